Context: an optimization exercise on an open-source flow, tuned for small area. The choices shown serve that exercise and are no tape-out recipe.
In this exercise RTL edits were held to simulation tests only and were not proved equivalent to the original.
The runs stand in the order in which they began. Some may have run side by side, so a run need not build on the results above it, and the first need not be the original design.
Some runs may be left out. An edit can pass the tests and still lose a function that they never use.

$ cat run.sh
#!/bin/bash
# synth_recipe.tcl (not shown) runs the flow's synth.tcl, then flattens the netlist and writes it again
# the make line also repeats each setting of config.mk as NAME=value (left out here)
make -C /OpenROAD-flow-scripts/flow DESIGN_CONFIG=/design/flow/config.mk WORK_HOME=/design/flow/orfs CLKGATE_MAP_FILE= SYNTH_SCRIPT=/design/flow/synth_recipe.tcl finish
$ cat config.mk
export PLATFORM = sky130hd
export DESIGN_NAME = simple_microprocessor
export DESIGN_NICKNAME = simple_microprocessor
export VERILOG_FILES = /design/flow/design.v
export SDC_FILE = /design/flow/constraint.sdc
export NUM_CORES = 4
export LEC_CHECK = 0
export CAP_MARGIN = 20
export CORE_MARGIN = 2
export CORE_UTILIZATION = 40
export SLEW_MARGIN = 20
$ cat constraint.sdc
create_clock -name core_clock -period 10.0 [get_ports {CLK100MHZ}]
set_input_delay 2.0000 -clock core_clock [delete_from_list [all_inputs] [get_ports {CLK100MHZ}]]
set_output_delay 2.0000 -clock core_clock [all_outputs]
set_load 0.01 [all_outputs]
$ cat design.v
`timescale 1ns / 1ps
module ALU(Y,A,B,F);
input logic [3:0] A,B;
input logic [2:0] F;
output logic [3:0] Y;
parameter OP_AND = 3'b000;
parameter OP_OR = 3'b001;
parameter OP_ADD = 3'b010;
parameter OP_ANDI = 3'b011;
parameter OP_MOV = 3'b100;
parameter OP_SUB = 3'b101;
parameter OP_LT = 3'b110;
parameter OP_GT = 3'b111;
always_comb
begin
    case(F)
        OP_AND : Y = A & B;
        OP_OR  : Y = A | B;
        OP_ADD : Y = A + B;
        OP_ANDI: Y = A & ~B;
        OP_MOV : Y = A;
        OP_SUB : Y = A - B;
        OP_LT : begin
            if(A < B)
                Y = A;
            else
                Y = B;
        end
        OP_GT : begin
            if(A >= B)
                Y = A;
            else
                Y = B;
        end
        default: Y = 0;
    endcase
end
endmodule
`timescale 1ns / 1ps
module mux_2_to_1(y,d0,d1,s);
input logic [3:0] d0,d1;
input logic s;
output logic [3:0] y;
assign y = s ? d1 : d0;
endmodule
`timescale 1ns / 1ps
module program_counter(address_out,clk,rst,enable);
input logic clk,rst,enable;
output logic [2:0] address_out;
always_ff@(posedge clk or posedge rst)
begin
    if(rst==1)
    begin
        address_out <= -1;
    end
    else begin
        if(enable==1)
            address_out <= address_out + 1;
    end
end
endmodule
`timescale 1ns / 1ps
module instruction_register(data_out,data_in,clk,rst);
input logic clk,rst;
input logic [11:0] data_in;
output logic [11:0] data_out;
always_ff@(posedge clk or posedge rst)
begin
    if(rst)
        data_out <= 0;
    else
        data_out <= data_in;
end
endmodule
`timescale 1ns / 1ps
module instruction_memory_v2(data_out,clk,rst,address,isexternal,switches,record);
input logic clk,rst,isexternal,record;
input logic [2:0] address;
input logic [11:0] switches;
output logic [11:0] data_out;
logic [11:0] memory [7:0];  
always_ff @(posedge clk or posedge rst)
begin
    if(rst==1) 
    begin  
        memory[0] <= 12'b010_010_000_001;  
        memory[1] <= 12'b011_011_000_001;  
        memory[2] <= 12'b110_000_000_111;  
        memory[3] <= 12'b100_100_000_100;  
        memory[4] <= 12'b110_000_000_111;  
        memory[5] <= 12'b101_100_000_100;  
        memory[6] <= 12'b110_000_000_111;  
        memory[7] <= 12'b111_111_111_111;  
        data_out <= 0;  
    end
    else
    begin
        if(record==0)
        begin
            if(isexternal==1)
                data_out <= switches;
            else
                data_out <= memory[address];
        end
        else
            memory[address] = switches;
    end
end
endmodule
`timescale 1ns / 1ps
module data_memory(M_rd,M_add,M_we,M_re,M_wd,clk,rst);
input logic M_we,M_re,clk,rst;
input logic [3:0] M_add;
input logic [3:0] M_wd;
output logic [3:0] M_rd;
logic [3:0] memory [15:0];
always_ff@(posedge clk or posedge rst)
begin
    if(rst)
    begin  
        memory[0] <= 0;
        memory[1] <= 1;
        memory[2] <= 5;
        memory[3] <= 0;
        memory[4] <= 0;
        memory[5] <= 0;
        memory[6] <= 0;
        memory[7] <= 0;
        memory[8] <= 0;
        memory[9] <= 0;
        memory[10] <= 0;
        memory[11] <= 0;
        memory[12] <= 0;
        memory[13] <= 0;
        memory[14] <= 0;
        memory[15] <= 0;
        M_rd <= 0;
    end
    else 
    begin
        if(M_we && M_re)  
        begin
            memory[M_add] <= M_wd;
            M_rd <= M_wd;
        end
        else if(M_we)
            memory[M_add] <= M_wd;
        else if(M_re)
            M_rd <= memory[M_add];
    end
end
endmodule
`timescale 1ns / 1ps
module register_file_v2(RF_d1,RF_d2,RF_ad1,RF_ad2,RF_wa,RF_we,RF_wd,clk,rst,sw,record);
input logic RF_we,clk,rst,record;
input logic [2:0] RF_ad1,RF_ad2,RF_wa;
input logic [3:0] RF_wd;
input logic [6:0] sw;
output logic [3:0] RF_d1,RF_d2;
logic [3:0] registers [7:0];
always_ff@(posedge clk or posedge rst)
begin
    if(rst==1)
    begin
        registers[0] <= 6;
        registers[1] <= 3;
        registers[2] <= 2;
        registers[3] <= 3;
        registers[4] <= 4;
        registers[5] <= 5;
        registers[6] <= 6;
        registers[7] <= 7;
        RF_d1 <= 0;
        RF_d2 <= 0;
    end
    else begin
        if(record==0)
        begin
            if(RF_we==1)  
            begin
                registers[RF_wa] <= RF_wd;
            end
            else  
            begin
                RF_d1 <= registers[RF_ad1];
                RF_d2 <= registers[RF_ad2];
            end
        end
        else
        begin
            registers[sw[2:0]] = sw[6:3];
        end
    end
end
endmodule
`timescale 1ns / 1ps
module control_block_v2(
btnC,btnU,btnL,btnR,
ALU_A,ALU_B,ALU_Y,
ALU_operation,M_re,
RF_ad1,RF_ad2,RF_wa,RF_we,
M_add,M_we,Mux_select,
PC_enable,IR,isexternal,
IM_record,RF_record,clk,rst,S4,S3,S2,S1);
input logic clk,rst;
input logic [11:0] IR;
input logic btnC,btnU,btnL,btnR;
input logic [3:0] ALU_A,ALU_B,ALU_Y;
output logic PC_enable,RF_we,M_we,M_re,Mux_select,IM_record,RF_record;
output logic [2:0] ALU_operation;
output logic [2:0] RF_ad1,RF_ad2,RF_wa;
output logic [3:0] M_add;
output logic [3:0] S4,S3,S2,S1;
output logic isexternal;
typedef enum {FETCH1,FETCH2,DECODE,
EX_LOAD,EX_STORE,EX_SUB1,EX_SUB2,EX_ADD1,EX_ADD2,
EX_ASC1,EX_ASC2,EX_ASC3,EX_ASC4,
EX_ASC5,EX_ASC6,EX_ASC7,EX_ASC8,EX_ASC9,
EX_DES1,EX_DES2,EX_DES3,EX_DES4,
EX_DES5,EX_DES6,EX_DES7,EX_DES8,EX_DES9,
EX_DISP1,EX_DISP2
} state_type;
state_type state;
localparam LOAD=3'b000;
localparam STORE=3'b001;
localparam SUB=3'b010;
localparam ADD=3'b011;
localparam ASC=3'b100;
localparam DES=3'b101;
localparam DISP=3'b110;
parameter OP_AND = 3'b000;
parameter OP_OR = 3'b001;
parameter OP_ADD = 3'b010;
parameter OP_ANDI = 3'b011;
parameter OP_MOV = 3'b100;
parameter OP_SUB = 3'b101;
parameter OP_LT = 3'b110;
parameter OP_GT = 3'b111;
logic [2:0] source_start_address;
logic [2:0] source_end_address;
logic [2:0] source_current_address;
logic [2:0] target_start_address;
logic [2:0] target_end_address;
logic [2:0] target_current_address;
logic ov;  
logic [2:0] count_limit;
localparam integer timer_limit = 20;  
integer counter;
state_type state_n;
integer counter_n;
logic PC_enable_n,RF_we_n,M_we_n,M_re_n,Mux_select_n,IM_record_n,RF_record_n,isexternal_n;
logic [2:0] ALU_operation_n,RF_ad1_n,RF_ad2_n,RF_wa_n;
logic [3:0] M_add_n,S1_n,S2_n,S3_n,S4_n;
logic [2:0] source_start_address_n,source_end_address_n,source_current_address_n;
logic [2:0] target_start_address_n,target_end_address_n,target_current_address_n,count_limit_n;
always_comb
begin
    ov = 0;
    state_n = state;
    counter_n = counter;
    PC_enable_n = PC_enable;
    RF_we_n = RF_we;
    M_we_n = M_we;
    M_re_n = M_re;
    Mux_select_n = Mux_select;
    ALU_operation_n = ALU_operation;
    RF_ad1_n = RF_ad1;
    RF_ad2_n = RF_ad2;
    RF_wa_n = RF_wa;
    M_add_n = M_add;
    source_start_address_n = source_start_address;
    source_end_address_n = source_end_address;
    source_current_address_n = source_current_address;
    target_start_address_n = target_start_address;
    target_end_address_n = target_end_address;
    target_current_address_n = target_current_address;
    count_limit_n = count_limit;
    isexternal_n = isexternal;
    IM_record_n = IM_record;
    RF_record_n = RF_record;
    S1_n = S1;
    S2_n = S2;
    S3_n = S3;
    S4_n = S4;
    begin
        case(state_n)
            FETCH1: begin  
                counter_n = 0;
                PC_enable_n = 0;
                RF_we_n = 0;
                M_we_n = 0;
                M_re_n = 0;
                Mux_select_n = 0;
                ALU_operation_n = 0;
                RF_ad1_n = 0;
                RF_ad2_n = 0;
                RF_wa_n = 0;
                M_add_n = 0;
                ov = 0;
                RF_record_n = 0;
                IM_record_n = 0;
                isexternal_n = 0;
                if(btnC)  
                    IM_record_n = 1;
                else if(btnU)  
                    RF_record_n = 1;
                else if(btnR)
                begin
                    isexternal_n = 1;
                    state_n = FETCH2;  
                end
                else if(btnL)
                    state_n = FETCH2;  
                else
                    state_n = FETCH1;  
            end
            FETCH2: begin  
                if(counter_n == 0)  
                begin
                    if(isexternal_n) 
                        PC_enable_n = 0; 
                    else
                        PC_enable_n = 1;  
                    counter_n = 1;
                end
                else if (counter_n < 2)
                begin
                    PC_enable_n = 0;
                    counter_n = counter_n + 1;
                end
                else
                begin
                    state_n = DECODE;
                    counter_n = 0;
                end
            end
            DECODE: begin
                case(IR[11:9])
                    LOAD: begin
                        Mux_select_n = 1;
                        M_re_n = 1;
                        M_we_n = 0;
                        M_add_n = IR[3:0];
                        state_n = EX_LOAD;
                    end
                    STORE: begin
                        RF_we_n = 0;
                        RF_ad1_n = IR[6:4];
                        state_n = EX_STORE;                    
                    end
                    SUB: begin
                        RF_we_n = 0;  
                        RF_ad1_n = IR[5:3];
                        RF_ad2_n = IR[2:0];
                        ALU_operation_n = OP_SUB;
                        Mux_select_n = 0;  
                        state_n = EX_SUB1;                    
                    end
                    ADD: begin
                        RF_we_n = 0;
                        RF_ad1_n = IR[5:3];
                        RF_ad2_n = IR[2:0];
                        ALU_operation_n = OP_ADD;
                        Mux_select_n = 0;
                        state_n = EX_ADD1;                    
                    end
                    ASC: begin
                        counter_n = 0;
                        count_limit_n = IR[2:0];
                        source_start_address_n = IR[5:3];
                        {ov,source_end_address_n} = IR[5:3] + IR[2:0] - 1;
                        if(ov == 1)
                            source_end_address_n = 3'b111;
                        source_current_address_n = IR[5:3];
                        target_start_address_n = IR[8:6];
                        target_current_address_n = IR[8:6];
                        {ov,target_end_address_n} = IR[8:6]+ IR[2:0] - 1;
                        if(ov == 1)
                            target_end_address_n = 3'b111;
                        Mux_select_n = 0;
                        state_n = EX_ASC1;
                    end
                    DES: begin
                        counter_n = 0;
                        count_limit_n = IR[2:0];
                        source_start_address_n = IR[5:3];
                        {ov,source_end_address_n} = IR[5:3] + IR[2:0] - 1;
                        if(ov == 1)
                            source_end_address_n = 3'b111;
                        source_current_address_n = IR[5:3];
                        target_start_address_n = IR[8:6];
                        target_current_address_n = IR[8:6];
                        if(ov == 1)
                            target_end_address_n = 3'b111;
                        Mux_select_n = 0;
                        state_n = EX_DES1;
                    end
                    DISP: begin
                        source_start_address_n = IR[5:3];
                        {ov,source_end_address_n} = IR[5:3] + IR[2:0] - 1;
                        if(ov == 1)
                            source_end_address_n = 3'b111;
                        source_current_address_n = IR[5:3];
                        Mux_select_n = 0;
                        RF_we_n = 0;
                        state_n = EX_DISP1;                    
                    end
                    default:  
                        state_n = FETCH1; 
                endcase
            end
            EX_LOAD: begin
                RF_we_n = 1;
                RF_wa_n = IR[6:4];
                state_n = FETCH1;
            end
            EX_STORE: begin
                M_we_n = 1;
                M_re_n = 0;
                M_add_n = IR[3:0];
                state_n = FETCH1;
            end
            EX_SUB1: begin
                state_n = EX_SUB2;
            end
            EX_SUB2: begin
                S4_n = ALU_A;
                S3_n = ALU_B;
                S2_n = 4'b1111;
                S1_n = ALU_Y;
                RF_we_n = 1;
                RF_wa_n = IR[8:6];
                state_n = FETCH1;
            end
            EX_ADD1: begin
                state_n = EX_ADD2;
            end
            EX_ADD2: begin
                S4_n = ALU_A;
                S3_n = ALU_B;
                S2_n = 4'b1111;
                S1_n = ALU_Y;
                RF_we_n = 1;
                RF_wa_n = IR[8:6];
                state_n = FETCH1;
            end
            EX_ASC1: begin
                RF_we_n = 0;
                ALU_operation_n = OP_LT;
                RF_ad1_n = source_current_address_n;
                RF_ad2_n = source_current_address_n+1;
                state_n = EX_ASC2;
            end
            EX_ASC2: begin
                RF_we_n = 1;
                RF_wa_n = target_current_address_n;
                state_n = EX_ASC3;
            end
            EX_ASC3: begin
                RF_we_n = 0;
                ALU_operation_n = OP_GT;
                RF_ad1_n = source_current_address_n;
                RF_ad2_n = source_current_address_n+1;
                state_n = EX_ASC4;
            end
            EX_ASC4: begin
                RF_we_n = 1;
                RF_wa_n = target_current_address_n+1;
                state_n = EX_ASC5;
            end 
            EX_ASC5: begin
                RF_we_n = 0;
                ALU_operation_n = OP_MOV;
                RF_ad1_n = target_current_address_n;
                RF_ad2_n = target_current_address_n+1;
                state_n = EX_ASC6;
            end
            EX_ASC6: begin
                RF_we_n = 1;
                RF_wa_n = source_current_address_n;
                state_n = EX_ASC7;
            end
            EX_ASC7: begin
                RF_we_n = 0;
                ALU_operation_n = OP_MOV;
                RF_ad1_n = target_current_address_n+1;
                RF_ad2_n = target_current_address_n;
                state_n = EX_ASC8;
            end
            EX_ASC8: begin
                RF_we_n = 1;
                RF_wa_n = source_current_address_n+1;
                state_n = EX_ASC9;
            end
            EX_ASC9: begin
                RF_we_n = 0;  
                if(source_current_address_n == source_end_address_n-1)
                begin
                    source_current_address_n = source_start_address_n;
                    target_current_address_n = target_start_address_n;
                    counter_n = counter_n + 1;
                end
                else begin
                    source_current_address_n = source_current_address_n + 1;
                    target_current_address_n = target_current_address_n + 1;   
                end
                if(count_limit_n == 0 || counter_n < count_limit_n-1)  
                    state_n = EX_ASC1;
                else  
                begin
                    source_current_address_n = source_start_address_n;
                    state_n = EX_DISP1;
                end
            end
            EX_DES1: begin
                RF_we_n = 0;
                ALU_operation_n = OP_GT;
                RF_ad1_n = source_current_address_n;
                RF_ad2_n = source_current_address_n+1;
                state_n = EX_DES2;
            end
            EX_DES2: begin
                RF_we_n = 1;
                RF_wa_n = target_current_address_n;
                state_n = EX_DES3;
            end
            EX_DES3: begin
                RF_we_n = 0;
                ALU_operation_n = OP_LT;
                RF_ad1_n = source_current_address_n;
                RF_ad2_n = source_current_address_n+1;
                state_n = EX_DES4;
            end
            EX_DES4: begin
                RF_we_n = 1;
                RF_wa_n = target_current_address_n+1;
                state_n = EX_DES5;
            end 
            EX_DES5: begin
                RF_we_n = 0;
                ALU_operation_n = OP_MOV;
                RF_ad1_n = target_current_address_n;
                RF_ad2_n = target_current_address_n+1;
                state_n = EX_DES6;
            end
            EX_DES6: begin
                RF_we_n = 1;
                RF_wa_n = source_current_address_n;
                state_n = EX_DES7;
            end
            EX_DES7: begin
                RF_we_n = 0;
                ALU_operation_n = OP_MOV;
                RF_ad1_n = target_current_address_n+1;
                RF_ad2_n = target_current_address_n;
                state_n = EX_DES8;
            end
            EX_DES8: begin
                RF_we_n = 1;
                RF_wa_n = source_current_address_n+1;
                state_n = EX_DES9;
            end
            EX_DES9: begin
                RF_we_n = 0;  
                if(source_current_address_n == source_end_address_n-1)
                begin
                    source_current_address_n = source_start_address_n;
                    target_current_address_n = target_start_address_n;
                    counter_n = counter_n + 1;
                end
                else begin
                    source_current_address_n = source_current_address_n + 1;
                    target_current_address_n = target_current_address_n + 1;   
                end
                if(count_limit_n == 0 || counter_n < count_limit_n-1)  
                    state_n = EX_DES1;
                else  
                begin
                    source_current_address_n = source_start_address_n;
                    state_n = EX_DISP1;
                end
            end
            EX_DISP1: begin
                counter_n = 0;
                ALU_operation_n = OP_MOV;
                RF_ad1_n = source_current_address_n;
                S4_n = RF_ad1_n;
                S3_n = 4'b1111;
                S2_n = 4'b1111;
                state_n = EX_DISP2;
            end           
            EX_DISP2: begin  
                S1_n = ALU_Y;
                if(counter_n < timer_limit)  
                begin
                    counter_n = counter_n + 1;
                end
                else 
                begin
                    if(source_current_address_n<source_end_address_n)
                    begin 
                        source_current_address_n = source_current_address_n + 1;
                        state_n = EX_DISP1;
                    end
                    else
                    begin
                        state_n = FETCH1;
                    end
                end
            end            
            default: state_n = FETCH1;
        endcase
    end
end
always_ff@(posedge clk or posedge rst)
begin
    if(rst)
    begin
        state <= FETCH1;
        counter <= 0;
        PC_enable <= 0;
        RF_we <= 0;
        M_we <= 0;
        M_re <= 0;
        Mux_select <= 0;
        ALU_operation <= 0;
        RF_ad1 <= 0;
        RF_ad2 <= 0;
        RF_wa <= 0;
        M_add <= 0;
        source_start_address <= 0;
        source_end_address <= 0;
        source_current_address <= 0;
        target_start_address <= 0;
        target_end_address <= 0;
        target_current_address <= 0;
        count_limit <= 0;
        isexternal <= 0;
        IM_record <= 0;
        RF_record <= 0;
        S1 <= 0;
        S2 <= 0;
        S3 <= 0;
        S4 <= 0;
    end
    else
    begin
        state <= state_n;
        counter <= counter_n;
        PC_enable <= PC_enable_n;
        RF_we <= RF_we_n;
        M_we <= M_we_n;
        M_re <= M_re_n;
        Mux_select <= Mux_select_n;
        ALU_operation <= ALU_operation_n;
        RF_ad1 <= RF_ad1_n;
        RF_ad2 <= RF_ad2_n;
        RF_wa <= RF_wa_n;
        M_add <= M_add_n;
        source_start_address <= source_start_address_n;
        source_end_address <= source_end_address_n;
        source_current_address <= source_current_address_n;
        target_start_address <= target_start_address_n;
        target_end_address <= target_end_address_n;
        target_current_address <= target_current_address_n;
        count_limit <= count_limit_n;
        isexternal <= isexternal_n;
        IM_record <= IM_record_n;
        RF_record <= RF_record_n;
        S1 <= S1_n;
        S2 <= S2_n;
        S3 <= S3_n;
        S4 <= S4_n;
    end
end
endmodule
`timescale 1ns / 1ps
module seven_segment(number,segment_out);
input logic [3:0] number;
output logic [6:0] segment_out;
reg[6:0] LED_out;
always_comb
begin
 case(number)
 4'b0000: segment_out = 7'b1000000;  
 4'b0001: segment_out = 7'b1111001;  
 4'b0010: segment_out = 7'b0100100;  
 4'b0011: segment_out = 7'b0110000;  
 4'b0100: segment_out = 7'b0011001;  
 4'b0101: segment_out = 7'b0010010;  
 4'b0110: segment_out = 7'b0000010;  
 4'b0111: segment_out = 7'b1111000;  
 4'b1000: segment_out = 7'b0000000;  
 4'b1001: segment_out = 7'b0010000;  
 4'b1010: segment_out = 7'b0001000;  
 4'b1011: segment_out = 7'b0000011;  
 4'b1100: segment_out = 7'b1000110;  
 4'b1101: segment_out = 7'b0100001;  
 4'b1110: segment_out = 7'b0000110;  
 4'b1111: segment_out = 7'b1111111;  
 default: segment_out = 7'b1000000;  
 endcase
end
endmodule
`timescale 1ns / 1ps
module seven_segment_four(segment_out,segment_enable,d4,d3,d2,d1,clk,rst);
input logic clk,rst;
input logic [3:0] d4,d3,d2,d1;
output logic [6:0] segment_out;
output logic [3:0] segment_enable;
logic [3:0] segment_number;
integer counter;
localparam counter_limit = 3;  
typedef enum {D1,D2,D3,D4} state_type;
state_type state;
seven_segment seven_segment_inst(segment_number,segment_out);
always_ff@(posedge clk or posedge rst)
begin
    if(rst)
    begin
        counter <= 0;
        state <= D1;
    end
    else begin
        if(counter<counter_limit)
        begin
            counter <= counter + 1;
        end
        else begin  
            counter <= 0;
            case(state)
            D1: begin
                state <= D2;
            end
            D2: begin
                state <= D3;
            end
            D3: begin
                state <= D4;
            end
            D4: begin
                state <= D1;
            end
            default: begin
                state <= D1;
            end                  
            endcase
        end
    end
end
always_comb
begin
    case(state)
        D1: begin
            segment_number = d1;
            segment_enable = 4'b1110;                    
        end
        D2: begin
            segment_number = d2;
            segment_enable = 4'b1101;                    
        end
        D3: begin
            segment_number = d3;
            segment_enable = 4'b1011;                    
        end
        D4: begin
            segment_number = d4;
            segment_enable = 4'b0111;                    
        end
        default: begin
            segment_number = 0;
            segment_enable = 0;         
        end
    endcase
end
endmodule
`timescale 1ns / 1ps
module debouncer(button,button_out,clk,rst);
input logic button,clk,rst;
output logic button_out;
typedef enum {FIRST,SECOND} state_type;
state_type state;
logic ff1_out, ff2_out, xor_out, counter_out,result;
integer counter;
localparam counter_limit = 20;  
assign xor_out = ff1_out^ff2_out;
always_ff@(posedge clk or posedge rst)  
begin
    if(rst)
    begin
        ff1_out <= 0;
        ff2_out <= 0;
        counter <= 0;
        counter_out <= 0;
        result <= 0;
    end
    else begin
        ff1_out <= button;
        ff2_out <= ff1_out;
        if(counter_out == 1)
            result <= ff2_out;
        if(xor_out)  
        begin
            counter <= 0;
            counter_out <= 0;
        end
        else
        begin
            if(counter_out==0)  
                if(counter < counter_limit)
                        counter <= counter + 1;
                else
                        counter_out <= 1;
        end
    end
end
always_ff@(posedge clk or posedge rst)  
begin
    if(rst)
    begin
        state <= FIRST;
        button_out <= 0;
    end
    else
    begin
        case(state)
        FIRST: begin
            if(result==1)
            begin
                state <= SECOND;
                button_out <= 1;
            end
            else
            begin
                state <= FIRST;
                button_out <= 0;
            end
        end
        SECOND: begin
            button_out <= 0;
            if(result==0)
                state <= FIRST;
            else
                state <= SECOND;
            end
        endcase
    end
end
endmodule
`timescale 1ns / 1ps
module simple_microprocessor(btnC,btnU,btnL,btnR,btnD,CLK100MHZ,rst_in,sw,seg,an);
input logic btnC,btnU,btnL,btnR,btnD;
input logic rst_in;  
input logic CLK100MHZ;
input logic [15:0] sw;
output logic [6:0] seg;
output logic [3:0] an;
logic btnC_dbd,btnL_dbd,btnR_dbd,btnU_dbd,btnD_dbd;
debouncer dbd1(btnC,btnC_dbd,CLK100MHZ,rst_in);
debouncer dbd2(btnR,btnR_dbd,CLK100MHZ,rst_in);
debouncer dbd3(btnL,btnL_dbd,CLK100MHZ,rst_in);
debouncer dbd4(btnU,btnU_dbd,CLK100MHZ,rst_in);
debouncer dbd5(btnD,btnD_dbd,CLK100MHZ,rst_in);
logic [2:0] ALU_operation;
logic PC_enable,RF_we,M_we,M_re,Mux_select,IM_record,RF_record;
logic [2:0] RF_ad1,RF_ad2,RF_wa;
logic [3:0] M_add;
logic isexternal;
logic rst;
assign rst = btnD_dbd | rst_in;
logic [3:0] S4,S3,S2,S1;
seven_segment_four seven_segment_four_inst(seg,an,S4,S3,S2,S1,CLK100MHZ,rst);
logic [2:0] PC_address_out;
logic [11:0] IM_data_out;
logic [11:0] IR_data_out;
logic [3:0] M_rd;
logic [3:0] Mux_out;
logic [3:0] ALU_out;
logic [3:0] RF_d1,RF_d2;
control_block_v2 control_block_inst(
.btnC(btnC_dbd),
.btnU(btnU_dbd),
.btnL(btnL_dbd),
.btnR(btnR_dbd),
.ALU_operation(ALU_operation),
.M_re(M_re),
.RF_ad1(RF_ad1),
.RF_ad2(RF_ad2),
.RF_wa(RF_wa),
.RF_we(RF_we),
.M_add(M_add),
.M_we(M_we),
.Mux_select(Mux_select),
.PC_enable(PC_enable),
.IR(IR_data_out),
.isexternal(isexternal),
.IM_record(IM_record),
.RF_record(RF_record),
.clk(CLK100MHZ),
.rst(rst),
.ALU_A(RF_d1),
.ALU_B(RF_d2),
.ALU_Y(ALU_out),
.S4(S4),
.S3(S3),
.S2(S2),
.S1(S1)
);
program_counter program_counter_inst(
.address_out(PC_address_out),
.clk(CLK100MHZ),
.rst(rst),
.enable(PC_enable));
instruction_memory_v2 instruction_memory_inst(
.data_out(IM_data_out),
.clk(CLK100MHZ),
.rst(rst),
.address(PC_address_out),
.isexternal(isexternal),
.switches(sw[11:0]),
.record(IM_record));
instruction_register instruction_register_inst(
.data_out(IR_data_out),
.data_in(IM_data_out),
.clk(CLK100MHZ),
.rst(rst));
data_memory data_memory_inst(
.M_rd(M_rd),
.M_add(M_add),
.M_we(M_we),
.M_re(M_re),
.M_wd(RF_d1),
.clk(CLK100MHZ),
.rst(rst));
mux_2_to_1 mux_2_to_1(
.y(Mux_out),
.d0(ALU_out),
.d1(M_rd),
.s(Mux_select));
ALU ALU_inst(
.Y(ALU_out),
.A(RF_d1),
.B(RF_d2),
.F(ALU_operation));
register_file_v2 register_file_inst(
.RF_d1(RF_d1),
.RF_d2(RF_d2),
.RF_ad1(RF_ad1),
.RF_ad2(RF_ad2),
.RF_wa(RF_wa),
.RF_we(RF_we),
.RF_wd(Mux_out),
.clk(CLK100MHZ),
.rst(rst),
.sw(sw[15:9]),
.record(RF_record));
endmodule
==> impl_metrics.toml, run 1 <==
[global_route]
grt_usage_pct = 18.95
grt_pass1_wl_mm = 120.4
grt_pass1_vias = 22450
antenna_found_initial = 0
grt_overflow_total = 0
grt_max_degree = 164

[synth]
ys_seq_elements = 547
synthArstFlopShare_pct = 100.0
syn_nets = 3193
synth_area_leader_cell = "dfrtp_1"
synthMuxAreaShare_pct = 8.577
synthSimpleGateAreaFrac_pct = 18.84
syn_area_um2 = 29660
synthMostInstantiatedCell = "dfrtp_1"
ys_seq_area_share_pct = 46.42
synth_fa_ha_area_share_pct = 3.662
synth_ff_type = "dfrtp_1"
ys.warnings.count = 13
synth_area_leaders = "dfrtp_1, mux2_2, dfstp_2, nor2_1, nand2_1"
synthCells = 3085
synth-compound-area-share_pct = 13.31
syn_avg_cell_area_um2 = 9.613
synth_top_family_by_area = "simple AND/OR/NAND/NOR gates"
synth_edf_count = 0
synth_cell_types = 80
synth-xor-area-share_pct = 5.928
synth_common_cells = "dfrtp_1, nor2_1, nand2_1"
yosysTopAreaCellShare_pct = 40.84

[clocking]
clock_latency_ps = 620
h-tree-depth = 3
cts.sinks = 547
cts_resized = 0
cts_root_buf = "clkbuf_16"
cts_buffer_depth = 3
cts_buffers = 66
cts_setup_buffers = 0
cts_hold_buf = 0
tritoncts = "done"
path_clk_slew_ps = 60

[worst_hold_path]
min_path_cells = 0
hold_end = "instruction_register_inst.data_out[4]"
hold_start = "instruction_memory_inst.data_out[4]"
hold_class = "reg2reg"

[setup_path]
end_kind = "primary output"
start_kind = "flip-flop"
critPathSlowestCell = "clkdlybuf4s50_1"
rrSetupSlack_ps = 5180
cp_max_fo = 7
max_stage_delay_ps = 470
rr_startpoint = "control_block_inst.counter[0]"
arrival_ps = 3310
critPathKind = "reg2out"
worstRegToRegCells = 16
regToRegEndpoint = "control_block_inst.source_current_address[0]"
cp.required_ps = 8000
critical_path.cell_chain = "inv_1 -> ha_1 -> a22oi_1 -> and3_1 -> inv_1 -> ha_1 -> or2_2 -> a31o_2 -> clkdlybuf4s50_1"
cp_top_family = "buffers and inverters"
crit_buf_inv = 3

[sta]
finClkSkew_ps = 31.69
timing.hold.ws_ps = 366.7
setup_viol = 0
grt_setup_unrepaired = "false"
finalSetupTns_ps = 0
post-route-period-util_pct = 53.13
max_freq_ghz = 0.1882
slew_headroom_pct = 30.52
min_period_ps = 5313
worst_pin_slew_ps = 1042
hold_viol = 0
drv_slew = 0

[die]
core.rowCount = 99
die_w_um = 276.3
dieArea_um2 = 76330
core_area_um2 = 73210
io_pins = 34
start_util_pct = 40.51
die_h_um = 276.3

[place]
gp_congestion = 0.9208
dp.final_hpwl_mm = 47.96
dp.cells = 3958
port_buffers = 33

[flow_run]
maxCapViolCount = 0

[cells_and_area]
layout.nets = 3175
drive_gt1_share_pct = 13.47
layoutNonFillerInstCount = 4076
fin_util_pct = 45.30
num_antenna_cells = 0
area_growth_syn_to_layout_pct = 11.82

[route]
wl_mm = 72.21
dr_total_vias = 22880
drc = 0
dr.pass1.iters = 5
detail_route.wl_per_cell_um = 17.72
ant_nets = 0
drtIter0Drc = 1862
avgViaCountPerCell = 5.613

[status]
outcome = "finished clean"
metal layers:
layer,GRT usage [%],share of wire (%)
met1,26.13,47
met2,30.74,47
met3,2.408,3.8
met4,6.641,2.9
met5,0,0
how the worst max path moves through the flow:
stage,start,end,slack [ps],cells after the start
global route,seven_segment_four_inst.state[0],seg[4],4490,9
global placement,control_block_inst.counter[0],control_block_inst.source_current_address[0],5340,16
finish,seven_segment_four_inst.state[0],seg[4],4690,9
detailed placement,control_block_inst.counter[0],control_block_inst.source_current_address[0],5270,16
CTS,seven_segment_four_inst.state[0],seg[4],4650,9
floorplan,rst_in,control_block_inst.ALU_operation[0],900,1
sequential cells by signal, summed over array words and instances (netlist names), 5 cells and up:
name	cells
dbd3.counter	32
control_block_inst.state	5
dbd4.counter	32
instruction_memory_inst.data_out	12
dbd5.counter	32
control_block_inst.counter	32
instruction_register_inst.data_out	12
dbd2.counter	32
data_memory_inst.memory	64
seven_segment_four_inst.counter	32
dbd1.counter	32
instruction_memory_inst.memory	96
register_file_inst.registers	32
cells by family after synthesis:
logic type      after synthesis
mux                         223
xor+xnor                    199
fa+ha+maj                    85
buf+inv                     256
flops                       547
simple gates               1147
compound gates              628
cell type report:
cell class                 instances  area [um^2]
fill                            6969        40050
sequential                       547        13770
tap                              959         1200
inverter                         104        397.9
timing repair buffer              66        590.6
clock buffer                     104         2006
clock inverter                    14        165.2
multi-input combinational       2282        15030
stage by stage:
stage,worst slack (ps),area (um^2)
after floorplan,899.2,29660
after global placement,5335,30970
after detailed placement,5275,30970
after CTS,4654,33140
after global routing,4491,33160
final,4687,33160
layout by cell type, fill, tap and decap left out, types with 20 or more instances in the layout:
cell / count
nand2b_1: 20
dfrtp_1: 484
buf_4: 32
nand3_1: 92
o22ai_1: 21
nand2_1: 286
and3_1: 46
nor4_1: 67
xor2_1: 82
a31oi_1: 21
a21oi_1: 175
dfstp_2: 63
nor2b_1: 29
a22oi_1: 23
a211oi_1: 21
xnor2_1: 111
nor2_1: 324
mux2i_1: 37
clkbuf_16: 67
nor3_1: 71
o21ai_0: 186
mux2_2: 178
clkdlybuf4s50_1: 33
ha_1: 82
or3_1: 53
inv_1: 97
a221o_1: 21
nand4_1: 70
Power of run 1 is not shown: the default activity estimate is doubtful for this run.
==> run 2: changes to the inputs <==
==> design.v (replaced) <==
`timescale 1ns / 1ps
module seven_segment(number,segment_out);
input logic [3:0] number;
output logic [6:0] segment_out;
always_comb
begin
 case(number)
 4'b0000: segment_out = 7'b1000000;
 4'b0001: segment_out = 7'b1111001;
 4'b0010: segment_out = 7'b0100100;
 4'b0011: segment_out = 7'b0110000;
 4'b0100: segment_out = 7'b0011001;
 4'b0101: segment_out = 7'b0010010;
 4'b0110: segment_out = 7'b0000010;
 4'b0111: segment_out = 7'b1111000;
 4'b1000: segment_out = 7'b0000000;
 4'b1001: segment_out = 7'b0010000;
 4'b1010: segment_out = 7'b0001000;
 4'b1011: segment_out = 7'b0000011;
 4'b1100: segment_out = 7'b1000110;
 4'b1101: segment_out = 7'b0100001;
 4'b1110: segment_out = 7'b0000110;
 default: segment_out = 7'b1111111;
 endcase
end
endmodule
`timescale 1ns / 1ps
module seven_segment_four(segment_out,segment_enable,d4,d3,d2,d1,clk,rst);
input logic clk,rst;
input logic [3:0] d4,d3,d2,d1;
output logic [6:0] segment_out;
output logic [3:0] segment_enable;
logic [3:0] cnt;  
logic [3:0] segment_number;
seven_segment seven_segment_inst(segment_number,segment_out);
always_ff @(posedge clk or posedge rst)
begin
    if (rst)
        cnt <= 0;
    else
        cnt <= cnt + 1;
end
always_comb
begin
    case (cnt[3:2])
        2'd0: begin segment_number = d1; segment_enable = 4'b1110; end
        2'd1: begin segment_number = d2; segment_enable = 4'b1101; end
        2'd2: begin segment_number = d3; segment_enable = 4'b1011; end
        default: begin segment_number = d4; segment_enable = 4'b0111; end
    endcase
end
endmodule
`timescale 1ns / 1ps
module debouncer(button,button_out,clk,rst);
input logic button,clk,rst;
output logic button_out;
logic ff1, ff2, result, state;
logic [4:0] cnt;
logic done;
assign done = cnt[4] & cnt[2] & cnt[0];  
always_ff @(posedge clk or posedge rst)
begin
    if (rst) begin
        ff1 <= 0;
        ff2 <= 0;
        cnt <= 0;
        result <= 0;
        state <= 0;
        button_out <= 0;
    end
    else begin
        ff1 <= button;
        ff2 <= ff1;
        if (done)
            result <= ff2;
        if (ff1 ^ ff2)
            cnt <= 0;
        else if (!done)
            cnt <= cnt + 1;
        state <= result;
        button_out <= result & ~state;
    end
end
endmodule
`timescale 1ns / 1ps
module simple_microprocessor(btnC,btnU,btnL,btnR,btnD,CLK100MHZ,rst_in,sw,seg,an);
input logic btnC,btnU,btnL,btnR,btnD;
input logic rst_in;
input logic CLK100MHZ;
input logic [15:0] sw;
output logic [6:0] seg;
output logic [3:0] an;
logic clk;
assign clk = CLK100MHZ;
logic bC,bL,bR,bU,bD;
debouncer dbd1(btnC,bC,clk,rst_in);
debouncer dbd2(btnR,bR,clk,rst_in);
debouncer dbd3(btnL,bL,clk,rst_in);
debouncer dbd4(btnU,bU,clk,rst_in);
debouncer dbd5(btnD,bD,clk,rst_in);
logic rst;
assign rst = bD | rst_in;
logic [3:0] S4,S3,S1;
logic S2;
seven_segment_four disp(seg,an,S4,S3,{4{S2}},S1,clk,rst);
localparam [4:0] FETCH1=5'd0, F2A=5'd1, F2B=5'd2, F2C=5'd3, DECODE=5'd4,
    EXLOAD=5'd5, EXSTORE=5'd6, AR1=5'd7, AR2=5'd8,
    SO1=5'd9, SO2=5'd10, SO3=5'd11, SO4=5'd12, SO5=5'd13, SO6=5'd14, SO7=5'd15, SO8=5'd16, SO9=5'd17,
    DISP1=5'd18, DISP2=5'd19;
logic [4:0] st;
logic [4:0] cnt;
logic isext, imrec, rfrec, rfwe, mwe, msel, opf;
logic [2:0] ad1, ad2, wa;
logic [3:0] madd;
logic [2:0] ss, cl, ts, sc, tc;
logic [11:0] im [0:7];
logic [11:0] sd1, sd2;
logic [11:0] I;
assign I = isext ? sd2 : im[0];
always_ff @(posedge clk)
begin
    sd1 <= sw[11:0];
    sd2 <= sd1;
end
logic rot;
assign rot = (st == DECODE) & ~isext;
always_ff @(posedge clk or posedge rst)
begin
    if (rst) begin
        im[0] <= 12'b111_111_111_111;
        im[1] <= 12'b010_010_000_001;
        im[2] <= 12'b011_011_000_001;
        im[3] <= 12'b110_000_000_111;
        im[4] <= 12'b100_100_000_100;
        im[5] <= 12'b110_000_000_111;
        im[6] <= 12'b101_100_000_100;
        im[7] <= 12'b110_000_000_111;
    end
    else if (rot) begin
        for (int k = 0; k < 7; k++) im[k] <= im[k+1];
        im[7] <= im[0];
    end
    else if (imrec)
        im[0] <= sw[11:0];
end
logic [3:0] rf [0:7];
logic [3:0] d1, d2;
logic [3:0] dm [0:15];
logic [3:0] Y;
logic [3:0] wd;
assign wd = msel ? dm[madd] : Y;
always_ff @(posedge clk or posedge rst)
begin
    if (rst) begin
        rf[0] <= 6; rf[1] <= 3; rf[2] <= 2; rf[3] <= 3;
        rf[4] <= 4; rf[5] <= 5; rf[6] <= 6; rf[7] <= 7;
        d1 <= 0;
        d2 <= 0;
    end
    else if (rfrec)
        rf[sw[11:9]] <= sw[15:12];
    else if (rfwe)
        rf[wa] <= wd;
    else begin
        d1 <= rf[ad1];
        d2 <= rf[ad2];
    end
end
always_ff @(posedge clk or posedge rst)
begin
    if (rst) begin
        for (int k = 0; k < 16; k++) dm[k] <= 0;
        dm[1] <= 1;
        dm[2] <= 5;
    end
    else if (mwe)
        dm[madd] <= d1;
end
logic [4:0] diff;
logic lt, wantmin, selA;
assign diff = {1'b0,d1} - {1'b0,d2};
assign lt = diff[4];
assign wantmin = (st == SO3) ^ opf;
assign selA = wantmin ? lt : ~lt;
always_comb
begin
    if (st == SO3 || st == SO5)
        Y = selA ? d1 : d2;
    else if (st == SO7 || st == SO9 || st == DISP2)
        Y = d1;
    else
        Y = opf ? d1 + d2 : diff[3:0];
end
logic [3:0] sum;
logic [2:0] se;
assign sum = ss + cl;
assign se = (sum == 4'd0 || sum[3]) ? 3'd7 : sum[2:0] - 3'd1;
logic pass_end, more;
logic [4:0] cnt_p;
assign pass_end = (se != 3'd0) && (sc == se - 3'd1);
assign cnt_p = pass_end ? cnt + 5'd1 : cnt;
assign more = (cl == 3'd0) || ({2'b00,cl} - 5'd1 > cnt_p);
always_ff @(posedge clk or posedge rst)
begin
    if (rst) begin
        st <= FETCH1;
        cnt <= 0;
        isext <= 0; imrec <= 0; rfrec <= 0; rfwe <= 0; mwe <= 0; msel <= 0; opf <= 0;
        ad1 <= 0; ad2 <= 0; wa <= 0; madd <= 0;
        ss <= 0; cl <= 0; ts <= 0; sc <= 0; tc <= 0;
        S1 <= 0; S2 <= 0; S3 <= 0; S4 <= 0;
    end
    else begin
        case (st)
        FETCH1: begin
            cnt <= 0;
            rfwe <= 0; mwe <= 0; msel <= 0;
            ad1 <= 0; ad2 <= 0; wa <= 0; madd <= 0;
            imrec <= bC;
            rfrec <= ~bC & bU;
            isext <= ~bC & ~bU & bR;
            if (~bC & ~bU & (bR | bL))
                st <= F2A;
        end
        F2A: st <= F2B;
        F2B: st <= F2C;
        F2C: st <= DECODE;
        DECODE: begin
            case (I[11:9])
            3'b000: begin msel <= 1; madd <= I[3:0]; st <= EXLOAD; end
            3'b001: begin ad1 <= I[6:4]; st <= EXSTORE; end
            3'b010, 3'b011: begin
                ad1 <= I[5:3]; ad2 <= I[2:0]; opf <= I[9]; msel <= 0; st <= AR1;
            end
            3'b100, 3'b101: begin
                cl <= I[2:0]; ss <= I[5:3]; sc <= I[5:3]; ts <= I[8:6]; tc <= I[8:6];
                opf <= I[9]; msel <= 0; st <= SO1;
            end
            3'b110: begin
                cl <= I[2:0]; ss <= I[5:3]; sc <= I[5:3]; msel <= 0; st <= DISP1;
            end
            default: st <= FETCH1;
            endcase
        end
        EXLOAD: begin rfwe <= 1; wa <= I[6:4]; st <= FETCH1; end
        EXSTORE: begin mwe <= 1; madd <= I[3:0]; st <= FETCH1; end
        AR1: st <= AR2;
        AR2: begin
            S4 <= d1; S3 <= d2; S2 <= 1; S1 <= Y;
            rfwe <= 1; wa <= I[8:6]; st <= FETCH1;
        end
        SO1: begin rfwe <= 0; ad1 <= sc; ad2 <= sc + 3'd1; st <= SO2; end
        SO2: begin rfwe <= 1; wa <= tc; st <= SO3; end
        SO3: begin rfwe <= 0; ad1 <= sc; ad2 <= sc + 3'd1; st <= SO4; end
        SO4: begin rfwe <= 1; wa <= tc + 3'd1; st <= SO5; end
        SO5: begin rfwe <= 0; ad1 <= tc; ad2 <= tc + 3'd1; st <= SO6; end
        SO6: begin rfwe <= 1; wa <= sc; st <= SO7; end
        SO7: begin rfwe <= 0; ad1 <= tc + 3'd1; ad2 <= tc; st <= SO8; end
        SO8: begin rfwe <= 1; wa <= sc + 3'd1; st <= SO9; end
        SO9: begin
            rfwe <= 0;
            cnt <= cnt_p;
            if (more) begin
                st <= SO1;
                if (pass_end) begin sc <= ss; tc <= ts; end
                else begin sc <= sc + 3'd1; tc <= tc + 3'd1; end
            end
            else begin
                st <= DISP1;
                sc <= ss;
                if (pass_end) tc <= ts; else tc <= tc + 3'd1;
            end
        end
        DISP1: begin
            cnt <= 0; ad1 <= sc;
            S4 <= {1'b0, sc}; S3 <= 4'b1111; S2 <= 1;
            st <= DISP2;
        end
        DISP2: begin
            S1 <= Y;
            if (cnt < 5'd20)
                cnt <= cnt + 5'd1;
            else if (sc < se) begin
                sc <= sc + 3'd1;
                st <= DISP1;
            end
            else
                st <= FETCH1;
        end
        default: st <= FETCH1;
        endcase
    end
end
endmodule
==> impl_metrics.toml, run 2 <==
[status]
outcome = "finished clean"

[synth]
synth_area_leader_cell = "dfrtp_1"
synthMostInstantiatedCell = "dfrtp_1"
synth_ff_type = "dfrtp_1"
ys.warnings.count = 7
syn_nets = 1593
synthArstFlopShare_pct = 92.86
synth_edf_count = 0
synth_cell_types = 71
ys_seq_elements = 336
syn_area_um2 = 16490
synth_area_leaders = "dfrtp_1, mux2_2, dfstp_2, mux2i_1, nand2_1"
synth_common_cells = "dfrtp_1, mux2_2, nand2_1"
syn_avg_cell_area_um2 = 10.79
synthCells = 1529
ys_seq_area_share_pct = 50.71
yosysTopAreaCellShare_pct = 38.23

[cells_and_area]
mostFrequentLayoutCells = "dfrtp_1, mux2_2, nand2_1"
drive_gt1_share_pct = 20.51
layout.nets = 1600
final_common_cell = "dfrtp_1"
area_growth_syn_to_layout_pct = 12.73
layoutNonFillerInstCount = 2098
largest_register = "im"
stdcell_area_um2 = 18590
largest_reg_flops = 96
reg.largest.list = "im (96), dm (64), rf (32)"
num-fill-cells = 3846

[place]
dp.cells = 2028
placed_area_um2 = 17290
dp.final_hpwl_mm = 25.59
port_buffers = 33
gp_congestion = 0.8932

[die]
die_w_um = 207.1
core_area_um2 = 40740
die_h_um = 207.1
dieArea_um2 = 42870
start_util_pct = 40.49
core.rowCount = 74
io_pins = 34

[sta]
drv_slew = 0
finalSetupTns_ps = 0
post-route-period-util_pct = 55.82
finClkSkew_ps = 14.44
setup_viol = 0
slew_headroom_pct = 35.11
grt_setup_unrepaired = "false"
min_period_ps = 5582
timing.hold.ws_ps = 319.2
max_freq_ghz = 0.1792
hold_viol = 0
worst_pin_slew_ps = 973.3

[setup_path]
arrival_ps = 6000
critPathKind = "reg2reg"
end_kind = "flip-flop"
cp_max_fo = 6
rrSetupSlack_ps = 4420
start_kind = "flip-flop"
cp.required_ps = 10420

[route]
drc = 0
ant_nets = 0
avgViaCountPerCell = 5.573
detail_route.wl_per_cell_um = 17.90
dr_total_vias = 11690
wl_mm = 37.55
dr.pass1.iters = 6
drtIter0Drc = 955

[global_route]
grt_max_degree = 141
grt_pass1_wl_mm = 62.28
grt_usage_pct = 17.55
antenna_found_initial = 0
grt_pass1_vias = 11790
grt_overflow_total = 0

[clocking]
cts_root_buf = "clkbuf_16"
path_clk_slew_ps = 60
cts_buffers = 38
cts_setup_buffers = 0
cts_hold_buf = 0
cts_buffer_depth = 3
clock_latency_ps = 530
tritoncts = "done"
cts.sinks = 336
h-tree-depth = 2
cts_resized = 0

[flow_run]
maxCapViolCount = 0

[worst_hold_path]
hold_class = "reg2reg"
[run 2: cell types whose count changed after synthesis, sizes merged, moves of 69 or more]
| cell | before | now |
|---|---|---|
| xor2 | 87 | 17 |
| clkbuf | 135 | 52 |
| xnor2 | 111 | 11 |
| dfrtp | 484 | 252 |
| nor4 | 72 | 3 |
| nand2 | 286 | 139 |
| o21ai | 194 | 102 |
| a21oi | 175 | 82 |
| nor2 | 326 | 99 |
[run 2: final cells by class]
type,instances,area (um^2),area share (%)
Antenna cell,1,2.502,0.01346
Clock buffer,57,1104,5.935
Clock inverter,12,191.4,1.030
Inverter,49,185.2,0.9960
Multi-Input combinational cell,1067,7656,41.18
Sequential cell,336,8363,44.98
Tap cell,532,665.6,3.580
Timing Repair Buffer,44,425.4,2.288
[run 2: cells by family after synthesis]
kind of cell	Yosys count	synth area share, %
xor+xnor	28	1.487
buf+inv	126	2.997
flops	336	50.71
mux	251	17.01
compound gates	338	12.68
simple gates	409	11.87
fa+ha+maj	41	3.247
[run 2: critical path: stages, from the launching register on]
cell,delay [ps]
dfrtp_1,420
ha_1,230
inv_1,70
fa_1,420
ha_1,220
a221oi_1,410
and2_1,210
ha_1,150
ha_1,230
xnor2_1,130
nor4_1,680
nand2_1,140
xor2_1,180
ha_1,300
and3_1,190
a31oi_1,90
or2_2,280
o21ai_0,430
mux2i_1,250
o221ai_1,130
mux2_2,300
[run 2: layer usage]
layer  routed length (um)  up-vias  GRT usage [%]
li1                     -     5537              -
met1                17900     5857          24.72
met2                17070      237          27.75
met3                 1705       62          2.911
met4                  879        0          5.443
met5                    0        -              0
[run 2: path summary, 6_finish.rpt]
check,startpoint,end,depth (start not counted)
min in group asynchronous,dbd5.button_out,im[4][5],2
worst max register to register,ss[0],sc[1],20
worst max-delay path,ss[0],sc[1],20
worst min register to register,sd1[1],sd2[1],0
max in group asynchronous,rst_in,tc[2],4
worst min-delay path,sd1[1],sd2[1],0
[run 2: stage by stage]
| stage | setup slack, ps | util [%] |
|---|---|---|
| 2_1_floorplan | 2848 | - |
| 3_3_place_gp | 4557 | 42.44 |
| 3_5_place_dp | 4371 | 42.45 |
| 4_1_cts | 4383 | 45.63 |
| 5_1_grt | 3871 | 45.63 |
| 6_report | 4418 | 45.64 |
Power of run 2 is not shown: the default activity estimate is doubtful for this run.
==> run 3: changes to the inputs <==
==> design.v (replaced) <==
`timescale 1ns / 1ps
module seven_segment(number,segment_out);
input logic [3:0] number;
output logic [6:0] segment_out;
always_comb
begin
 case(number)
 4'b0000: segment_out = 7'b1000000;
 4'b0001: segment_out = 7'b1111001;
 4'b0010: segment_out = 7'b0100100;
 4'b0011: segment_out = 7'b0110000;
 4'b0100: segment_out = 7'b0011001;
 4'b0101: segment_out = 7'b0010010;
 4'b0110: segment_out = 7'b0000010;
 4'b0111: segment_out = 7'b1111000;
 4'b1000: segment_out = 7'b0000000;
 4'b1001: segment_out = 7'b0010000;
 4'b1010: segment_out = 7'b0001000;
 4'b1011: segment_out = 7'b0000011;
 4'b1100: segment_out = 7'b1000110;
 4'b1101: segment_out = 7'b0100001;
 4'b1110: segment_out = 7'b0000110;
 default: segment_out = 7'b1111111;
 endcase
end
endmodule
`timescale 1ns / 1ps
module seven_segment_four(segment_out,segment_enable,d4,d3,d2,d1,clk,rst);
input logic clk,rst;
input logic [3:0] d4,d3,d2,d1;
output logic [6:0] segment_out;
output logic [3:0] segment_enable;
logic [3:0] cnt;  
logic [3:0] segment_number;
seven_segment seven_segment_inst(segment_number,segment_out);
always_ff @(posedge clk or posedge rst)
begin
    if (rst)
        cnt <= 0;
    else
        cnt <= cnt + 1;
end
always_comb
begin
    case (cnt[3:2])
        2'd0: begin segment_number = d1; segment_enable = 4'b1110; end
        2'd1: begin segment_number = d2; segment_enable = 4'b1101; end
        2'd2: begin segment_number = d3; segment_enable = 4'b1011; end
        default: begin segment_number = d4; segment_enable = 4'b0111; end
    endcase
end
endmodule
`timescale 1ns / 1ps
module debouncer(button,button_out,clk,rst);
input logic button,clk,rst;
output logic button_out;
logic ff1, ff2, result, state;
logic [4:0] cnt;
logic done;
assign done = cnt[4] & cnt[2] & cnt[0];  
always_ff @(posedge clk or posedge rst)
begin
    if (rst) begin
        ff1 <= 0;
        ff2 <= 0;
        cnt <= 0;
        result <= 0;
        state <= 0;
        button_out <= 0;
    end
    else begin
        ff1 <= button;
        ff2 <= ff1;
        if (done)
            result <= ff2;
        if (ff1 ^ ff2)
            cnt <= 0;
        else if (!done)
            cnt <= cnt + 1;
        state <= result;
        button_out <= result & ~state;
    end
end
endmodule
`timescale 1ns / 1ps
module simple_microprocessor(btnC,btnU,btnL,btnR,btnD,CLK100MHZ,rst_in,sw,seg,an);
input logic btnC,btnU,btnL,btnR,btnD;
input logic rst_in;
input logic CLK100MHZ;
input logic [15:0] sw;
output logic [6:0] seg;
output logic [3:0] an;
logic clk;
assign clk = CLK100MHZ;
logic bC,bL,bR,bU,bD;
debouncer dbd1(btnC,bC,clk,rst_in);
debouncer dbd2(btnR,bR,clk,rst_in);
debouncer dbd3(btnL,bL,clk,rst_in);
debouncer dbd4(btnU,bU,clk,rst_in);
debouncer dbd5(btnD,bD,clk,rst_in);
logic rst;
assign rst = bD | rst_in;
logic [3:0] S4,S3,S1;
logic S2;
seven_segment_four disp(seg,an,S4,S3,{4{S2}},S1,clk,rst);
localparam [5:0]
    F1=6'd0, F1L=6'd1, F1A=6'd2, F1S=6'd3, F1C=6'd4, F1U=6'd5,   
    F2=6'd8, DEC=6'd9,
    L1=6'd10, L2=6'd11, L3=6'd12,
    T1=6'd13, T2=6'd14, T3=6'd15,
    A1=6'd16, A2=6'd17, A3=6'd18, A4=6'd19,
    Q1=6'd20, Q2=6'd21, P1=6'd22, P2=6'd23, N1=6'd24, N2=6'd25,
    DISP1=6'd26, DISP2=6'd27,
    SO1=6'd32, SO2=6'd33, SO3=6'd34, SO4=6'd35, SO5=6'd36, SO6=6'd37, SO7=6'd38, SO8=6'd39, SO9=6'd40;
logic [5:0] st;
logic [4:0] cnt;
logic isext, opf;
logic [2:0] ss, cl, ts, sc, tc;
logic idle;
assign idle = (st[5:3] == 3'b000);
logic [11:0] im [0:7];
logic [11:0] I;
assign I = isext ? sw[11:0] : im[0];
logic rot;
assign rot = (st == DEC) & ~isext;
always_ff @(posedge clk or posedge rst)
begin
    if (rst) begin
        im[0] <= 12'b111_111_111_111;
        im[1] <= 12'b010_010_000_001;
        im[2] <= 12'b011_011_000_001;
        im[3] <= 12'b110_000_000_111;
        im[4] <= 12'b100_100_000_100;
        im[5] <= 12'b110_000_000_111;
        im[6] <= 12'b101_100_000_100;
        im[7] <= 12'b110_000_000_111;
    end
    else if (rot) begin
        for (int k = 0; k < 7; k++) im[k] <= im[k+1];
        im[7] <= im[0];
    end
    else if (st == F1C)
        im[0] <= sw[11:0];
end
logic [3:0] rf [0:7];
logic [3:0] dm [0:15];
logic [3:0] A, B, Y, wd;
logic [2:0] ra1, ra2, wa;
logic we;
always_comb
begin
    if (st == SO7 || (st == DISP2 && cnt == 5'd0))
        ra1 = tc;
    else if (st == SO9)
        ra1 = tc + 3'd1;
    else if (st == F1S)
        ra1 = {tc[0], sc[2:1]};
    else
        ra1 = sc;
    if (st[5])
        ra2 = sc + 3'd1;
    else
        ra2 = cl;
    if (st == F1U)
        wa = sw[11:9];
    else if (st == F1L || st == F1A || st == SO3)
        wa = tc;
    else if (st == SO5)
        wa = tc + 3'd1;
    else if (st == SO7)
        wa = sc;
    else
        wa = sc + 3'd1;
    we = (st == F1U) || (st == F1L) || (st == F1A) || (st == SO3) || (st == SO5) || (st == SO7) || (st == SO9);
    if (st == F1U)
        wd = sw[15:12];
    else if (st == F1L)
        wd = dm[{opf, cl}];
    else
        wd = Y;
end
assign A = rf[ra1];
assign B = rf[ra2];
always_ff @(posedge clk or posedge rst)
begin
    if (rst) begin
        rf[0] <= 6; rf[1] <= 3; rf[2] <= 2; rf[3] <= 3;
        rf[4] <= 4; rf[5] <= 5; rf[6] <= 6; rf[7] <= 7;
    end
    else if (we)
        rf[wa] <= wd;
end
always_ff @(posedge clk or posedge rst)
begin
    if (rst) begin
        for (int k = 0; k < 16; k++) dm[k] <= 0;
        dm[1] <= 1;
        dm[2] <= 5;
    end
    else if (st == F1S)
        dm[{opf, cl}] <= A;
end
logic [4:0] diff;
logic lt, wantmin, selA;
assign diff = {1'b0,A} - {1'b0,B};
assign lt = diff[4];
assign wantmin = (st == SO3) ^ opf;
assign selA = wantmin ? lt : ~lt;
always_comb
begin
    if (st == SO3 || st == SO5)
        Y = selA ? A : B;
    else if (st[5] || st == DISP2)
        Y = A;
    else
        Y = opf ? A + B : diff[3:0];
end
logic [3:0] sum;
logic [2:0] se;
assign sum = ss + cl;
assign se = (sum == 4'd0 || sum[3]) ? 3'd7 : sum[2:0] - 3'd1;
logic pass_end, more;
logic [4:0] cnt_p;
assign pass_end = (sc == se - 3'd1);
assign cnt_p = pass_end ? cnt + 5'd1 : cnt;
assign more = (cl == 3'd0) || ({2'b00,cl} - 5'd1 > cnt_p);
always_ff @(posedge clk or posedge rst)
begin
    if (rst) begin
        st <= F1;
        cnt <= 0;
        isext <= 0; opf <= 0;
        ss <= 0; cl <= 0; ts <= 0; sc <= 0; tc <= 0;
        S1 <= 0; S2 <= 0; S3 <= 0; S4 <= 0;
    end
    else begin
        if (idle) begin
            cnt <= 0;
            isext <= ~bC & ~bU & bR;
            if (bC) st <= F1C;
            else if (bU) st <= F1U;
            else if (bR | bL) st <= F2;
            else st <= F1;
        end
        else case (st)
        F2: st <= DEC;
        DEC: begin
            ss <= I[5:3]; sc <= I[5:3]; cl <= I[2:0]; ts <= I[8:6];
            opf <= (I[11:9] == 3'b000) ? I[3] : I[9];
            tc <= (I[11:9] == 3'b110) ? 3'd0 : I[8:6];
            case (I[11:9])
            3'b000: st <= L1;
            3'b001: st <= T1;
            3'b010, 3'b011: st <= A1;
            3'b100, 3'b101: st <= Q1;
            3'b110: st <= P1;
            default: st <= N1;
            endcase
        end
        L1: begin tc <= I[6:4]; st <= L2; end
        L2: st <= L3;
        L3: st <= F1L;
        T1: begin cl <= I[2:0]; opf <= I[3]; st <= T2; end
        T2: st <= T3;
        T3: st <= F1S;
        A1: st <= A2;
        A2: begin tc <= I[8:6]; st <= A3; end
        A3: st <= A4;
        A4: begin
            S4 <= A; S3 <= B; S2 <= 1; S1 <= Y;
            st <= F1A;
        end
        Q1: st <= Q2;
        Q2: st <= SO1;
        P1: st <= P2;
        P2: st <= DISP1;
        N1: st <= N2;
        N2: st <= F1;
        SO1: st <= SO2;
        SO2: st <= SO3;
        SO3: st <= SO4;
        SO4: st <= SO5;
        SO5: st <= SO6;
        SO6: st <= SO7;
        SO7: st <= SO8;
        SO8: st <= SO9;
        SO9: begin
            cnt <= cnt_p;
            if (more) begin
                st <= SO1;
                if (pass_end) begin sc <= ss; tc <= ts; end
                else begin sc <= sc + 3'd1; tc <= tc + 3'd1; end
            end
            else begin
                st <= DISP1;
                sc <= ss;
                tc <= tc + 3'd1;
            end
        end
        DISP1: begin
            cnt <= 0;
            S4 <= {1'b0, sc}; S3 <= 4'b1111; S2 <= 1;
            st <= DISP2;
        end
        DISP2: begin
            S1 <= Y;
            if (cnt < 5'd20)
                cnt <= cnt + 5'd1;
            else if (sc < se) begin
                tc <= sc;
                sc <= sc + 3'd1;
                st <= DISP1;
            end
            else
                st <= F1;
        end
        default: st <= F1;
        endcase
    end
end
endmodule
==> impl_metrics.toml, run 3 <==
[status]
outcome = "finished clean"

[clocking]
h-tree-depth = 1
cts_setup_buffers = 0
cts.sinks = 287
cts_buffers = 31
tritoncts = "done"
clock_latency_ps = 590
cts_hold_buf = 0
cts_root_buf = "clkbuf_16"
cts_buffer_depth = 3
path_clk_slew_ps = 60
cts_resized = 0

[synth]
synth_common_cells = "dfrtp_1, nand2_1, mux2_2"
ys_seq_elements = 287
synthMostInstantiatedCell = "dfrtp_1"
syn_avg_cell_area_um2 = 10.81
synthArstFlopShare_pct = 100.0
yosysTopAreaCellShare_pct = 36.95
synth_area_leader_cell = "dfrtp_1"
syn_nets = 1490
synth_area_leaders = "dfrtp_1, mux2_2, dfstp_2, nand2_1, ha_1"
synth-xor-area-share_pct = 1.815
synth-compound-area-share_pct = 15.29
syn_area_um2 = 15370
ys.warnings.count = 7
synth_edf_count = 0
synth_ff_type = "dfrtp_1"
ys_seq_area_share_pct = 47.20
synthCells = 1422
synth_top_family_by_area = "multiplexers"
synth_fa_ha_area_share_pct = 3.809
synthMuxAreaShare_pct = 15.61
synth_cell_types = 101
synthSimpleGateAreaFrac_pct = 12.83

[sta]
min_period_ps = 6566
post-route-period-util_pct = 65.66
drv_slew = 0
setup_viol = 0
slew_headroom_pct = 30.21
finClkSkew_ps = 11.83
hold_viol = 0
worst_pin_slew_ps = 1038
postLayoutSetupSlackWorst_ps = 3434
grt_setup_unrepaired = "false"
max_freq_ghz = 0.1523
finalSetupTns_ps = 0

[setup_path]
rrSetupSlack_ps = 3430
rr_startpoint = "st[3]"
regToRegEndpoint = "rf[2][0]"
cp.depth = 16
critPathKind = "reg2reg"
start_kind = "flip-flop"
cp_max_fo = 27
cp_common_cell = "nand2_1"
worstRegToRegCells = 16
cp_top_family = "simple AND/OR/NAND/NOR gates"
crit_buf_inv = 1
crit_end = "rf[2][0]"
critPathSlowestCell = "dfrtp_1"
cp.required_ps = 10460
critical_path.cell_chain = "nor2b_1 -> nand2_1 -> nor2_1 -> o31a_1 -> nand3_2 -> o32a_1 -> a32oi_2 -> inv_1 -> ha_1 -> a21oi_1 -> xnor2_1 -> mux2_2 -> or2_2 -> or3_1 -> nand2_1 -> o21ai_0"
arrival_ps = 7020
crit_start = "st[3]"
max_stage_delay_ps = 930
end_kind = "flip-flop"

[route]
detail_route.wl_per_cell_um = 18.10
ant_nets = 0
dr.pass1.iters = 8
dr_wl_met2_mm = 16.33
dr_total_vias = 10970
drc = 0
wl_mm = 35.48
highest_layer = "met4"
drtIter0Drc = 864
wl_met3_mm = 1.595
avgViaCountPerCell = 5.597
wl_met1_mm = 16.71

[worst_hold_path]
hold_start = "dbd2.state"
hold_class = "reg2reg"

[die]
dieArea_um2 = 40020
core_area_um2 = 37760
io_pins = 34
core.rowCount = 71
start_util_pct = 40.72
die_h_um = 200.0
die_w_um = 200.0

[cells_and_area]
largest_reg_flops = 96
mostFrequentLayoutCells = "dfrtp_1, nand2_1, mux2_2"
layout.nets = 1492
reg.largest.list = "im (96), dm (64), rf (32)"
drive_gt1_share_pct = 23.26
area_growth_syn_to_layout_pct = 11.69
largest_register = "im"
fin_util_pct = 45.48
final_common_cell = "dfrtp_1"
num_antenna_cells = 0

[global_route]
grt_pass1_vias = 10790
grt_pass1_wl_mm = 58.53
grt_overflow_total = 0
grt_usage_pct = 18.24
grt_max_degree = 156
antenna_found_initial = 0

[place]
pre_cts_ws_ps = 3615
dp.final_hpwl_mm = 24.50
gp_congestion = 0.8828
port_buffers = 33

[flow_run]
maxCapViolCount = 0
run 3: cell types whose count changed after synthesis, sizes merged, moves of 12 or more:
cell / delta
a21oi: -19
a22oi: +17
a31oi: -19
dfrtp: -25
dfxtp: -24
inv: -12
mux2i: -39
nand2: +36
nor2: -25
run 3: cells by family (layout without fill, tap and decap cells):
logic type,count (synthesis),in the layout
AOI/OAI and AO/OA,333,333
xor gates and xnor gates,31,31
adders and majority gates,45,45
buffers and inverters,115,142
DFF,287,287
muxes,206,206
and+or+nand+nor,405,405
run 3: metal layers:
metal,vias to the layer above,GRT usage [%]
met5,-,0
met3,57,2.688
met2,258,28.52
met1,5457,26.43
li1,5199,-
met4,0,5.075
run 3: how the worst min path moves through the flow:
stage | cells past startpoint | to
finish | 1 | dbd2.button_out
global route | 0 | dbd2.ff2
CTS | 1 | dbd2.button_out
detailed placement | 0 | dbd3.state
global placement | 0 | dbd3.state
floorplan | 0 | dbd1.state
run 3: stage by stage:
stage | hold WS [ps] | instance area, um^2 | cells
2_1_floorplan | 361.6 | 15380 | 1422
3_3_place_gp | 375.2 | 16080 | 1901
3_5_place_dp | 379.8 | 16080 | 1901
4_1_cts | 394.7 | 17150 | 1959
5_1_grt | 407.9 | 17170 | 1960
6_report | 387.4 | 17170 | 1960
run 3: area by class of cell:
| class | count | area (um^2) |
|---|---|---|
| clock inverter | 12 | 155.1 |
| timing repair buffer | 46 | 452.9 |
| clock buffer | 46 | 912.1 |
| fill | 3548 | 20580 |
| inverter | 38 | 143.9 |
| multi-input combinational | 1020 | 7610 |
| tap | 511 | 639.4 |
| sequential | 287 | 7257 |
Power of run 3 is not shown: the default activity estimate is doubtful for this run.
==> run 4: changes to the inputs <==
--- a/config.mk
+++ b/config.mk
@@ -5,7 +5,9 @@
 export SDC_FILE = /design/flow/constraint.sdc
 export NUM_CORES = 4
 export LEC_CHECK = 0
+export ABC_AREA = 1
 export CAP_MARGIN = 20
 export CORE_MARGIN = 2
-export CORE_UTILIZATION = 40
+export CORE_UTILIZATION = 60
+export CTS_BUF_LIST = sky130_fd_sc_hd__clkbuf_4 sky130_fd_sc_hd__clkbuf_8
 export SLEW_MARGIN = 20
==> impl_metrics.toml, run 4 <==
[synth]
ys_seq_elements = 287
synth_area_leader_cell = "dfrtp_1"
synthMostInstantiatedCell = "nand2_1"
ys.warnings.count = 7
synth_cell_types = 55
synth_ff_type = "dfrtp_1"
synthArstFlopShare_pct = 100.0
synth_common_cells = "nand2_1, dfrtp_1, inv_1"
syn_avg_cell_area_um2 = 8.081
syn_nets = 1918
synth_area_leaders = "dfrtp_1, nand2_1, dfstp_2, inv_1, o21ai_0"
synth_edf_count = 0
syn_area_um2 = 14950
synthCells = 1850
yosysTopAreaCellShare_pct = 37.99
ys_seq_area_share_pct = 48.54

[cells_and_area]
area_growth_syn_to_layout_pct = 11.33
mostFrequentLayoutCells = "nand2_1, dfrtp_1, inv_1"
drive_gt1_share_pct = 12.35
fin_util_pct = 68.24
reg.largest.list = "im (96), dm (64), rf (32)"
num_antenna_cells = 0
final_common_cell = "nand2_1"
largest_register = "im"
largest_reg_flops = 96
layout.nets = 1966
num-fill-cells = 2031

[route]
drc = 0
drtIter0Drc = 1115
wl_mm = 35.96
detail_route.wl_per_cell_um = 15.92
dr.pass1.iters = 7
ant_nets = 0
avgViaCountPerCell = 5.548
dr_total_vias = 12530

[place]
gp_congestion = 0.9565
pre_cts_ws_ps = 5132
port_buffers = 33
dp.final_hpwl_mm = 25.65

[clocking]
h-tree-depth = 2
cts_resized = 0
cts_buffer_depth = 3
cts_root_buf = "clkbuf_8"
cts.sinks = 287
tritoncts = "done"
path_clk_slew_ps = 60
cts_setup_buffers = 0
cts_buffers = 47
clock_latency_ps = 560
cts_hold_buf = 0

[setup_path]
arrival_ps = 3260
cp_max_fo = 7
critPathKind = "reg2out"
regToRegEndpoint = "rf[4][0]"
rrSetupSlack_ps = 5040
start_kind = "flip-flop"
end_kind = "primary output"
cp.required_ps = 8000
rr_startpoint = "st[3]"
worstRegToRegCells = 28

[worst_hold_path]
hold_end = "dbd3.state"
hold_class = "reg2reg"
min_path_cells = 0
hold_start = "dbd3.result"

[die]
dieArea_um2 = 26200
start_util_pct = 61.30
core_area_um2 = 24390
io_pins = 34
die_w_um = 161.9
die_h_um = 161.9
core.rowCount = 57

[global_route]
grt_usage_pct = 28.16
grt_overflow_total = 0
grt_pass1_wl_mm = 59.93
grt_max_degree = 189
antenna_found_initial = 0
grt_pass1_vias = 12060

[sta]
postLayoutSetupSlackWorst_ps = 4741
post-route-period-util_pct = 52.59
min_period_ps = 5259
grt_setup_unrepaired = "false"
drv_slew = 0
hold_viol = 0
max_freq_ghz = 0.1901
finalSetupTns_ps = 0
slew_headroom_pct = 31.00
setup_viol = 0
worst_pin_slew_ps = 1035
finClkSkew_ps = 21.32

[flow_run]
maxCapViolCount = 0

[status]
outcome = "finished clean"
==> run 4: changes by cell type after synthesis, sizes merged, moves of 22 or more <==
| cell | previous run | this run |
|---|---|---|
| nor2 | 74 | 160 |
| nor3 | 35 | 13 |
| mux2i | 41 | 0 |
| nand3 | 27 | 87 |
| o21ai | 105 | 177 |
| mux2 | 154 | 9 |
| nand4 | 6 | 30 |
| nand2 | 175 | 554 |
| inv | 37 | 244 |
==> run 4: layout make-up <==
cell class / count / area [um^2] / area share (%)
multi-input combinational: 1279 / 6593 / 39.61
sequential: 287 / 7257 / 43.60
inverter: 246 / 925.9 / 5.563
timing repair buffer: 37 / 372.9 / 2.240
clock buffer: 78 / 967.2 / 5.811
clock inverter: 8 / 123.9 / 0.7442
tap: 324 / 405.4 / 2.436
==> run 4: worst max path at each step <==
| stage | start | to | slack (ps) | cells after the start |
|---|---|---|---|---|
| after floorplan | rst_in | S1[0] | 3360 | 1 |
| after global placement | cl[0] | st[3] | 5210 | 25 |
| after detailed placement | cl[0] | st[3] | 5130 | 25 |
| after CTS | disp.cnt[2] | seg[3] | 4700 | 10 |
| after global routing | disp.cnt[3] | seg[3] | 4490 | 10 |
| final | disp.cnt[2] | seg[3] | 4740 | 10 |
==> run 4: worst max-delay path, cell delays in order, from the launching register on <==
cell and delay [ps]:
dfrtp_1 450, or2_2 360, o221ai_1 190, o21a_1 290, inv_1 150, ha_1 300
inv_1 60, o21ai_0 150, nor2_1 60, a31oi_1 140, clkdlybuf4s50_1 550
==> run 4: cells by family (layout without fill, tap and decap cells) <==
family	count (synthesis)	in the layout	share of synthesized area (%)
AO/OA/AOI/OAI	336	336	13.09
buffers and inverters	284	369	7.448
adder cells (fa/ha/maj)	45	45	3.917
XOR/XNOR	31	31	1.916
multiplexers	9	9	0.6779
flip-flops	287	287	48.54
AND/OR/NAND/NOR	858	858	24.41
==> run 4: layer usage <==
| layer | up-vias | GRT usage (%) | wire length (um) |
|---|---|---|---|
| li1 | 6117 | - | - |
| met1 | 5947 | 39.73 | 16300 |
| met2 | 384 | 44.97 | 16680 |
| met3 | 86 | 4.545 | 1996 |
| met4 | 0 | 9.212 | 978 |
| met5 | - | 0 | 0 |
==> run 4: per-stage QoR <==
step | hold slack [ps] | cell area [um^2] | instances
floorplan | 353.7 | 14960 | 1850
global placement | 356.4 | 15550 | 2173
detailed placement | 364.1 | 15550 | 2173
CTS | 377.9 | 16640 | 2259
global route | 383.0 | 16640 | 2259
finish | 375.4 | 16640 | 2259
Power of run 4 is not shown: the default activity estimate is doubtful for this run.
==> run 5: changes to the inputs <==
--- a/design.v
+++ b/design.v
@@ -58,14 +58,14 @@
 logic [4:0] cnt;
 logic done;
 assign done = cnt[4] & cnt[2] & cnt[0];  
-always_ff @(posedge clk or posedge rst)
+always_ff @(posedge clk)
 begin
+    state <= result;
     if (rst) begin
         ff1 <= 0;
         ff2 <= 0;
         cnt <= 0;
         result <= 0;
-        state <= 0;
         button_out <= 0;
     end
     else begin
@@ -77,7 +77,6 @@
             cnt <= 0;
         else if (!done)
             cnt <= cnt + 1;
-        state <= result;
         button_out <= result & ~state;
     end
 end
@@ -112,7 +111,7 @@
     Q1=6'd20, Q2=6'd21, P1=6'd22, P2=6'd23, N1=6'd24, N2=6'd25,
     DISP1=6'd26, DISP2=6'd27,
     SO1=6'd32, SO2=6'd33, SO3=6'd34, SO4=6'd35, SO5=6'd36, SO6=6'd37, SO7=6'd38, SO8=6'd39, SO9=6'd40;
-logic [5:0] st;
+logic [5:0] st, st_n;
 logic [4:0] cnt;
 logic isext, opf;
 logic [2:0] ss, cl, ts, sc, tc;
@@ -123,7 +122,7 @@
 assign I = isext ? sw[11:0] : im[0];
 logic rot;
 assign rot = (st == DEC) & ~isext;
-always_ff @(posedge clk or posedge rst)
+always_ff @(posedge clk)
 begin
     if (rst) begin
         im[0] <= 12'b111_111_111_111;
@@ -181,7 +180,7 @@
 end
 assign A = rf[ra1];
 assign B = rf[ra2];
-always_ff @(posedge clk or posedge rst)
+always_ff @(posedge clk)
 begin
     if (rst) begin
         rf[0] <= 6; rf[1] <= 3; rf[2] <= 2; rf[3] <= 3;
@@ -190,7 +189,7 @@
     else if (we)
         rf[wa] <= wd;
 end
-always_ff @(posedge clk or posedge rst)
+always_ff @(posedge clk)
 begin
     if (rst) begin
         for (int k = 0; k < 16; k++) dm[k] <= 0;
@@ -200,122 +199,129 @@
     else if (st == F1S)
         dm[{opf, cl}] <= A;
 end
-logic [4:0] diff;
-logic lt, wantmin, selA;
-assign diff = {1'b0,A} - {1'b0,B};
-assign lt = diff[4];
-assign wantmin = (st == SO3) ^ opf;
-assign selA = wantmin ? lt : ~lt;
-always_comb
-begin
-    if (st == SO3 || st == SO5)
-        Y = selA ? A : B;
-    else if (st[5] || st == DISP2)
-        Y = A;
-    else
-        Y = opf ? A + B : diff[3:0];
-end
-logic [3:0] sum;
+logic sub, mm, lt, selB;
+logic [4:0] sum;
+assign mm = (st == SO3) || (st == SO5);
+assign sub = ~opf | st[5];
+assign sum = {1'b0,A} + {1'b0,B ^ {4{sub}}} + {4'b0,sub};
+assign lt = ~sum[4];
+assign selB = mm & (lt ^ ((st == SO3) ^ opf));
+assign Y = selB ? B : ((st[5] || st == DISP2) ? A : sum[3:0]);
+logic [3:0] esum;
 logic [2:0] se;
-assign sum = ss + cl;
-assign se = (sum == 4'd0 || sum[3]) ? 3'd7 : sum[2:0] - 3'd1;
+assign esum = ss + cl;
+assign se = (esum == 4'd0 || esum[3]) ? 3'd7 : esum[2:0] - 3'd1;
 logic pass_end, more;
 logic [4:0] cnt_p;
 assign pass_end = (sc == se - 3'd1);
 assign cnt_p = pass_end ? cnt + 5'd1 : cnt;
 assign more = (cl == 3'd0) || ({2'b00,cl} - 5'd1 > cnt_p);
+always_comb
+begin
+    st_n = st;
+    if (idle) begin
+        if (bC) st_n = F1C;
+        else if (bU) st_n = F1U;
+        else if (bR | bL) st_n = F2;
+        else st_n = F1;
+    end
+    else case (st)
+    F2: st_n = DEC;
+    DEC: case (I[11:9])
+        3'b000: st_n = L1;
+        3'b001: st_n = T1;
+        3'b010, 3'b011: st_n = A1;
+        3'b100, 3'b101: st_n = Q1;
+        3'b110: st_n = P1;
+        default: st_n = N1;
+        endcase
+    L1: st_n = L2;
+    L2: st_n = L3;
+    L3: st_n = F1L;
+    T1: st_n = T2;
+    T2: st_n = T3;
+    T3: st_n = F1S;
+    A1: st_n = A2;
+    A2: st_n = A3;
+    A3: st_n = A4;
+    A4: st_n = F1A;
+    Q1: st_n = Q2;
+    Q2: st_n = SO1;
+    P1: st_n = P2;
+    P2: st_n = DISP1;
+    N1: st_n = N2;
+    N2: st_n = F1;
+    SO1: st_n = SO2;
+    SO2: st_n = SO3;
+    SO3: st_n = SO4;
+    SO4: st_n = SO5;
+    SO5: st_n = SO6;
+    SO6: st_n = SO7;
+    SO7: st_n = SO8;
+    SO8: st_n = SO9;
+    SO9: st_n = more ? SO1 : DISP1;
+    DISP1: st_n = DISP2;
+    DISP2: st_n = (cnt < 5'd20) ? DISP2 : ((sc < se) ? DISP1 : F1);
+    default: st_n = F1;
+    endcase
+end
 always_ff @(posedge clk or posedge rst)
 begin
-    if (rst) begin
+    if (rst)
         st <= F1;
-        cnt <= 0;
-        isext <= 0; opf <= 0;
-        ss <= 0; cl <= 0; ts <= 0; sc <= 0; tc <= 0;
+    else
+        st <= st_n;
+end
+always_ff @(posedge clk or posedge rst)
+begin
+    if (rst) begin
         S1 <= 0; S2 <= 0; S3 <= 0; S4 <= 0;
     end
-    else begin
-        if (idle) begin
-            cnt <= 0;
-            isext <= ~bC & ~bU & bR;
-            if (bC) st <= F1C;
-            else if (bU) st <= F1U;
-            else if (bR | bL) st <= F2;
-            else st <= F1;
-        end
-        else case (st)
-        F2: st <= DEC;
-        DEC: begin
-            ss <= I[5:3]; sc <= I[5:3]; cl <= I[2:0]; ts <= I[8:6];
-            opf <= (I[11:9] == 3'b000) ? I[3] : I[9];
-            tc <= (I[11:9] == 3'b110) ? 3'd0 : I[8:6];
-            case (I[11:9])
-            3'b000: st <= L1;
-            3'b001: st <= T1;
-            3'b010, 3'b011: st <= A1;
-            3'b100, 3'b101: st <= Q1;
-            3'b110: st <= P1;
-            default: st <= N1;
-            endcase
-        end
-        L1: begin tc <= I[6:4]; st <= L2; end
-        L2: st <= L3;
-        L3: st <= F1L;
-        T1: begin cl <= I[2:0]; opf <= I[3]; st <= T2; end
-        T2: st <= T3;
-        T3: st <= F1S;
-        A1: st <= A2;
-        A2: begin tc <= I[8:6]; st <= A3; end
-        A3: st <= A4;
-        A4: begin
-            S4 <= A; S3 <= B; S2 <= 1; S1 <= Y;
-            st <= F1A;
-        end
-        Q1: st <= Q2;
-        Q2: st <= SO1;
-        P1: st <= P2;
-        P2: st <= DISP1;
-        N1: st <= N2;
-        N2: st <= F1;
-        SO1: st <= SO2;
-        SO2: st <= SO3;
-        SO3: st <= SO4;
-        SO4: st <= SO5;
-        SO5: st <= SO6;
-        SO6: st <= SO7;
-        SO7: st <= SO8;
-        SO8: st <= SO9;
-        SO9: begin
-            cnt <= cnt_p;
-            if (more) begin
-                st <= SO1;
-                if (pass_end) begin sc <= ss; tc <= ts; end
-                else begin sc <= sc + 3'd1; tc <= tc + 3'd1; end
-            end
-            else begin
-                st <= DISP1;
-                sc <= ss;
-                tc <= tc + 3'd1;
-            end
+    else if (st == A4) begin
+        S4 <= A; S3 <= B; S2 <= 1; S1 <= Y;
+    end
+    else if (st == DISP1) begin
+        S4 <= {1'b0, sc}; S3 <= 4'b1111; S2 <= 1;
+    end
+    else if (st == DISP2)
+        S1 <= Y;
+end
+always_ff @(posedge clk)
+begin
+    if (idle) begin
+        cnt <= 0;
+        isext <= ~bC & ~bU & bR;
+    end
+    case (st)
+    DEC: begin
+        ss <= I[5:3]; sc <= I[5:3]; cl <= I[2:0]; ts <= I[8:6];
+        opf <= (I[11:9] == 3'b000) ? I[3] : I[9];
+        tc <= (I[11:9] == 3'b110) ? 3'd0 : I[8:6];
+    end
+    L1: tc <= I[6:4];
+    T1: begin cl <= I[2:0]; opf <= I[3]; end
+    A2: tc <= I[8:6];
+    SO9: begin
+        cnt <= cnt_p;
+        if (more) begin
+            if (pass_end) begin sc <= ss; tc <= ts; end
+            else begin sc <= sc + 3'd1; tc <= tc + 3'd1; end
         end
-        DISP1: begin
-            cnt <= 0;
-            S4 <= {1'b0, sc}; S3 <= 4'b1111; S2 <= 1;
-            st <= DISP2;
+        else begin
+            sc <= ss;
+            tc <= tc + 3'd1;
         end
-        DISP2: begin
-            S1 <= Y;
-            if (cnt < 5'd20)
-                cnt <= cnt + 5'd1;
-            else if (sc < se) begin
-                tc <= sc;
-                sc <= sc + 3'd1;
-                st <= DISP1;
-            end
-            else
-                st <= F1;
+    end
+    DISP1: cnt <= 0;
+    DISP2: begin
+        if (cnt < 5'd20)
+            cnt <= cnt + 5'd1;
+        else if (sc < se) begin
+            tc <= sc;
+            sc <= sc + 3'd1;
         end
-        default: st <= F1;
-        endcase
     end
+    default: ;
+    endcase
 end
 endmodule
==> impl_metrics.toml, run 5 <==
[synth]
synth_area_leader_cell = "edfxtp_1"
synth_edf_count = 113
syn_avg_cell_area_um2 = 8.073
synthArstFlopShare_pct = 8.014
synthCells = 1755
syn_area_um2 = 14170
synth_common_cells = "nand2_1, nor2_1, inv_1"
ys_seq_area_share_pct = 49.35
synth_cell_types = 59
ys_seq_elements = 287
syn_nets = 1812
synth_ff_type = "dfxtp_1"
synth_area_leaders = "edfxtp_1, dfxtp_1, nand2_1, nor2_1, o21ai_0"
synthMostInstantiatedCell = "nand2_1"
yosysTopAreaCellShare_pct = 23.95
ys.warnings.count = 5

[route]
wl_met3_mm = 2.219
ant_nets = 0
wl_mm = 33.40
wl_met1_mm = 14.81
avgViaCountPerCell = 5.585
dr_wl_met2_mm = 15.62
highest_layer = "met4"
dr.pass1.iters = 8
dr_total_vias = 11930
drc = 0
detail_route.wl_per_cell_um = 15.65
drtIter0Drc = 1067

[setup_path]
cp_common_cell = "nand2_1"
start_kind = "flip-flop"
critPathKind = "reg2reg"
cp_max_fo = 23
cp.required_ps = 10300
rrSetupSlack_ps = 4460
critical_path.cell_chain = "inv_1 -> o21ai_2 -> inv_1 -> o21ai_0 -> o22ai_1 -> o21ai_0 -> xor2_1 -> fa_1 -> a21oi_1 -> nor2_1 -> nor2_1 -> xor2_1 -> nand2_1 -> o21a_1 -> inv_1 -> nand2_1 -> nand2_1 -> xor2_1 -> a21oi_1 -> a21oi_4 -> nand2_1"
critPathSlowestCell = "edfxtp_1"
max_stage_delay_ps = 790
end_kind = "flip-flop"
arrival_ps = 5850

[global_route]
grt_max_degree = 96
grt_overflow_total = 0
antenna_found_initial = 0
grt_pass1_vias = 10970
grt_usage_pct = 27.21
grt_pass1_wl_mm = 54.23

[sta]
drv_slew = 0
min_period_ps = 5542
slew_headroom_pct = 37.58
post-route-period-util_pct = 55.42
hold_viol = 0
grt_setup_unrepaired = "false"
setup_viol = 0
finalSetupTns_ps = 0
worst_pin_slew_ps = 930.8
finClkSkew_ps = 32.88
max_freq_ghz = 0.1804

[clocking]
cts_hold_buf = 0
h-tree-depth = 2
cts_buffer_depth = 3
cts_setup_buffers = 0
cts_resized = 0
tritoncts = "done"
cts_root_buf = "clkbuf_8"
cts_buffers = 49
clock_latency_ps = 580
path_clk_slew_ps = 60
cts.sinks = 287

[flow_run]
maxCapViolCount = 0

[cells_and_area]
mostFrequentLayoutCells = "nand2_1, nor2_1, inv_1"
largest_reg_flops = 96
reg.largest.list = "im (96), dm (64), rf (32)"
layout.nets = 1840
num_antenna_cells = 0
area_growth_syn_to_layout_pct = 10.68
fin_util_pct = 67.21
drive_gt1_share_pct = 8.590
final_common_cell = "nand2_1"
largest_register = "im"

[die]
io_pins = 34
die_w_um = 157.7
dieArea_um2 = 24860
core.rowCount = 56
die_h_um = 157.7
core_area_um2 = 23330
start_util_pct = 60.73

[worst_hold_path]
hold_class = "reg2reg"

[place]
dp.final_hpwl_mm = 23.04
port_buffers = 33
gp_congestion = 0.9417

[status]
outcome = "finished clean"
run 5: changes by cell type in the layout (fill, tap and decap cells not counted), moves of 13 or more:
cell	delta
nand2_1	-217
dfrtp_1	-204
nor2_1	+175
dfxtp_1	+151
edfxtp_1	+113
dfstp_2	-60
inv_1	-45
o21ai_1	-30
nand4_1	-17
o21ai_0	+17
nand3_1	+15
o211ai_1	+14
a22oi_1	-13
run 5: cells by family (layout without fill, tap and decap cells):
group           Yosys count  after routing  share of synthesized area, %
compound gates          340            340                         14.49
xor+xnor                 26             26                         1.607
fa+ha+maj                34             34                         3.108
buf+inv                 262            323                         7.276
flops                   287            287                         49.35
mux                       1              1                       0.07065
simple gates            805            805                         24.10
run 5: worst paths after layout:
kind                                  from          to  cells past startpoint
max in group asynchronous           rst_in       S1[3]                      3
max                                  cl[1]    rf[3][0]                     21
min in group asynchronous  dbd5.button_out       st[5]                      2
min reg2reg                    dbd5.result  dbd5.state                      0
max reg2reg                          cl[1]    rf[3][0]                     21
min                            dbd5.result  dbd5.state                      0
run 5: critical path, delay by kind of cell (launching register included):
kind / cells / cell delay [ps]
compound gates: 8 / 1960
buf+inv: 3 / 930
flops: 1 / 790
xor+xnor: 3 / 620
simple gates: 6 / 500
fa+ha+maj: 1 / 480
run 5: layer usage:
layer	vias to the layer above	GRT usage, %
li1	5915	-
met1	5502	36.93
met2	438	44.62
met3	70	4.270
met4	0	9.221
met5	-	0
run 5: final cells by class:
class                      count  area, um^2
clock buffer                  72       897.1
clock inverter                12       91.34
fill                        1996        7650
inverter                     198       748.2
multi-input combinational   1206        6165
sequential                   287        6992
tap                          319       399.1
timing repair buffer          41       390.4
run 5: stage by stage:
stage	hold slack, ps	cell area (um^2)	setup WS, ps	cells
final	366.3	15680	4458	2135
after global routing	377.5	15680	4062	2135
after CTS	368.1	15680	4535	2135
after detailed placement	355.7	14690	3949	2051
after global placement	352.0	14690	4134	2051
after floorplan	346.1	14170	5758	1755
Power of run 5 is not shown: the default activity estimate is doubtful for this run.
==> run 6: changes to the inputs <==
--- a/config.mk
+++ b/config.mk
@@ -9,5 +9,6 @@
 export CAP_MARGIN = 20
 export CORE_MARGIN = 2
 export CORE_UTILIZATION = 60
-export CTS_BUF_LIST = sky130_fd_sc_hd__clkbuf_4 sky130_fd_sc_hd__clkbuf_8
+export CTS_CLUSTER_DIAMETER = 100
+export CTS_CLUSTER_SIZE = 30
 export SLEW_MARGIN = 20
==> impl_metrics.toml, run 6 <==
[status]
outcome = "finished clean"

[route]
dr.pass1.iters = 5
drc = 0
dr_total_vias = 11640
avgViaCountPerCell = 5.616
ant_nets = 0
wl_mm = 32.51
detail_route.wl_per_cell_um = 15.69
drtIter0Drc = 1065

[cells_and_area]
largest_register = "im"
num_antenna_cells = 0
final_common_cell = "nand2_1"
area_growth_syn_to_layout_pct = 6.596
reg.largest.list = "im (96), dm (64), rf (32)"
layout.nets = 1804
mostFrequentLayoutCells = "nand2_1, nor2_1, inv_1"
largest_reg_flops = 96
layoutNonFillerInstCount = 2072
drive_gt1_share_pct = 5.305

[sta]
post-route-period-util_pct = 55.34
drv_slew = 0
finalSetupTns_ps = 0
timing.hold.ws_ps = 372.5
setup_viol = 0
grt_setup_unrepaired = "false"
max_freq_ghz = 0.1807
worst_pin_slew_ps = 909.9
finClkSkew_ps = 16.97
hold_viol = 0
min_period_ps = 5534
slew_headroom_pct = 39.12

[setup_path]
cp_max_fo = 23
cp.required_ps = 10250
critPathKind = "reg2reg"
rrSetupSlack_ps = 4470
arrival_ps = 5780
start_kind = "flip-flop"
end_kind = "flip-flop"

[die]
die_w_um = 157.7
core.rowCount = 56
io_pins = 34
start_util_pct = 60.73
dieArea_um2 = 24860
core_area_um2 = 23330
die_h_um = 157.7

[place]
dp.final_hpwl_mm = 23.04
dp.cells = 2051
port_buffers = 33
gp_congestion = 0.9417

[synth]
syn_avg_cell_area_um2 = 8.073
synth_cell_types = 59
synthCells = 1755
synthArstFlopShare_pct = 8.014
synthMostInstantiatedCell = "nand2_1"
synth_common_cells = "nand2_1, nor2_1, inv_1"
yosysTopAreaCellShare_pct = 23.95
ys.warnings.count = 5
synth_ff_type = "dfxtp_1"
synth_edf_count = 113
syn_area_um2 = 14170
ys_seq_elements = 287
synth_area_leader_cell = "edfxtp_1"
ys_seq_area_share_pct = 49.35
syn_nets = 1812
synth_area_leaders = "edfxtp_1, dfxtp_1, nand2_1, nor2_1, o21ai_0"

[clocking]
cts_buffers = 13
cts_root_buf = "clkbuf_16"
cts_setup_buffers = 0
cts_buffer_depth = 3
path_clk_slew_ps = 110
cts_hold_buf = 0
cts_resized = 0
cts.sinks = 287
tritoncts = "done"
h-tree-depth = 1
clock_latency_ps = 500

[worst_hold_path]
hold_class = "reg2reg"

[global_route]
grt_pass1_vias = 10590
grt_max_degree = 96
antenna_found_initial = 0
grt_pass1_wl_mm = 52.85
grt_usage_pct = 26.42
grt_overflow_total = 0

[flow_run]
maxCapViolCount = 0
-- run 6: cell counts after synthesis --
Identical to the previous run, type by type.
-- run 6: logic make-up (layout without fill, tap and decap cells) --
group,Yosys count,in the layout,share of synthesized area (%)
and+or+nand+nor,805,805,24.10
muxes,1,1,0.07065
xor gates and xnor gates,26,26,1.607
buffers and inverters,262,260,7.276
adders and majority gates,34,34,3.108
AOI/OAI and AO/OA,340,340,14.49
DFF,287,287,49.35
-- run 6: layer usage --
metal  global-route usage [%]  part of all wire, %
met1                    36.58                   45
met5                        0                    0
met3                    2.491                  5.9
met4                    7.403                  1.9
met2                    44.45                   47
-- run 6: critical path, cell delays in order (launching register included) --
cell	delay, ps
edfxtp_1	810
inv_1	560
o21ai_2	470
inv_1	240
o21ai_0	130
o22ai_1	90
o21ai_0	500
xor2_1	220
fa_1	480
a21oi_1	160
nor2_1	50
nor2_1	110
xor2_1	190
nand2_1	70
o21a_1	150
inv_1	110
nand2_1	100
nand2_1	80
xor2_1	200
a21oi_1	140
a21oi_4	330
nand2_1	90
-- run 6: final cells by class --
cell class                      count  area, um^2
Fill cell                        2043        8229
Multi-Input combinational cell   1206        6165
Sequential cell                   287        6992
Clock inverter                      1       5.005
Tap cell                          319       399.1
Timing Repair Buffer               41       390.4
Inverter                          198       748.2
Clock buffer                       20       404.1
-- run 6: worst paths after layout --
kind,start,to,cells after the start
max in group asynchronous,rst_in,disp.cnt[2],3
worst min register to register,dbd4.result,dbd4.state,0
worst max-delay path,cl[1],rf[3][0],21
worst min-delay path,dbd4.result,dbd4.state,0
worst max register to register,cl[1],rf[3][0],21
min in group asynchronous,dbd5.button_out,st[0],2
-- run 6: metrics by stage --
step	area, um^2	worst slack [ps]	util (%)
after global placement	14690	4134	62.98
after CTS	15100	4496	64.73
after global routing	15100	4053	64.73
final	15100	4466	64.73
after floorplan	14170	5758	-
after detailed placement	14690	3949	62.98
Power of run 6 is not shown: the default activity estimate is doubtful for this run.
==> run 7: changes to the inputs <==
--- a/design.v
+++ b/design.v
@@ -76,7 +76,7 @@
         if (ff1 ^ ff2)
             cnt <= 0;
         else if (!done)
-            cnt <= cnt + 1;
+            cnt <= {cnt[4] ^ (&cnt[3:0]), cnt[3] ^ (&cnt[2:0]), cnt[2] ^ (&cnt[1:0]), cnt[1] ^ cnt[0], ~cnt[0]};
         button_out <= result & ~state;
     end
 end
==> impl_metrics.toml, run 7 <==
[sta]
postLayoutSetupSlackWorst_ps = 4066
drv_slew = 0
finClkSkew_ps = 24.62
min_period_ps = 5934
max_freq_ghz = 0.1685
timing.hold.ws_ps = 359.5
setup_viol = 0
grt_setup_unrepaired = "false"
finalSetupTns_ps = 0
post-route-period-util_pct = 59.34
worst_pin_slew_ps = 984.8
slew_headroom_pct = 34.35
hold_viol = 0

[route]
dr.pass1.iters = 6
dr_total_vias = 11700
wl_mm = 32.99
detail_route.wl_per_cell_um = 16.01
ant_nets = 0
drc = 0
drtIter0Drc = 969
avgViaCountPerCell = 5.678

[setup_path]
worstRegToRegCells = 22
start_kind = "flip-flop"
arrival_ps = 6190
regToRegEndpoint = "rf[0][2]"
critical_path.cell_chain = "clkinv_1 -> o21ai_1 -> inv_1 -> o21ai_0 -> o22ai_1 -> o21ai_0 -> xor2_1 -> inv_1 -> fa_1 -> nor2_1 -> nor2_1 -> nor2_1 -> nor2_1 -> xor2_1 -> o21a_1 -> inv_1 -> nor2_1 -> a21oi_1 -> o21ai_1 -> o211ai_1 -> a21boi_4 -> nand2_1"
critPathSlowestCell = "edfxtp_1"
rrSetupSlack_ps = 4070
critPathKind = "reg2reg"
cp_common_cell = "nor2_1"
rr_startpoint = "cl[1]"
cp_max_fo = 22
max_stage_delay_ps = 820
cp.required_ps = 10260
end_kind = "flip-flop"

[synth]
ys_seq_area_share_pct = 49.69
synth_area_leader_cell = "edfxtp_1"
syn_avg_cell_area_um2 = 8.058
synth_common_cells = "nand2_1, nor2_1, inv_1"
synthArstFlopShare_pct = 8.014
yosysTopAreaCellShare_pct = 24.12
syn_nets = 1810
synthMostInstantiatedCell = "nand2_1"
synthCells = 1746
synth_cell_types = 54
syn_area_um2 = 14070
synth_area_leaders = "edfxtp_1, dfxtp_1, nand2_1, nor2_1, o21ai_0"
ys_seq_elements = 287
ys.warnings.count = 5
synth_ff_type = "dfxtp_1"
synth_edf_count = 113

[cells_and_area]
num-fill-cells = 2126
num_antenna_cells = 0
final_common_cell = "nand2_1"
largest_register = "im"
layout.nets = 1800
area_growth_syn_to_layout_pct = 6.509
drive_gt1_share_pct = 3.846
largest_reg_flops = 96
reg.largest.list = "im (96), dm (64), rf (32)"
mostFrequentLayoutCells = "nand2_1, nor2_1, inv_1"

[place]
port_buffers = 33
gp_congestion = 0.9791
dp.final_hpwl_mm = 23.78
pre_cts_ws_ps = 4177

[die]
core_area_um2 = 23260
dieArea_um2 = 24690
die_h_um = 157.1
start_util_pct = 60.48
core.rowCount = 56
io_pins = 34
die_w_um = 157.1

[clocking]
cts_buffers = 13
h-tree-depth = 1
cts_resized = 0
cts.sinks = 287
clock_latency_ps = 500
path_clk_slew_ps = 110
cts_setup_buffers = 0
cts_hold_buf = 0
tritoncts = "done"
cts_root_buf = "clkbuf_16"
cts_buffer_depth = 3

[worst_hold_path]
hold_class = "reg2reg"
hold_start = "dbd3.result"
hold_end = "dbd3.state"
min_path_cells = 0

[status]
outcome = "finished clean"

[global_route]
grt_usage_pct = 26.97
grt_max_degree = 110
antenna_found_initial = 0
grt_pass1_vias = 11080
grt_pass1_wl_mm = 53.76
grt_overflow_total = 0

[flow_run]
maxCapViolCount = 0
[run 7: how the worst max path moves through the flow]
stage                     startpoint        to  cells after the start
after floorplan                cl[0]     sc[0]                     25
after global placement         cl[1]  rf[6][2]                     22
after detailed placement       cl[1]  rf[0][2]                     22
after CTS                      cl[1]  rf[0][2]                     22
after global routing           cl[1]  rf[7][2]                     23
final                          cl[1]  rf[0][2]                     22
[run 7: per-layer routing]
| layer | global-route usage (%) | vias up | share of wire (%) |
|---|---|---|---|
| met5 | 0 | - | 0 |
| met4 | 8.052 | 0 | 2.4 |
| met3 | 3.552 | 62 | 6.3 |
| met2 | 45.20 | 369 | 47 |
| met1 | 36.75 | 5487 | 44 |
| li1 | - | 5784 | - |
[run 7: kinds of logic (layout without fill, tap and decap cells)]
group,Yosys count,count (layout),synth area share [%]
DFF,287,287,49.69
buffers and inverters,268,264,7.381
xor gates and xnor gates,27,27,1.681
adders and majority gates,41,41,3.753
and+or+nand+nor,784,784,23.25
AOI/OAI and AO/OA,339,339,14.24
[run 7: worst max-delay path, delay by kind of cell, from the launching register on]
kind | cells | cell delay [ps]
buf+inv | 4 | 1190
fa+ha+maj | 1 | 430
xor+xnor | 2 | 390
compound gates | 9 | 2390
flops | 1 | 820
simple gates | 6 | 450
[run 7: layout make-up]
type                    instances  area, um^2  area share (%)
clock buffers                  19       369.1           2.463
well taps                     319       399.1           2.663
repair buffers                 38       367.9           2.455
inverters                     205       769.5           5.135
multi-input cells            1191        6052           40.39
flip-flops and latches        287        6992           46.66
clock inverters                 2       36.28          0.2421
[run 7: metrics by stage]
step | std cells | area [um^2] | utilization (%)
2_1_floorplan | 1746 | 14070 | -
5_1_grt | 2061 | 14990 | 64.42
3_3_place_gp | 2040 | 14580 | 62.68
4_1_cts | 2061 | 14990 | 64.42
6_report | 2061 | 14990 | 64.42
3_5_place_dp | 2040 | 14580 | 62.68
Power of run 7 is not shown: the default activity estimate is doubtful for this run.
==> run 8: changes to the inputs <==
--- a/config.mk
+++ b/config.mk
@@ -8,7 +8,8 @@
 export ABC_AREA = 1
 export CAP_MARGIN = 20
 export CORE_MARGIN = 2
-export CORE_UTILIZATION = 60
+export CORE_UTILIZATION = 75
 export CTS_CLUSTER_DIAMETER = 100
 export CTS_CLUSTER_SIZE = 30
+export PLACE_DENSITY = 0.85
 export SLEW_MARGIN = 20
==> impl_metrics.toml, run 8 <==
[cells_and_area]
stdcell_area_um2 = 14860
mostFrequentLayoutCells = "nand2_1, nor2_1, inv_1"
final_common_cell = "nand2_1"
num_antenna_cells = 0
largest_register = "im"
largest_reg_flops = 96
fin_util_pct = 79.97
layout.nets = 1800
drive_gt1_share_pct = 3.787
num-fill-cells = 1288
regArea_um2 = 6992
multiInputGateArea_um2 = 6052
layoutNonFillerInstCount = 1977
reg.largest.list = "im (96), dm (64), rf (32)"
area_growth_syn_to_layout_pct = 5.602

[route]
drtIter0Drc = 1188
dr_total_vias = 12080
avgViaCountPerCell = 6.111
detail_route.wl_per_cell_um = 16.62
drc = 0
ant_nets = 0
dr.pass1.iters = 5
wl_mm = 32.85

[sta]
finClkSkew_ps = 24.70
drv_slew = 0
hold_viol = 0
setup_viol = 0
finalSetupTns_ps = 0
slew_headroom_pct = 36.85
post-route-period-util_pct = 59.65
max_freq_ghz = 0.1677
min_period_ps = 5965
grt_setup_unrepaired = "false"
worst_pin_slew_ps = 947.2

[clocking]
cts.sinks = 287
tritoncts = "done"
cts_root_buf = "clkbuf_16"
path_clk_slew_ps = 120
h-tree-depth = 1
cts_resized = 0
cts_buffer_depth = 3
clock_latency_ps = 510
cts_setup_buffers = 0
cts_buffers = 13
cts_hold_buf = 0

[place]
dp.cells = 1954
dp.final_hpwl_mm = 23.43
placed_area_um2 = 14470
port_buffers = 33
gp_congestion = 0.9925

[global_route]
grt_overflow_total = 0
grt_usage_pct = 33.42
grt_max_degree = 105
grt_pass1_vias = 11480
antenna_found_initial = 0
grt_pass1_wl_mm = 54.28

[synth]
syn_avg_cell_area_um2 = 8.058
synthMostInstantiatedCell = "nand2_1"
yosysTopAreaCellShare_pct = 24.12
synth_area_leader_cell = "edfxtp_1"
ys_seq_elements = 287
syn_nets = 1810
synthCells = 1746
synth_ff_type = "dfxtp_1"
synth_cell_types = 54
synth_common_cells = "nand2_1, nor2_1, inv_1"
synth_area_leaders = "edfxtp_1, dfxtp_1, nand2_1, nor2_1, o21ai_0"
syn_area_um2 = 14070
ys.warnings.count = 5
synthArstFlopShare_pct = 8.014
ys_seq_area_share_pct = 49.69
synth_edf_count = 113

[die]
io_pins = 34
die_h_um = 141.0
dieArea_um2 = 19870
start_util_pct = 75.72
die_w_um = 141.0
core_area_um2 = 18580
core.rowCount = 50

[setup_path]
max_stage_delay_ps = 850
start_kind = "flip-flop"
end_kind = "flip-flop"
cp_max_fo = 22
worstRegToRegCells = 22
cp_common_cell = "nor2_1"
regToRegEndpoint = "rf[0][2]"
cp.required_ps = 10260
critPathKind = "reg2reg"
rrSetupSlack_ps = 4040
arrival_ps = 6220
crit_buf_inv = 4
rr_startpoint = "cl[1]"
cp_top_family = "compound AO/OA/AOI/OAI gates"
critical_path.cell_chain = "clkinv_1 -> o21ai_1 -> inv_1 -> o21ai_0 -> o22ai_1 -> o21ai_0 -> xor2_1 -> inv_1 -> fa_1 -> nor2_1 -> nor2_1 -> nor2_1 -> nor2_1 -> xor2_1 -> o21a_1 -> inv_1 -> nor2_1 -> a21oi_1 -> o21ai_1 -> o211ai_1 -> a21boi_4 -> nand2_1"
critPathSlowestCell = "edfxtp_1"

[worst_hold_path]
hold_start = "dbd4.result"
min_path_cells = 0
hold_end = "dbd4.state"
hold_class = "reg2reg"

[status]
outcome = "finished clean"

[flow_run]
maxCapViolCount = 0
-- run 8: changes by cell type in the layout (fill, tap and decap cells not counted), sizes merged --
cell	change
bufinv	-1
clkinv	+1
clkbuf	+1
-- run 8: cells by family (layout without fill, tap and decap cells) --
family          after synthesis  count (layout)  share of synthesized area, %
simple gates                784             784                         23.25
flops                       287             287                         49.69
xor+xnor                     27              27                         1.681
compound gates              339             339                         14.24
buf+inv                     268             265                         7.381
fa+ha+maj                    41              41                         3.753
-- run 8: final cells by class --
type	count	area share [%]
clock inverter	2	0.1684
timing repair buffer	38	2.526
inverter	205	5.179
multi-input combinational	1191	40.73
sequential	287	47.06
clock buffer	20	2.366
tap	234	1.971
-- run 8: how the worst max path moves through the flow --
stage           from  endpoint  slack (ps)  depth (start not counted)
2_1_floorplan  cl[0]     sc[0]        5810                         25
4_1_cts        cl[1]  rf[5][2]        4240                         22
3_5_place_dp   cl[1]  rf[5][2]        4320                         22
5_1_grt        cl[1]  rf[7][2]        3580                         23
3_3_place_gp   cl[1]  rf[6][2]        4470                         22
6_report       cl[1]  rf[0][2]        4040                         22
-- run 8: metal layers --
metal  up-vias  wire, um  GRT usage [%]
met4         0      1069          12.68
met1      5627     13580          44.98
met3        87      2760          4.212
met5         -         0              0
met2       576     15440          55.97
li1       5791         -              -
-- run 8: metrics by stage --
| step | hold slack [ps] | setup WS [ps] |
|---|---|---|
| after detailed placement | 341.7 | 4322 |
| after global routing | 367.3 | 3583 |
| after floorplan | 330.8 | 5809 |
| after CTS | 360.3 | 4245 |
| final | 360.1 | 4035 |
| after global placement | 332.4 | 4470 |
-- run 8: worst register-to-register path, cell delays in order, from the launching register on --
cell and delay (ps):
edfxtp_1 850, clkinv_1 720, o21ai_1 780, inv_1 290, o21ai_0 150, o22ai_1 80, o21ai_0 400, xor2_1 230
inv_1 80, fa_1 420, nor2_1 120, nor2_1 50, nor2_1 90, nor2_1 60, xor2_1 150, o21a_1 220
inv_1 130, nor2_1 50, a21oi_1 110, o21ai_1 100, o211ai_1 190, a21boi_4 330, nand2_1 100
Power of run 8 is not shown: the default activity estimate is doubtful for this run.
==> run 9: changes to the inputs <==
==> flow/run.sh (new file) <==
#!/bin/bash
# Own flow: the standard synthesis, then its combinational logic re-mapped
# for area with ABC (registers kept as they are), then the standard layout.
set -e
W=$(pwd)
PLAT=${FLOW_PLATFORM:-sky130hd}
YOSYS=$FLOW_HOME/../tools/install/yosys/bin/yosys
LIB=$FLOW_HOME/platforms/$PLAT/lib/sky130_fd_sc_hd__tt_025C_1v80.lib
R=$W/orfs/results/$PLAT/simple_microprocessor/base

# 1. standard synthesis
bash standard.sh synth > $W/log_1_standard_synth.txt 2>&1

# 2. re-map the combinational logic
cp $R/1_2_yosys.v $W/std_netlist.v
python3 $W/flow/genmodels.py $LIB > $W/cell_models.v 2> $W/log_2_genmodels.txt
DONTUSE=$(grep -o 'cell *( *"\?sky130_fd_sc_hd__\(lpflow\|probe\)[a-z0-9_]*' $LIB | sed 's/.*(\s*"\?//' | sort -u | sed 's/^/-dont_use /' | tr '\n' ' ')
cat > $W/remap.ys <<EOY
read_verilog $W/cell_models.v
read_liberty -lib -ignore_redef $LIB
read_verilog $W/std_netlist.v
hierarchy -top $FLOW_TOP
flatten
techmap
opt -purge
abc -liberty $LIB $DONTUSE -script $W/flow/remap.abc
opt_clean -purge
stat -liberty $LIB
write_verilog -noattr -noexpr $W/remapped.v
EOY
$YOSYS -s $W/remap.ys > $W/log_3_remap.txt 2>&1

ffs() { grep -oE 'sky130_fd_sc_hd__(df|edf|sdf|dl)[a-z0-9_]* +[^ (]+' "$1" | sort; }
if ! diff <(ffs $W/std_netlist.v) <(ffs $W/remapped.v) > $W/log_4_regcheck.txt 2>&1; then
    echo "register mismatch after re-mapping" >&2
    exit 1
fi

# 3. standard layout from the re-mapped netlist
cp $W/remapped.v $R/1_2_yosys.v
rm -f $R/1_synth.odb $R/1_synth.sdc
# the same port buffers as the standard flow, in the smallest buffer cell
BUFFER_PORTS_ARGS="-buffer_cell sky130_fd_sc_hd__buf_1" bash standard.sh finish > $W/log_5_standard_layout.txt 2>&1
==> flow/genmodels.py (new file) <==
# Writes Verilog models of the combinational cells of a liberty file (stdout),
# so that Yosys can flatten a mapped netlist back into logic for re-mapping.
import re, sys
lib = open(sys.argv[1]).read()
out = []
for m in re.finditer(r'\n\s*cell\s*\(\s*"?(\w+)"?\s*\)\s*\{', lib):
    name = m.group(1)
    i = m.end(); depth = 1; start = i
    while depth:
        c = lib[i]
        if c == '{': depth += 1
        elif c == '}': depth -= 1
        i += 1
    body = lib[start:i]
    if re.search(r'\b(ff|latch|statetable)\s*\(', body):
        continue
    pins = []
    for pm in re.finditer(r'\n\s*pin\s*\(\s*"?(\w+)"?\s*\)\s*\{', body):
        j = pm.end(); d = 1; s = j
        while d:
            c = body[j]
            if c == '{': d += 1
            elif c == '}': d -= 1
            j += 1
        pb = body[s:j]
        dm = re.search(r'direction\s*:\s*"?(\w+)"?', pb)
        fm = re.search(r'\bfunction\s*:\s*"([^"]*)"', pb)
        pins.append((pm.group(1), dm.group(1) if dm else None, fm.group(1) if fm else None))
    outs = [p for p in pins if p[1] == 'output']
    ins = [p for p in pins if p[1] == 'input']
    if not outs or any(p[2] is None for p in outs):
        continue
    def conv(f):
        f = f.replace('!', '~').replace('*', '&').replace('+', '|')
        f = re.sub(r"(\w+)'", r'~\1', f)
        f = re.sub(r'(\w|\))\s+(?=[\w~(])', r'\1&', f)
        return f
    s = 'module %s(%s);\n' % (name, ', '.join(p[0] for p in ins + outs))
    for p in ins:
        s += '  input %s;\n' % p[0]
    for p in outs:
        s += '  output %s;\n  assign %s = %s;\n' % (p[0], p[0], conv(p[2]))
    s += 'endmodule\n'
    out.append(s)
print('\n'.join(out))
==> flow/remap.abc (new file) <==
strash
dc2
dch -f
amap
mfs2
strash
dc2
dch -f
amap
mfs2
strash
dch -f
amap
topo
==> standard.sh (new file) <==
#!/bin/bash
# synth_recipe.tcl (not shown) runs the flow's synth.tcl, then flattens the netlist and writes it again
# the make line also repeats each setting of config.mk as NAME=value (left out here)
make -C /OpenROAD-flow-scripts/flow DESIGN_CONFIG=/design/flow/config.mk WORK_HOME=/design/flow/orfs CLKGATE_MAP_FILE= SYNTH_SCRIPT=/design/flow/synth_recipe.tcl "${@:-finish}"
removed: run.sh
==> impl_metrics.toml, run 9 <==
[clocking]
cts_buffer_depth = 3
cts_buffers = 13
tritoncts = "done"
cts.sinks = 287
cts_setup_buffers = 0
clock_latency_ps = 520
path_clk_slew_ps = 120
cts_root_buf = "clkbuf_16"
h-tree-depth = 1
cts_hold_buf = 0
cts_resized = 0

[die]
core_area_um2 = 16410
die_h_um = 132.9
start_util_pct = 75.91
core.rowCount = 47
die_w_um = 132.9
io_pins = 34
dieArea_um2 = 17650

[global_route]
grt_pass1_wl_mm = 51.03
grt_overflow_total = 0
grt_pass1_vias = 10350
grt_max_degree = 88
grt_usage_pct = 35.80
antenna_found_initial = 0

[setup_path]
critPathSlowestCell = "o22ai_1"
start_kind = "flip-flop"
critPathKind = "reg2reg"
regToRegEndpoint = "rf[2][1]"
end_kind = "flip-flop"
crit_buf_inv = 5
crit_end = "rf[2][1]"
cp.required_ps = 10210
worstRegToRegCells = 26
cp_max_fo = 13
crit_start = "st[0]"
rrSetupSlack_ps = 1870
cp.depth = 26
rr_startpoint = "st[0]"
max_stage_delay_ps = 820
cp_top_family = "compound AO/OA/AOI/OAI gates"
arrival_ps = 8340

[synth]
synthCells = 1284
syn_area_um2 = 12450
syn_avg_cell_area_um2 = 9.700
syn_nets = 1307
ys.warnings.count = 5

[status]
outcome = "finished clean"

[sta]
max_freq_ghz = 0.1230
hold_viol = 0
slew_headroom_pct = 27.37
drv_slew = 0
post-route-period-util_pct = 81.28
finalSetupTns_ps = 0
finClkSkew_ps = 44.31
timing.hold.ws_ps = 352.3
grt_setup_unrepaired = "false"
min_period_ps = 8128
setup_viol = 0
worst_pin_slew_ps = 1089

[cells_and_area]
largest_register = "im"
reg.largest.list = "im (96), dm (64), rf (32)"
mostFrequentLayoutCells = "nor2_1, dfxtp_1, clkinv_1"
layout.nets = 1372
num_antenna_cells = 0
drive_gt1_share_pct = 2.729
final_common_cell = "nor2_1"
area_growth_syn_to_layout_pct = 7.414
largest_reg_flops = 96

[place]
port_buffers = 33
gp_congestion = 1.052
dp.final_hpwl_mm = 21.92

[flow_run]
maxCapViolCount = 0

[route]
dr_total_vias = 10770
detail_route.wl_per_cell_um = 20.06
ant_nets = 0
drc = 0
avgViaCountPerCell = 6.835
dr.pass1.iters = 6
drtIter0Drc = 1494
wl_mm = 31.62

[worst_hold_path]
hold_class = "reg2async"
==> run 9: how the worst min path moves through the flow <==
stage | start | endpoint | depth (start not counted)
floorplan | dbd1.result | dbd1.state | 0
global placement | dbd5.result | dbd5.state | 0
detailed placement | dbd4.result | dbd4.state | 0
CTS | dbd3.result | dbd3.state | 0
global route | dbd3.result | dbd3.state | 0
finish | dbd5.button_out | st[5] | 2
==> run 9: cell type report <==
| type | instances | area (um^2) |
|---|---|---|
| clock buffer | 20 | 351.6 |
| inverter | 145 | 544.3 |
| tap | 220 | 275.3 |
| multi-input combinational | 852 | 4938 |
| timing repair buffer | 50 | 251.5 |
| sequential | 287 | 6992 |
| fill | 981 | 3029 |
| clock inverter | 2 | 25.02 |
==> run 9: worst register-to-register path, stage by stage, from the launching register on <==
cell and delay, ps:
dfrtp_1 500, nor2_1 240, nand3_1 210, nor2_1 360, clkinv_1 430, nor2_1 260, a211oi_1 90, o22ai_1 500
clkinv_1 360, a221oi_1 290, a21oi_1 80, o22ai_1 820, clkinv_1 370, o21ai_0 300, nor2_1 100, a21oi_1 210
and2_0 190, o22ai_1 90, nor2_1 130, a21oi_1 60, o21ai_0 570, clkinv_1 260, o22ai_1 250, clkinv_1 100
o21ai_0 130, a21boi_0 810, nand2_1 160
==> run 9: metrics by stage <==
stage | worst slack [ps] | instances | utilization (%) | instance area, um^2
2_1_floorplan | 253.7 | 1284 | - | 12450
3_3_place_gp | 2848 | 1554 | 79.21 | 13000
3_5_place_dp | 2336 | 1554 | 79.21 | 13000
4_1_cts | 2245 | 1576 | 81.51 | 13370
5_1_grt | 1112 | 1576 | 81.54 | 13380
6_report | 1872 | 1576 | 81.54 | 13380
==> run 9: layer usage <==
layer / up-vias / GRT usage (%) / routed length (um)
met5: - / 0 / 0
met4: 0 / 13.20 / 1129
met3: 123 / 5.785 / 2706
met2: 627 / 60.10 / 15110
met1: 5061 / 47.40 / 12670
li1: 4961 / - / -
Power of run 9 is not shown: the default activity estimate is doubtful for this run.
==> run 10: changes to the inputs <==
==> flow/remap.abc (replaced) <==
strash
dc2
dch -f
amap
mfs2
strash
dc2
dch -f
amap
mfs2
strash
dch -f
amap
mfs2
strash
dch -f
amap
mfs2
strash
dch -f
amap
topo
--- a/config.mk
+++ b/config.mk
@@ -6,10 +6,10 @@
 export NUM_CORES = 4
 export LEC_CHECK = 0
 export ABC_AREA = 1
-export CAP_MARGIN = 20
+export CAP_MARGIN = 0
 export CORE_MARGIN = 2
 export CORE_UTILIZATION = 75
 export CTS_CLUSTER_DIAMETER = 100
 export CTS_CLUSTER_SIZE = 30
 export PLACE_DENSITY = 0.85
-export SLEW_MARGIN = 20
+export SLEW_MARGIN = 0
==> impl_metrics.toml, run 10 <==
[status]
outcome = "finished clean"

[die]
dieArea_um2 = 17610
io_pins = 34
core_area_um2 = 16410
die_h_um = 132.7
start_util_pct = 75.70
core.rowCount = 47
die_w_um = 132.7

[global_route]
grt_pass1_vias = 10220
grt_pass1_wl_mm = 52.47
grt_overflow_total = 0
antenna_found_initial = 0
grt_usage_pct = 37.20
grt_max_degree = 96

[synth]
syn_nets = 1300
syn_avg_cell_area_um2 = 9.726
ys.warnings.count = 5
syn_area_um2 = 12420
synthCells = 1277

[route]
ant_nets = 0
drtIter0Drc = 1637
detail_route.wl_per_cell_um = 20.90
avgViaCountPerCell = 6.924
drc = 0
dr_total_vias = 10870
wl_mm = 32.82
dr.pass1.iters = 6

[clocking]
cts.sinks = 287
cts_root_buf = "clkbuf_16"
path_clk_slew_ps = 110
cts_setup_buffers = 0
h-tree-depth = 1
clock_latency_ps = 520
tritoncts = "done"
cts_resized = 0
cts_buffer_depth = 3
cts_buffers = 13
cts_hold_buf = 0

[setup_path]
arrival_ps = 8020
cp_top_family = "compound AO/OA/AOI/OAI gates"
critPathSlowestCell = "a21boi_0"
critPathKind = "reg2reg"
cp_max_fo = 13
start_kind = "flip-flop"
worstRegToRegCells = 30
regToRegEndpoint = "rf[7][0]"
cp.depth = 30
rr_startpoint = "st[1]"
rrSetupSlack_ps = 2200
cp.required_ps = 10220
end_kind = "flip-flop"
cp_common_cell = "nor2_1"
max_stage_delay_ps = 770
crit_buf_inv = 6

[place]
pre_cts_ws_ps = 2523
dp.final_hpwl_mm = 22.91
port_buffers = 33
gp_congestion = 1.055

[cells_and_area]
mostFrequentLayoutCells = "nor2_1, dfxtp_1, clkinv_1"
num_antenna_cells = 0
area_growth_syn_to_layout_pct = 7.455
reg.largest.list = "im (96), dm (64), rf (32)"
drive_gt1_share_pct = 2.667
largest_reg_flops = 96
final_common_cell = "nor2_1"
num-fill-cells = 1024
layout.nets = 1366
largest_register = "im"

[sta]
slew_headroom_pct = 31.69
postLayoutSetupSlackWorst_ps = 2198
hold_viol = 0
drv_slew = 0
setup_viol = 0
min_period_ps = 7802
post-route-period-util_pct = 78.02
max_freq_ghz = 0.1282
grt_setup_unrepaired = "false"
worst_pin_slew_ps = 1016
finalSetupTns_ps = 0
finClkSkew_ps = 36.53

[worst_hold_path]
hold_end = "dbd3.state"
min_path_cells = 0
hold_start = "dbd3.result"
hold_class = "reg2reg"

[flow_run]
maxCapViolCount = 0
run 10: layout make-up:
class                   instances  area (um^2)  area share [%]
flip-flops and latches        287         6992           52.39
multi-input cells             854         4933           36.96
inverters                     136        510.5           3.825
clock buffers                  20        351.6           2.634
well taps                     220        275.3           2.062
repair buffers                 51        259.0           1.941
clock inverters                 2        25.02          0.1875
run 10: worst max-delay path by stage:
stage                    end  startpoint  slack (ps)
global placement    rf[5][0]       st[1]        2920
CTS                 rf[6][2]       st[1]        2480
finish              rf[7][0]       st[1]        2200
floorplan           dm[4][0]      rst_in         150
global route        rf[4][2]       st[1]        1440
detailed placement  rf[6][2]       st[1]        2520
run 10: metal layers:
metal | routed length (um) | GRT usage [%] | up-vias
met5 | 0 | 0 | -
met4 | 1546 | 16.61 | 0
met2 | 15700 | 61.14 | 696
li1 | - | - | 4959
met1 | 12330 | 49.16 | 5082
met3 | 3239 | 6.054 | 134
run 10: through the flow:
stage	hold slack, ps	cells	utilization, %	area [um^2]
floorplan	338.0	1277	-	12420
global placement	339.6	1548	79.05	12970
detailed placement	343.2	1548	79.05	12970
CTS	346.2	1570	81.35	13350
finish	335.1	1570	81.35	13350
global route	346.2	1570	81.35	13350
run 10: worst reg2reg max path: cells and delay by family (launching register included):
kind / cells / cell delay [ps]
AOI/OAI and AO/OA: 14 / 3710
buffers and inverters: 6 / 1540
DFF: 1 / 440
and+or+nand+nor: 10 / 1830
Power of run 10 is not shown: the default activity estimate is doubtful for this run.

-- re-timing with driven ports --
No port has a modelled driver above. Below, the same layouts with a new extraction and two added sets of constraints.
Step 1 (the two cells are an assumption about what drives the block):
set clk [get_ports {CLK100MHZ}]
set_driving_cell -lib_cell sky130_fd_sc_hd__clkbuf_16 $clk
set_driving_cell -lib_cell sky130_fd_sc_hd__buf_2 [delete_from_list [all_inputs] $clk]
Step 2 also shifts input and output timing later by t, the mid clock arrival at the registers, as if the neighbouring blocks saw the same clock.
a / b / c = ideal ports / drivers / drivers and shift; a / b = the first two.
run | t (ns) | slack for setup (ns) | worst setup path at the end | clock arrival spread, ns
run 1 | 0.665 | 4.687 / 4.622 / 5.180 | register to register | 0.034 / 0.034
run 2 | 0.577 | 4.418 / 4.418 / 4.418 | register to register | 0.017 / 0.017
run 3 | 0.632 | 3.434 / 3.434 / 3.434 | register to register | 0.012 / 0.012
run 4 | 0.600 | 4.741 / 4.694 / 5.036 | register to register | 0.022 / 0.022
run 5 | 0.607 | 4.458 / 4.458 / 3.943 | input to register | 0.033 / 0.033
run 6 | 0.538 | 4.466 / 4.466 / 4.060 | input to register | 0.025 / 0.025
run 7 | 0.540 | 4.066 / 4.066 / 4.066 | register to register | 0.027 / 0.027
run 8 | 0.546 | 4.035 / 4.035 / 4.035 | register to register | 0.029 / 0.029
run 9 | 0.543 | 1.872 / 1.872 / 1.872 | register to register | 0.044 / 0.044
run 10 | 0.540 | 2.198 / 2.198 / 2.198 | register to register | 0.040 / 0.040
After both steps setup and hold are still met in every run listed. The setup slack of run 5, which loses most, moves by 0.000 ns with the drivers and by -0.515 ns with both steps.
